What follows belongs to an exercise in optimizing a design on an open flow for small area and a short achievable clock period; a production flow would make more cautious choices. The RTL was checked by simulation tests, not by an equivalence proof against the original design. The runs stand in the order in which they began. Some may have run side by side, so a run need not build on the results above it, and the first need not be the original design. Not every run is shown, and edits may drop behaviour that the tests do not exercise. Power is estimated from default activity; no workload was simulated.

==> flow/design.v <==
module just_add (a, b, sum);
	parameter numwidth = 16;
	input [numwidth:0] a;
	input [7:0] b;
	output [numwidth:0] sum; 
	wire [numwidth:0] a;
	wire [7:0] b;
	wire [numwidth:0] sum;
	assign sum = 				
						(((a[numwidth] == b[7])) ? 
							{a[numwidth], a[numwidth-1:0] + b[6:0]} : 
							(((a[numwidth-1:0] > b[6:0]) && (a[numwidth] != b[7])) ? 
								{a[numwidth], a[numwidth-1:0] + ~b[6:0] + 1'b1} : 
								(((b[6:0] > a[numwidth-1:0]) && (a[numwidth] != b[7])) ? 
									{b[7], ~a[numwidth-1:0] + b[6:0] + 1'b1} : 
									0)));
endmodule
module compute_in_memory(clk, reset, ld_en, ld_weight, eff_tag, aff_tag, read_en, swap, fifo_empty, busy, req_deq, fired_tag, i_tag, i_out, state_out);
    parameter numwidth = 16;
    parameter tagbits = 4;
    parameter numneurons = 2**tagbits;
    parameter WAIT_TAG = 2'b00;
    parameter FETCH_WEIGHT = 2'b01;
    parameter COMPUTE_I_NEXT = 2'b11;
    parameter SWAP = 2'b10;
    input clk, reset, swap, fifo_empty, read_en, ld_en;
    input [tagbits-1:0] fired_tag, i_tag, eff_tag, aff_tag;
	 input [7:0] ld_weight;
    output req_deq, busy;
    output [1:0] state_out;
    output [numwidth:0] i_out;
    reg [tagbits-1:0] fired_tag_reg, i_tag_reg;
    wire req_deq, busy;
    wire [numwidth:0] i_out;
    wire [1:0] state_out;
    reg [numwidth:0] i_out_reg;
    reg [numwidth:0] i_next [0:numneurons-1];
    reg [numwidth:0] i [0:numneurons-1];
    reg [numwidth:0] j, j2;
    reg [1:0] i_next_state; 
    reg [7:0] eff_syn_reg [0:numneurons-1];
    wire [numwidth:0] i_next_result [0:numneurons-1];
    generate
    genvar k;
    for (k=0; k<numneurons; k=k+1) begin : adders
        just_add k_just_add(
        .a(i_next[k])
        ,.b(eff_syn_reg[k])
        ,.sum(i_next_result[k])
        );
    end
    endgenerate
    assign i_out = i_out_reg;  
    assign req_deq = (i_next_state == FETCH_WEIGHT);
    assign busy = (i_next_state != WAIT_TAG);
    assign state_out = i_next_state;
    reg [7:0] mem [0:numneurons-1][0:numneurons-1];
    always @(posedge clk)
    begin
        if (reset) begin
            i_next_state <= 2'b00;
            for (j=0; j<numneurons; j=j+1)
                    i_next[j][numwidth:0] <= 17'b0_0000_0000_0000_0000;
            for (j=0; j<numneurons; j=j+1)
                    i[j][numwidth:0] <= 17'b0_0000_0000_0000_0000; 
            for (j=0; j<numneurons; j=j+1) begin
					for (j2=0; j2<numneurons; j2=j2+1) begin
						mem[j][j2] <= 17'b0_0000_0000_0000_0000;  
					end
				end
			end else if (ld_en) begin
				mem[eff_tag][aff_tag] <= ld_weight;
			end else begin
            case (i_next_state)
                WAIT_TAG: begin
                    if (!fifo_empty) begin
                        i_next_state <= FETCH_WEIGHT;
                        fired_tag_reg <= fired_tag;
                    end else if (swap) begin
                        i_next_state <= SWAP;
                    end else begin
                        i_next_state <= WAIT_TAG;
                    end
                end
                FETCH_WEIGHT: begin
                    i_next_state <= COMPUTE_I_NEXT;
                    for (j=0; j<numneurons; j=j+1) begin
                        eff_syn_reg[j] <= mem[fired_tag_reg][j];
                    end	
                end
                COMPUTE_I_NEXT: begin
                    if (fifo_empty)
                        i_next_state <= WAIT_TAG;  
                    else begin
                        i_next_state <= FETCH_WEIGHT;  
                        fired_tag_reg <= fired_tag;
                    end
                    for (j=0; j<numneurons; j=j+1) begin
                        i_next[j] <= i_next_result[j];  
                    end
                end
                SWAP: begin
                    i_next_state <= WAIT_TAG;
                    for (j=0; j<numneurons; j=j+1)
            	       i[j][numwidth:0] <= i_next[j][numwidth:0];
                    for (j=0; j<numneurons; j=j+1) begin
                            i_next[j][numwidth-2:0] <= i_next[j][numwidth-1:1];
                            i_next[j][numwidth-1] <= 1'b0;  
	                end
                end
            endcase
	    end
    end 
    always @(posedge clk) begin
		if (reset) begin
			i_tag_reg <= 0;
			i_out_reg <= i[0];
		end else begin
			if (read_en)
				i_tag_reg <= i_tag;  
			i_out_reg <= i[i_tag_reg];
		end   
	 end
endmodule
==> flow/run.sh <==
#!/bin/bash
# synth_recipe.tcl (not shown) runs the flow's synth.tcl, then flattens the netlist and writes it again
# the make line also repeats each setting of config.mk as NAME=value (left out here)
make -C /OpenROAD-flow-scripts/flow DESIGN_CONFIG=/design/flow/config.mk WORK_HOME=/design/flow/orfs CLKGATE_MAP_FILE= SYNTH_SCRIPT=/design/flow/synth_recipe.tcl finish
==> flow/config.mk <==
export PLATFORM = sky130hd
export DESIGN_NAME = compute_in_memory
export DESIGN_NICKNAME = compute_in_memory
export VERILOG_FILES = /design/flow/design.v
export SDC_FILE = /design/flow/constraint.sdc
export NUM_CORES = 4
export LEC_CHECK = 0
export CAP_MARGIN = 20
export CORE_MARGIN = 2
export CORE_UTILIZATION = 40
export SLEW_MARGIN = 20
==> flow/constraint.sdc <==
create_clock -name core_clock -period 7.0 [get_ports {clk}]
set_input_delay 1.4000 -clock core_clock [delete_from_list [all_inputs] [get_ports {clk}]]
set_output_delay 1.4000 -clock core_clock [all_outputs]
set_load 0.01 [all_outputs]
==> results of run 1 <==
-- cell type report --
cell class / instances / area (µm²) / share of cell area, %
clock buffer: 366 / 8110 / 5.107
multi-input combinational: 8319 / 61760 / 38.89
inverter: 367 / 1388 / 0.8738
clock inverter: 183 / 1953 / 1.230
timing repair buffer: 311 / 2795 / 1.760
sequential: 2747 / 76810 / 48.37
tap: 4751 / 5944 / 3.743
antenna: 12 / 30.03 / 0.01891
-- power breakdown --
part | switching, W | leakage (nW) | internal [W]
clock network | 0.00688 | 4.89 | 0.00953
registers | 0.000470 | 25.2 | 0.0183
logic | 0.00258 | 24.3 | 0.00141
-- layer usage --
metal / global-route usage [%] / vias to the layer above / routed length [µm]
li1: - / 44782 / -
met1: 34.32 / 51202 / 191100
met2: 38.39 / 5133 / 207700
met3: 3.545 / 858 / 39090
met4: 10.28 / 4 / 21440
met5: 0 / - / 27
-- final timing paths --
path,from,to,slack (ns),depth (start not counted)
worst min-delay path,i[7][5],i[7][5],0.46,2
worst min register to register,i[7][5],i[7][5],0.46,2
worst max register to register,i_next_state[0],i_next[14][11],2.98,11
worst max-delay path,eff_tag[2],mem[106][4],2.41,5
-- worst max-delay path, cell delays in order --
cell             delay (ns)
clkdlybuf4s50_1        0.86
nor2b_1                0.57
nand2_1                0.87
buf_4                  0.51
o21ai_0                0.87
-- cell families (layout without fill, tap and decap cells) --
group / Yosys count / count (layout)
muxes: 662 / 662
AOI/OAI and AO/OA: 2421 / 2421
buffers and inverters: 1370 / 1227
adders and majority gates: 389 / 389
and+or+nand+nor: 4701 / 4701
DFF: 2747 / 2747
other: 0 / 12
xor gates and xnor gates: 146 / 146
-- through the flow --
| stage | setup WS (ns) | hold slack [ns] |
|---|---|---|
| 2_1_floorplan | 1.096 | 0.4360 |
| 3_3_place_gp | 1.452 | 0.4432 |
| 3_5_place_dp | 1.550 | 0.4489 |
| 4_1_cts | 2.536 | 0.4565 |
| 5_1_grt | 2.340 | 0.4739 |
| 6_report | 2.412 | 0.4552 |
-- synth_stat cells (184+ instances only) --
cell      instances
nand2_1         979
ha_1            341
nor3_1          226
and2_1         2078
inv_1           365
clkbuf_1        900
mux4_2          625
a21oi_1         643
o21ai_0         612
dfxtp_1         567
edfxtp_1       2180
nor2_1          664
nand3_1         184
==> impl_results.md, run 1 <==
* Final min period at 4.588 ns
* Synth top area cells: edfxtp_1, mux4_2, and2_1, dfxtp_1, ha_1
* RSZ-0062 raised after global routing: no
* Via Count at 101979
* Hold crit path type: flop to flop
* Peak supply drop at 179.9 µV
* Cell Area, Placed at 148600 µm²
* Max Clock Skew at 0.06691 ns
* Port Buf Inserts at 50
* Worst EP arrival at 5.11 ns
* Final setup vio count at 0
* CTS Buf Count at 303
* Post CTS Setup Buffer Count at 0
* Gp weighted congestion at 0.9611
* Slew HR at 17.67%
* Synth Area in Simple Gates at 17.43%
* Area growth syn-to-layout at 10.66%
* Layout cells sized above 1 at 11.95%
* Post-synthesis mux area share at 10.07%
* Endpoint type of the worst setup path: flop
* Layout Cells excl Fill at 17056
* Vias in the first global route at 97827
* Die X at 602.9 µm
* Tightest Pin Transition at 1.235 ns
* GRT Total Usage at 24.60%
* Area share of fa/ha/maj cells after synthesis at 3.643%
* Commonest non-fill, non-tap cells in the layout: edfxtp_1, and2_1, nand2_1, nor2_1, a21oi_1
* Antenna violation net count after detailed routing at 0
* CP Max Fanout at 9
* Leakage dissipation at 54.42 nW
* Core Util, Final at 44.54%
* Post-synthesis compound-gate area fraction at 10.82%
* Total power at 0.03918 W
* DPL Wire Length at 301700 µm
* Fill cells at 32072
* Largest Register: mem
* Crit start category: input port
* Post-Synthesis Cells at 12436
* Die height at 602.9 µm
* First-pass GRT wire length at 670200 µm
* Worst-path clk slew at 0.06 ns
* Post-synth EDFFs at 2180
* Sequential area share after synthesis at 53.53%
* #FFs+latches synth at 2747
* Clk root buf: clkbuf_16
* Die Area at 363500 µm²
* Starting DRT DRC Count at 13636
* NumNets Final at 12468
* Synth cell types at 98
* Post-Syn Area per Cell at 11.54 µm²
* Initial Util at 40.25%
* Core box area at 356500 µm²
* Synthesized area at 143500 µm²
* Largest family of logic cells by synthesized area: simple AND/OR/NAND/NOR gates
* Via/cell ratio at 5.979
* Synth Flop Type: edfxtp_1
* Placement Rows at 219
* Post-route cell area at 158800 µm²
* Post-CTS Hold Fix Bufs at 0
* CTS resizes at 0
* CTS H-tree depth at 5
* Max cap viols at 0
* Antenna violations before repair at 20
* Yosys Warn Count at 7
* Final Slew Violations at 0
* Critical setup path kind: input port to flop
* Final Hold Vio Count at 0
* CTS tree: done
* Per-cell routed wire length at 26.94 µm
* First-pass DRT Iterations at 7
* Leading area contributor after synthesis: edfxtp_1
* Fmax at 218.0 MHz
* Max reg flops at 2048
* Grt ovf at 0
* Largest net degree at the start of global routing at 172
* Synth Net Count at 12855
* Crit share post-route at 65.54%
* Placed instance count at 16486
* Clock buffer depth at 4
* Clock Latency Late Sink at 0.93 ns
* DRC Markers at 0
* PwrDens at 246.7 nW/µm²
* Outcome: no timing/DRC/antenna violations
* I/O pin cnt at 51
* Top cell type's share of synthesized area at 45.62%
* Req. time, crit path at 7.53 ns
* Setup TNS at 0 ns
* Most common cell after layout, fill and taps aside: edfxtp_1
* WL final at 459400 µm
* CTS sink count at 2747
* Async set or reset register ratio after synthesis at 0%
* Post-Synth XOR/XNOR Area at 0.8911%
* Biggest regs: mem: 2048 flops, i: 272 flops, i_next: 272 flops
==> run 2, diff against run 1 <==
==> flow/design.v (replaced) <==
module just_add (a, b, sum);
    input  [16:0] a;
    input  [7:0]  b;
    output [16:0] sum;
    wire       sa = a[16];
    wire       sw = b[7];
    wire [6:0] m  = b[6:0];
    wire [6:0] al = a[6:0];
    wire [8:0] hi = a[15:7];
    wire [7:0] lo_sum  = {1'b0, al} + {1'b0, m};
    wire [7:0] lo_dif  = {1'b0, al} - {1'b0, m};
    wire [6:0] lo_ndif = m - al;
    wire [8:0] hi_inc  = hi + 9'd1;
    wire [8:0] hi_dec  = hi - 9'd1;
    wire       hi_zero = (hi == 9'd0);
    wire       lo_eq   = (al == m);
    wire same = (sa == sw);
    wire brw  = lo_dif[7];
    reg [16:0] r;
    always @(*) begin
        if (same)
            r = {sa, (lo_sum[7] ? hi_inc : hi), lo_sum[6:0]};
        else if (!hi_zero)
            r = {sa, (brw ? hi_dec : hi), lo_dif[6:0]};
        else if (brw)
            r = {sw, 9'd0, lo_ndif};
        else if (lo_eq)
            r = 17'd0;
        else
            r = {sa, 9'd0, lo_dif[6:0]};
    end
    assign sum = r;
endmodule
module compute_in_memory(clk, reset, ld_en, ld_weight, eff_tag, aff_tag, read_en, swap, fifo_empty, busy, req_deq, fired_tag, i_tag, i_out, state_out);
    input clk, reset, swap, fifo_empty, read_en, ld_en;
    input [3:0] fired_tag, i_tag, eff_tag, aff_tag;
    input [7:0] ld_weight;
    output req_deq, busy;
    output [1:0] state_out;
    output [16:0] i_out;
    localparam WAIT_TAG = 2'b00, FETCH_WEIGHT = 2'b01, COMPUTE_I_NEXT = 2'b11, SWAP = 2'b10;
    reg [1:0]  st;
    reg [15:0] tag_oh;       
    reg [15:0] rd_oh;        
    reg [16:0] i_out_reg;
    reg [16:0] i_next [0:15];
    reg [16:0] i      [0:15];
    reg [7:0]  w      [0:255];
    assign state_out = st;
    assign req_deq   = (st == FETCH_WEIGHT);
    assign busy      = (st != WAIT_TAG);
    assign i_out     = i_out_reg;
    wire go      = !reset && !ld_en;
    wire do_fetch = go && (st == FETCH_WEIGHT);
    wire do_swap  = go && (st == SWAP);
    wire ld_tag  = go && !fifo_empty && (st == WAIT_TAG || st == COMPUTE_I_NEXT);
    always @(posedge clk) begin
        if (reset)
            st <= WAIT_TAG;
        else if (!ld_en) begin
            case (st)
                WAIT_TAG:       st <= !fifo_empty ? FETCH_WEIGHT : (swap ? SWAP : WAIT_TAG);
                FETCH_WEIGHT:   st <= COMPUTE_I_NEXT;
                COMPUTE_I_NEXT: st <= !fifo_empty ? FETCH_WEIGHT : WAIT_TAG;
                SWAP:           st <= WAIT_TAG;
            endcase
        end
    end
    integer t;
    always @(posedge clk) begin
        if (ld_tag)
            for (t = 0; t < 16; t = t + 1)
                tag_oh[t] <= (fired_tag == t);
    end
    wire [7:0] wdata = ld_weight & {8{!reset}};
    genvar r, c;
    generate
        for (r = 0; r < 16; r = r + 1) begin : wrow
            wire row_we = ld_en && (eff_tag == r);
            for (c = 0; c < 16; c = c + 1) begin : wcol
                wire we = reset || (row_we && (aff_tag == c));
                always @(posedge clk)
                    if (we) w[16*r+c] <= wdata;
            end
        end
    endgenerate
    generate
        for (c = 0; c < 16; c = c + 1) begin : col
            reg [7:0] rowv;
            integer k;
            always @(*) begin
                rowv = 8'd0;
                for (k = 0; k < 16; k = k + 1)
                    rowv = rowv | (w[16*k+c] & {8{tag_oh[k]}});
            end
            wire [16:0] acc;
            just_add u_add (.a(i_next[c]), .b(rowv), .sum(acc));
            always @(posedge clk) begin
                if (reset) begin
                    i_next[c] <= 17'd0;
                    i[c]      <= 17'd0;
                end else if (do_fetch) begin
                    i_next[c] <= acc;
                end else if (do_swap) begin
                    i_next[c] <= {i_next[c][16], 1'b0, i_next[c][15:1]};
                    i[c]      <= i_next[c];
                end
            end
        end
    endgenerate
    reg [16:0] iv;
    integer q;
    always @(*) begin
        iv = 17'd0;
        for (q = 0; q < 16; q = q + 1)
            iv = iv | (i[q] & {17{rd_oh[q]}});
    end
    always @(posedge clk) begin
        if (reset) begin
            rd_oh     <= 16'd1;
            i_out_reg <= i[0];
        end else begin
            if (read_en)
                for (q = 0; q < 16; q = q + 1)
                    rd_oh[q] <= (i_tag == q);
            i_out_reg <= iv;
        end
    end
endmodule
==> run 2 against run 1 <==
Still clean; sequential cell count fell by 104; via count fell by 15%; final cell count fell by 17%; sequential share of layout area rose by 6.8 points; critical path depth rose by 9; routed wire length decreased by 15%; count of clock-buffer cells in the layout grew 4; synthesized cell count decreased by 19%; design area fell by 16%; clock power shrank about 10%; largest cell class unchanged.
==> impl_results.md, run 2 <==
* CTS tree: done
* Per-cell routed wire length at 27.59 µm (+2.4%)
* CP Cell Sequence: buf_12, buf_4, a22oi_1, nand2_1, or4_1, ha_1, and2_1, o211ai_1, and3_1, o21ai_0, o21ai_0, nand2_1, o21ai_0, a221o_1
* Clk pwr share at 40.3% (-1.6 points)
* Total power at 0.03639 W (-7.1%)
* Layout cells sized above 1 at 7.668% (-4.3 points)
* Sequential area share after synthesis at 61.84% (+8.3 points)
* Most common library cells after synthesis: edfxtp_1, nand2_1, a22oi_1
* Post-Syn Area per Cell at 11.74 µm² (+1.8%)
* Tightest Pin Transition at 1.219 ns (-0.01620 ns)
* Placement Rows at 200 (-8.7%)
* GRT Total Usage at 25.23% (+0.63 points)
* Via Count at 86669 (-15%)
* Starting DRT DRC Count at 12331 (-9.6%)
* Clk root buf: clkbuf_16
* Count leader, synth: edfxtp_1
* CP Max Fanout at 35 (+26)
* Area growth syn-to-layout at 11.99%
* Yosys Warn Count at 8 (+1)
* Die Area at 301800 µm² (-17%)
* RSZ-0062 raised after global routing: no
* Sw Pwr at 0.008867 W (-11%)
* Placed instance count at 13659 (-17%)
* Worst path max stage delay at 0.82 ns (-0.05 ns)
* Synthesized area at 119000 µm² (-17%)
* Sw frac at 24.37% (-0.98 points)
* Antenna violations before repair at 19 (-5.0%)
* Clock Latency Late Sink at 0.89 ns (-0.04 ns)
* Async set or reset register ratio after synthesis at 0% (unchanged)
* #FFs+latches synth at 2643 (-3.8%)
* Pint at 0.02752 W (-5.9%)
* CTS Buf Count at 284 (-6.3%)
* Synth Flop Type: edfxtp_1
* Endpoint type of the worst setup path: flop
* Die X at 549.4 µm (-8.9%)
* CTS resizes at 0 (unchanged)
* WL final at 391000 µm (-15%)
* Synth Net Count at 10567 (-18%)
* Final setup vio count at 0 (unchanged)
* Grt ovf at 0 (unchanged)
* CTS sink count at 2643 (-3.8%)
* Final Slew Violations at 0 (unchanged)
* Crit share post-route at 75.25% (+9.7 points)
* Core box area at 296300 µm² (-17%)
* Crit start category: flop
* Worst-path clk slew at 0.06 ns (about the same)
* DPL Wire Length at 253100 µm (-16%)
* Die height at 549.4 µm (-8.9%)
* Reg power frac at 50.9% (+3.0 points)
* First-pass DRT Iterations at 7 (unchanged)
* Final Hold Vio Count at 0 (unchanged)
* Gp weighted congestion at 0.9223 (-4.0%)
* Worst path bufs/invs at 2 (unchanged)
* Clock buffer depth at 4 (unchanged)
* Max cap viols at 0 (unchanged)
* Most common cell after layout, fill and taps aside: edfxtp_1
* Core Util, Final at 44.97% (+0.42 points)
* Post-CTS Hold Fix Bufs at 0 (unchanged)
* Max Clock Skew at 0.06933 ns (+0.002418 ns)
* Via/cell ratio at 6.116 (+2.3%)
* Slew HR at 18.64% (+0.97 points)
* DRC Markers at 0 (unchanged)
* Leading area contributor after synthesis: edfxtp_1
* First-pass GRT wire length at 570100 µm (-15%)
* Largest net degree at the start of global routing at 192 (+12%)
* Biggest regs: w: 2048 flops, i: 272 flops, i_next: 272 flops
* Hold crit path type: flop to flop
* Leakage dissipation at 46.57 nW (-14%)
* CTS H-tree depth at 5 (unchanged)
* Port Buf Inserts at 50 (unchanged)
* Final min period at 5.268 ns (+0.6795 ns)
* Critical Path Most Common Cell: o21ai_0
* Top cell family by delay on the critical path: compound AO/OA/AOI/OAI gates
* I/O pin cnt at 51 (unchanged)
* Peak supply drop at 186.3 µV (+3.6%)
* Top cell type's share of synthesized area at 52.10% (+6.5 points)
* Combinational Power Share at 8.8% (-1.4 points)
* Post-synth EDFFs at 2064 (-5.3%)
* Layout Cells excl Fill at 14172 (-17%)
* Fill cells at 26968 (-16%)
* Slowest cell on crit path: edfxtp_1
* Post-Synthesis Cells at 10132 (-19%)
* Largest Register: w
* Commonest non-fill, non-tap cells in the layout: edfxtp_1, nand2_1, a22oi_1, a21oi_1, dfxtp_1
* Synth top area cells: edfxtp_1, dfxtp_1, a22oi_1, nand2_1, ha_1
* Vias in the first global route at 82486 (-16%)
* Synth cell types at 107 (+9.2%)
* Hold WS at 0.4544 ns (-0.0008580 ns)
* Req. time, crit path at 7.72 ns (+0.19 ns)
* Outcome: no timing/DRC/antenna violations
* NumNets Final at 10441 (-16%)
* Initial Util at 40.15% (-0.098 points)
* Fmax at 189.8 MHz (-13%)
* PwrDens at 273.1 nW/µm² (+11%)
* Post CTS Setup Buffer Count at 0 (unchanged)
* Worst EP arrival at 5.99 ns (+0.88 ns)
* Max reg flops at 2048 (unchanged)
* Critical setup path kind: flop to flop
* Antenna violation net count after detailed routing at 0 (unchanged)
run 2: logic make-up (layout without fill, tap and decap cells):
group / after synthesis / after routing / synth area share [%]
AO/OA/AOI/OAI: 3004 / 3004 / 17.64
buffers and inverters: 1141 / 1233 / 3.733
AND/OR/NAND/NOR: 2710 / 2710 / 10.45
flip-flops: 2643 / 2643 / 61.84
XOR/XNOR: 189 / 189 / 1.423
other: 0 / 9 / 0
adder cells (fa/ha/maj): 405 / 405 / 4.562
multiplexers: 40 / 40 / 0.3565
run 2: final timing paths:
| kind | end | from | slack (ns) | depth (start not counted) |
|---|---|---|---|---|
| worst max-delay path | i_next[7][5] | tag_oh[11] | 1.73 | 14 |
| worst min-delay path | i[9][0] | i[9][0] | 0.45 | 2 |
| worst max register to register | i_next[7][5] | tag_oh[11] | 1.73 | 14 |
| worst min register to register | i[9][0] | i[9][0] | 0.45 | 2 |
run 2: metrics by stage:
| step | setup WS (ns) | setup TNS (ns) | area (µm²) |
|---|---|---|---|
| floorplan | -2.429 | -4973.89 | 119000 |
| global placement | 1.613 | 0 | 124200 |
| detailed placement | 1.521 | 0 | 124300 |
| CTS | 1.827 | 0 | 133200 |
| global route | 1.444 | 0 | 133200 |
| finish | 1.732 | 0 | 133200 |
run 2: layer usage:
metal / vias up / routed length [µm] / global-route usage [%] / share of wire (%)
met4: 16 / 14460 / 8.796 / 3.7
met5: - / 103 / 0 / 0.026
met2: 4539 / 176600 / 39.25 / 45
met1: 43291 / 162000 / 35.32 / 41
met3: 636 / 37840 / 4.626 / 9.7
li1: 38187 / - / - / -
run 2: power by group through the flow:
stage | clock network (W) | registers (W) | logic, W
5_1_grt | 0.0155 | 0.0186 | 0.00348
4_1_cts | 0.0148 | 0.0185 | 0.00316
3_5_place_dp | 0 | 0.0188 | 0.00315
2_1_floorplan | 0 | 0.0187 | 0.00207
3_3_place_gp | 0 | 0.0188 | 0.00310
6_report | 0.0147 | 0.0185 | 0.00320
run 2: final cells by class:
| cell class | instances | area, µm² | area share (%) |
|---|---|---|---|
| multi-input cells | 6348 | 41200 | 30.92 |
| flip-flops and latches | 2643 | 73570 | 55.22 |
| well taps | 3939 | 4928 | 3.699 |
| clock buffers | 370 | 7690 | 5.772 |
| diodes | 9 | 22.52 | 0.01690 |
| repair buffers | 310 | 3008 | 2.258 |
| clock inverters | 134 | 1230 | 0.9232 |
| inverters | 419 | 1580 | 1.186 |
run 2: worst register-to-register path: stages (launching register included):
cell      delay, ns
edfxtp_1       0.82
buf_12         0.43
buf_4          0.27
a22oi_1        0.21
nand2_1        0.08
or4_1          0.72
ha_1           0.58
and2_1         0.23
o211ai_1       0.14
and3_1         0.20
o21ai_0        0.66
o21ai_0        0.18
nand2_1        0.11
o21ai_0        0.13
a221o_1        0.35
==> run 3, diff against run 2 <==
==> flow/design.v (replaced) <==
module just_add (a, b, sum);
    input  [16:0] a;
    input  [7:0]  b;
    output [16:0] sum;
    wire       sa  = a[16];
    wire       sw  = b[7];
    wire       sub = sa ^ sw;
    wire [6:0] m   = b[6:0];
    wire [8:0] hi  = a[15:7];
    wire [6:0] x   = a[6:0] ^ {7{sub}};
    wire [6:0] g = x & m;
    wire [6:0] p = x ^ m;
    reg [6:0] G, P;
    reg       term;
    integer i, j, k;
    always @(*) begin
        for (i = 0; i < 7; i = i + 1) begin
            G[i] = 1'b0;
            P[i] = 1'b1;
            for (k = 0; k <= i; k = k + 1)
                P[i] = P[i] & p[k];
            for (j = 0; j <= i; j = j + 1) begin
                term = g[j];
                for (k = j + 1; k <= i; k = k + 1)
                    term = term & p[k];
                G[i] = G[i] | term;
            end
        end
    end
    wire [6:0] s0 = p ^ {G[5:0], 1'b0};
    wire [6:0] s1 = p ^ {G[5:0] | P[5:0], 1'b1};
    wire       co = G[6];
    wire [8:0] hi_inc = hi + 9'd1;
    wire [8:0] hi_dec = hi - 9'd1;
    wire       hz     = ~|hi;
    wire ltm = sub & hz & co;            
    wire eq  = sub & hz & P[6];          
    wire inc = ~sub & co;
    wire dec = sub & co & ~hz;
    wire [6:0] lo = ~sub ? s0 : (hz & co ? s1 : ~s0);
    wire [8:0] hn = inc ? hi_inc : (dec ? hi_dec : hi);
    wire       s  = ltm ? sw : (sa & ~eq);
    assign sum = {s, hn, lo};
endmodule
module compute_in_memory(clk, reset, ld_en, ld_weight, eff_tag, aff_tag, read_en, swap, fifo_empty, busy, req_deq, fired_tag, i_tag, i_out, state_out);
    input clk, reset, swap, fifo_empty, read_en, ld_en;
    input [3:0] fired_tag, i_tag, eff_tag, aff_tag;
    input [7:0] ld_weight;
    output req_deq, busy;
    output [1:0] state_out;
    output [16:0] i_out;
    localparam WAIT_TAG = 2'b00, FETCH_WEIGHT = 2'b01, COMPUTE_I_NEXT = 2'b11, SWAP = 2'b10;
    reg [1:0]  st;
    reg        acc_e;        
    reg        acc_o;        
    reg [15:0] sel_e;        
    reg [15:0] sel_o;        
    reg        busy_r, req_r;
    reg [15:0] rd_oh;        
    reg [16:0] i_out_reg;
    reg [16:0] i_next [0:15];
    reg [16:0] i      [0:15];
    reg [7:0]  w      [0:255];
    assign state_out = st;
    assign req_deq   = req_r;
    assign busy      = busy_r;
    assign i_out     = i_out_reg;
    wire go       = !reset && !ld_en;
    wire do_even  = go && (st == FETCH_WEIGHT);
    wire do_swap  = go && (st == SWAP);
    wire ld_tag   = go && !fifo_empty && (st == WAIT_TAG || st == COMPUTE_I_NEXT);
    reg [1:0] st_nx;
    always @(*) begin
        st_nx = st;
        if (reset)
            st_nx = WAIT_TAG;
        else if (!ld_en) begin
            case (st)
                WAIT_TAG:       st_nx = !fifo_empty ? FETCH_WEIGHT : (swap ? SWAP : WAIT_TAG);
                FETCH_WEIGHT:   st_nx = COMPUTE_I_NEXT;
                COMPUTE_I_NEXT: st_nx = !fifo_empty ? FETCH_WEIGHT : WAIT_TAG;
                SWAP:           st_nx = WAIT_TAG;
            endcase
        end
    end
    always @(posedge clk) begin
        st     <= st_nx;
        busy_r <= (st_nx != WAIT_TAG);
        req_r  <= (st_nx == FETCH_WEIGHT);
    end
    always @(posedge clk) begin
        acc_e  <= do_even;
        acc_o  <= !reset && acc_e;
    end
    integer t;
    always @(posedge clk) begin
        if (ld_tag) begin
            for (t = 0; t < 16; t = t + 1)
                sel_e[t] <= (fired_tag == t);
        end else if (do_even)
            sel_e <= 16'd0;
        sel_o <= do_even ? sel_e : 16'd0;
    end
    wire [7:0] wdata = ld_weight & {8{!reset}};
    genvar r, c;
    generate
        for (r = 0; r < 16; r = r + 1) begin : wrow
            wire row_we = ld_en && (eff_tag == r);
            for (c = 0; c < 16; c = c + 1) begin : wcol
                wire we = reset || (row_we && (aff_tag == c));
                always @(posedge clk)
                    if (we) w[16*r+c] <= wdata;
            end
        end
    endgenerate
        generate
        for (c = 0; c < 8; c = c + 1) begin : col
            reg [7:0] rowv;
            reg [7:0] row_h;
            integer k;
            always @(*) begin
                rowv = 8'd0;
                for (k = 0; k < 16; k = k + 1)
                    rowv = rowv | (w[16*k+2*c] & {8{sel_e[k]}}) | (w[16*k+2*c+1] & {8{sel_o[k]}});
            end
            always @(posedge clk)
                row_h <= rowv;
            wire [16:0] opnd = acc_o ? i_next[2*c+1] : i_next[2*c];
            wire [16:0] acc;
            just_add u_add (.a(opnd), .b(row_h), .sum(acc));
            always @(posedge clk) begin
                if (reset) begin
                    i_next[2*c]   <= 17'd0;
                    i_next[2*c+1] <= 17'd0;
                    i[2*c]        <= 17'd0;
                    i[2*c+1]      <= 17'd0;
                end else begin
                    if (acc_e)
                        i_next[2*c] <= acc;
                    else if (do_swap)
                        i_next[2*c] <= {i_next[2*c][16], 1'b0, i_next[2*c][15:1]};
                    if (acc_o)
                        i_next[2*c+1] <= acc;
                    else if (do_swap)
                        i_next[2*c+1] <= {i_next[2*c+1][16], 1'b0, i_next[2*c+1][15:1]};
                    if (do_swap) begin
                        i[2*c]   <= i_next[2*c];
                        i[2*c+1] <= i_next[2*c+1];
                    end
                end
            end
        end
    endgenerate
    reg [16:0] iv;
    integer q;
    always @(*) begin
        iv = 17'd0;
        for (q = 0; q < 16; q = q + 1)
            iv = iv | (i[q] & {17{rd_oh[q]}});
    end
    always @(posedge clk) begin
        if (reset) begin
            rd_oh     <= 16'd1;
            i_out_reg <= i[0];
        end else begin
            if (read_en)
                for (q = 0; q < 16; q = q + 1)
                    rd_oh[q] <= (i_tag == q);
            i_out_reg <= iv;
        end
    end
endmodule
--- a/flow/config.mk
+++ b/flow/config.mk
@@ -9,3 +9,5 @@
 export CORE_MARGIN = 2
 export CORE_UTILIZATION = 40
+export SETUP_SLACK_MARGIN = 4.2
 export SLEW_MARGIN = 20
+export TNS_END_PERCENT = 20
==> run 3 against run 2 <==
Sequential cell count up 84; synthesized cell count fell by 16%; worst hold slack lost 0.0046 ns; register-to-register slack better by 1.6 ns; routed wire length increased by 0.12%; area after synthesis down 7.5%; via count fell by 7.4%; clock skew is 0.020 ns higher; critical path type unchanged; critical endpoint is now i_next[4][8]; largest cell class unchanged; highest routed layer unchanged.
==> impl_results.md, run 3 <==
* Placed instance count at 11808 (-14%)
* Layout cells sized above 1 at 18.99% (+11 points)
* Gp weighted congestion at 0.9159 (-0.69%)
* Synth cell types at 104 (-2.8%)
* Synthesized area at 110100 µm² (-7.5%)
* Leakage dissipation at 44.81 nW (-3.8%)
* Grt ovf at 0 (unchanged)
* Core Util, Final at 48.45% (+3.5 points)
* Largest family of logic cells by synthesized area: compound AO/OA/AOI/OAI gates
* CP Cell Sequence: buf_6, buf_16, buf_12, mux2i_4, xnor2_2, buf_12, buf_6, xnor2_1, ha_1, buf_6, a21oi_4, a21oi_4, buf_12, buf_6, or2_4, nand2_1, mux2i_1, a221o_1, a221oi_2
* Antenna violations before repair at 21 (+2)
* Sequential area share after synthesis at 68.37% (+6.5 points)
* Count leader, synth: edfxtp_1
* Tightest Pin Transition at 1.402 ns (+0.1833 ns)
* #FFs+latches synth at 2727 (+3.2%)
* Fmax at 274.9 MHz (+45%)
* Post-Syn Area per Cell at 12.86 µm² (+9.5%)
* Per-cell routed wire length at 30.81 µm (+12%)
* Clock buffer depth at 4 (unchanged)
* DRC Markers at 0 (unchanged)
* Core box area at 273600 µm² (-7.6%)
* Max Clock Skew at 0.08945 ns (+0.02012 ns)
* Synth Net Count at 8687 (-18%)
* Most common cell after layout, fill and taps aside: edfxtp_1
* Critical setup path kind: flop to flop
* Req. time, crit path at 7.73 ns (about the same)
* Post-Synth XOR/XNOR Area at 1.712% (+0.29 points)
* Worst EP arrival at 4.36 ns (-1.63 ns)
* Post-synthesis compound-gate area fraction at 14.93% (-2.7 points)
* M3 GR Usage at 4.484% (-0.14 points)
* Slew HR at 6.530% (-12 points)
* Outcome: no timing/DRC/antenna violations
* Starting DRT DRC Count at 11360 (-7.9%)
* Clk root buf: clkbuf_16
* CTS H-tree depth at 5 (unchanged)
* Largest net degree at the start of global routing at 205 (+6.8%)
* CTS Buf Count at 291 (+2.5%)
* Area share of fa/ha/maj cells after synthesis at 1.191% (-3.4 points)
* Final setup vio count at 0 (unchanged)
* Hold WS at 0.4498 ns (-0.004556 ns)
* M2 GR Usage at 42.68% (+3.4 points)
* RSZ-0062 raised after global routing: yes
* Post-route cell area at 132600 µm² (-0.49%)
* CTS sink count at 2727 (+3.2%)
* Die Area at 279400 µm² (-7.4%)
* Endpoint type of the worst setup path: flop
* Leading area contributor after synthesis: edfxtp_1
* Met1 Use GR at 36.20% (+0.88 points)
* Post-Synthesis Cells at 8557 (-16%)
* Final Hold Vio Count at 0 (unchanged)
* First-pass DRT Iterations at 7 (unchanged)
* Via Count at 80290 (-7.4%)
* CTS tree: done
* Vias in the first global route at 75573 (-8.4%)
* Crit share post-route at 51.97% (-23 points)
* PwrDens at 295.0 nW/µm² (+8.0%)
* Clock Latency Late Sink at 0.91 ns (+0.02 ns)
* Cell Area, Placed at 114700 µm² (-7.7%)
* Synth Area in Simple Gates at 9.438% (-1.0 points)
* Critical Path Most Common Cell: buf_6
* Crit start category: flop
* Placement Rows at 192 (-4.0%)
* DPL Wire Length at 227900 µm (-10%)
* Peak supply drop at 222.8 µV (+20%)
* Post-synthesis mux area share at 1.735% (+1.4 points)
* Slowest cell on crit path: a221o_1
* I/O pin cnt at 51 (unchanged)
* Setup TNS at 0 ns (unchanged)
* Biggest regs: w: 2048 flops, i: 272 flops, i_next: 272 flops
* Die X at 528.6 µm (-3.8%)
* Yosys Warn Count at 5 (-3)
* CP Max Fanout at 6 (-83%)
* Post-synth EDFFs at 2064 (unchanged)
* Worst path bufs/invs at 8 (+6)
* WL final at 391500 µm (+0.12%)
* Area growth syn-to-layout at 20.46%
* Synth top area cells: edfxtp_1, dfxtp_1, a22oi_1, nand2_1, a21oi_1
* Top cell type's share of synthesized area at 56.31% (+4.2 points)
* Final min period at 3.638 ns (-1.630 ns)
* Worst path max stage delay at 0.38 ns (-0.44 ns)
* NumNets Final at 9009 (-14%)
* Fill cells at 23272 (-14%)
* Most common library cells after synthesis: edfxtp_1, nand2_1, a22oi_1
* Commonest non-fill, non-tap cells in the layout: edfxtp_1, nand2_1, a22oi_1, dfxtp_1, a21oi_1
* Initial Util at 40.22% (+0.069 points)
* Max reg flops at 2048 (unchanged)
* Layout Cells excl Fill at 12706 (-10%)
* Die height at 528.6 µm (-3.8%)
* Async set or reset register ratio after synthesis at 0% (unchanged)
* First-pass GRT wire length at 548200 µm (-3.8%)
* Via/cell ratio at 6.319 (+3.3%)
* Busiest grt layer: met2
* Antenna violation net count after detailed routing at 0 (unchanged)
* Largest Register: w
* Final Slew Violations at 0 (unchanged)
* Top cell family by delay on the critical path: buffers and inverters
* Worst-path clk slew at 0.07 ns (about the same)
* Port Buf Inserts at 50 (unchanged)
* Synth Flop Type: edfxtp_1
* GRT Total Usage at 26.82% (+1.6 points)
* Max cap viols at 0 (unchanged)
* Hold crit path type: flop to flop
==> run 3: cell count changes after synthesis, moves of 114 or more <==
| cell | previous run | this run |
|---|---|---|
| a22oi_1 | 996 | 842 |
| nor2_1 | 322 | 190 |
| ha_1 | 357 | 92 |
| a221oi_1 | 136 | 250 |
| a21oi_1 | 635 | 520 |
| nand2_1 | 1449 | 1322 |
| o21ai_0 | 330 | 214 |
| inv_1 | 416 | 85 |
| nand3_1 | 132 | 253 |
==> run 3: timing repair <==
action / 4_1_cts / 5_1_grt
cloned: 16 / 1
gates resized for setup: 629 / 407
hold buffers: 0 / 0
endpoints found under the setup margin: 3085 / 2708
pin swaps: 377 / 244
setup buffers: 240 / 110
==> run 3: worst register-to-register path, cell delays in order, from the launching register on <==
cell and delay [ns]:
dfxtp_4 0.36, buf_6 0.13, buf_16 0.13, buf_12 0.13
mux2i_4 0.19, xnor2_2 0.15, buf_12 0.15, buf_6 0.12
xnor2_1 0.12, ha_1 0.33, buf_6 0.14, a21oi_4 0.17
a21oi_4 0.08, buf_12 0.15, buf_6 0.12, or2_4 0.29
nand2_1 0.09, mux2i_1 0.06, a221o_1 0.38, a221oi_2 0.25
==> run 3: cell type report <==
| type | instances | area (µm²) | share of cell area, % |
|---|---|---|---|
| flip-flops and latches | 2727 | 75320 | 56.81 |
| multi-input cells | 5120 | 36540 | 27.56 |
| clock buffers | 365 | 7828 | 5.904 |
| repair buffers | 651 | 6546 | 4.938 |
| well taps | 3589 | 4491 | 3.387 |
| clock inverters | 152 | 1485 | 1.120 |
| inverters | 88 | 339.1 | 0.2557 |
| diodes | 14 | 35.03 | 0.02642 |
==> run 3: stage by stage <==
| stage | power (W) | setup WS (ns) |
|---|---|---|
| 2_1_floorplan | 0.02110 | 2.466 |
| 3_3_place_gp | 0.02221 | 1.218 |
| 3_5_place_dp | 0.02232 | 1.766 |
| 4_1_cts | 0.03838 | 3.443 |
| 5_1_grt | 0.04011 | 3.251 |
| 6_report | 0.03911 | 3.362 |
==> run 3: path summary, 6_finish.rpt <==
kind	from	to	slack, ns	depth (start not counted)
hold reg to reg	i[5][8]	i[5][8]	0.45	1
setup / recovery	acc_o	i_next[4][8]	3.36	19
setup reg to reg	acc_o	i_next[4][8]	3.36	19
hold / removal	i[5][8]	i[5][8]	0.45	1
==> run 3: where the power goes <==
part           internal [W]  switching [W]  leakage (nW)
clock               0.00881        0.00650          4.55
combinational       0.00195        0.00289          15.0
sequential           0.0186       0.000404          25.3
total                0.0293        0.00979          44.8
==> run 3: cells by family (layout without fill, tap and decap cells) <==
kind of cell,count (synthesis),count (layout)
DFF,2727,2727
other,0,14
buffers and inverters,713,1256
and+or+nand+nor,2294,2297
AOI/OAI and AO/OA,2344,2344
xor gates and xnor gates,207,207
adders and majority gates,100,100
muxes,172,172
==> run 3: metal layers <==
layer | routed length (µm) | vias to the layer above
met2 | 180800 | 5205
met1 | 149700 | 40483
met4 | 19780 | 10
li1 | - | 33622
met5 | 57 | -
met3 | 41160 | 970
==> run 4, diff against run 3 <==
--- a/flow/design.v
+++ b/flow/design.v
@@ -34,10 +34,9 @@
     wire [8:0] hi_dec = hi - 9'd1;
     wire       hz     = ~|hi;
-    wire ltm = sub & hz & co;            
-    wire eq  = sub & hz & P[6];          
-    wire inc = ~sub & co;
-    wire dec = sub & co & ~hz;
-    wire [6:0] lo = ~sub ? s0 : (hz & co ? s1 : ~s0);
-    wire [8:0] hn = inc ? hi_inc : (dec ? hi_dec : hi);
+    wire       ltm    = sub & hz & co;                        
+    wire       eq     = sub & hz & P[6];                      
+    wire [8:0] hi_co  = sub ? (hz ? hi : hi_dec) : hi_inc;    
+    wire [6:0] lo = ltm ? s1 : (s0 ^ {7{sub}});
+    wire [8:0] hn = co ? hi_co : hi;
     wire       s  = ltm ? sw : (sa & ~eq);
     assign sum = {s, hn, lo};
@@ -126,7 +125,6 @@
             always @(posedge clk)
                 row_h <= rowv;
-            wire [16:0] opnd = acc_o ? i_next[2*c+1] : i_next[2*c];
             wire [16:0] acc;
-            just_add u_add (.a(opnd), .b(row_h), .sum(acc));
+            just_add u_add (.a(i_next[2*c]), .b(row_h), .sum(acc));
             always @(posedge clk) begin
                 if (reset) begin
@@ -135,17 +133,12 @@
                     i[2*c]        <= 17'd0;
                     i[2*c+1]      <= 17'd0;
-                end else begin
-                    if (acc_e)
-                        i_next[2*c] <= acc;
-                    else if (do_swap)
-                        i_next[2*c] <= {i_next[2*c][16], 1'b0, i_next[2*c][15:1]};
-                    if (acc_o)
-                        i_next[2*c+1] <= acc;
-                    else if (do_swap)
-                        i_next[2*c+1] <= {i_next[2*c+1][16], 1'b0, i_next[2*c+1][15:1]};
-                    if (do_swap) begin
-                        i[2*c]   <= i_next[2*c];
-                        i[2*c+1] <= i_next[2*c+1];
-                    end
+                end else if (acc_e || acc_o) begin
+                    i_next[2*c]   <= i_next[2*c+1];
+                    i_next[2*c+1] <= acc;
+                end else if (do_swap) begin
+                    i_next[2*c]   <= {i_next[2*c][16], 1'b0, i_next[2*c][15:1]};
+                    i_next[2*c+1] <= {i_next[2*c+1][16], 1'b0, i_next[2*c+1][15:1]};
+                    i[2*c]        <= i_next[2*c];
+                    i[2*c+1]      <= i_next[2*c+1];
                 end
             end
==> run 4 against run 3 <==
Global-route usage down 1.1 points; clock power down 4%; synthesized cell count down 3.4%; register-to-register slack better by 0.67 ns; sequential cell count unchanged; final cell count down 5.0%; clock skew up 0.0052 ns; setup slack better by 0.67 ns; non-clock buffer count down 299.
==> impl_results.md, run 4 <==
* GRT Total Usage at 25.73% (-1.1 points)
* Post-route cell area at 125000 µm² (-5.7%)
* CP Cell Sequence: buf_8, buf_16, buf_8, a21o_1
* Initial Util at 40.13% (-0.095 points)
* Synthesized area at 108400 µm² (-1.5%)
* Synth Flop Type: edfxtp_1
* Fill cells at 23615 (+1.5%)
* Commonest non-fill, non-tap cells in the layout: edfxtp_1, nand2_1, a22oi_1, dfxtp_1, a21oi_1
* Synth Net Count at 8395 (-3.4%)
* Die height at 524.5 µm (-0.77%)
* Via Count at 75836 (-5.5%)
* HP Start: i_next[7][16]
* CTS tree: done
* Final setup vio count at 0 (unchanged)
* Most common cell after layout, fill and taps aside: edfxtp_1
* Hold crit path type: flop to flop
* CTS H-tree depth at 5 (unchanged)
* Worst-path clk slew at 0.06 ns (about the same)
* I/O pin cnt at 51 (unchanged)
* Port Buf Inserts at 50 (unchanged)
* Core box area at 270000 µm² (-1.3%)
* Area share of fa/ha/maj cells after synthesis at 1.210% (+0.019 points)
* Endpoint type of the worst setup path: flop
* Post-synth EDFFs at 2064 (unchanged)
* Tightest Pin Transition at 1.197 ns (-0.2046 ns)
* Leakage dissipation at 41.95 nW (-6.4%)
* Max reg flops at 2048 (unchanged)
* #FFs+latches synth at 2727 (unchanged)
* Via/cell ratio at 6.284 (-0.56%)
* Req. time, crit path at 7.56 ns (-0.17 ns)
* Antenna violation net count after detailed routing at 0 (unchanged)
* Crit start category: input port
* Setup TNS at 0 ns (unchanged)
* Worst path max stage delay at 0.53 ns (+0.15 ns)
* CTS Buf Count at 297 (+2.1%)
* Post-Syn Area per Cell at 13.11 µm² (+1.9%)
* Post-Synthesis Cells at 8265 (-3.4%)
* PwrDens at 298.6 nW/µm² (+1.2%)
* Max Clock Skew at 0.09462 ns (+0.005175 ns)
* Synth top area cells: edfxtp_1, dfxtp_1, a22oi_1, nand2_1, a21oi_1
* Final Hold Vio Count at 0 (unchanged)
* Count leader, synth: edfxtp_1
* Largest Register: w
* Gp weighted congestion at 0.8792 (-4.0%)
* Yosys Warn Count at 8 (+3)
* Clock buffer depth at 4 (unchanged)
* Critical setup path kind: input port to flop
* Crit share post-route at 42.33% (-9.6 points)
* Most common library cells after synthesis: edfxtp_1, nand2_1, a22oi_1
* Per-cell routed wire length at 30.59 µm (-0.73%)
* Final min period at 2.963 ns (-0.6748 ns)
* First-pass DRT Iterations at 6 (-1)
* Area growth syn-to-layout at 15.34%
* Critical R2R Launch: sel_o[9]
* Antenna violations before repair at 13 (-38%)
* Max cap viols at 0 (unchanged)
* Synth cell types at 91 (-13%)
* Starting DRT DRC Count at 11602 (+2.1%)
* Largest net degree at the start of global routing at 205 (unchanged)
* Crit path from: reset
* PnR worst setup slack at 4.037 ns (+0.6748 ns)
* Fmax at 337.5 MHz (+23%)
* Grt ovf at 0 (unchanged)
* Critical Path Most Common Cell: buf_8
* Slew HR at 20.17% (+14 points)
* Post-synthesis mux area share at 0.4676% (-1.3 points)
* Layout cells sized above 1 at 14.31% (-4.7 points)
* Sequential area share after synthesis at 69.44% (+1.1 points)
* Async set or reset register ratio after synthesis at 0% (unchanged)
* Die Area at 275100 µm² (-1.5%)
* Dpl ws at 1.643 ns (-0.1232 ns)
* Post-CTS Hold Fix Bufs at 0 (unchanged)
* NumNets Final at 8410 (-6.6%)
* WL final at 369100 µm (-5.7%)
* Cell Area, Placed at 112600 µm² (-1.9%)
* Clock Latency Late Sink at 0.96 ns (+0.05 ns)
* First-pass GRT wire length at 518700 µm (-5.4%)
* Post-Synth XOR/XNOR Area at 1.648% (-0.064 points)
* Outcome: no timing/DRC/antenna violations
* Clk root buf: clkbuf_16
* Leading area contributor after synthesis: edfxtp_1
* Peak supply drop at 210.8 µV (-5.4%)
* CTS sink count at 2727 (unchanged)
* Largest family of logic cells by synthesized area: compound AO/OA/AOI/OAI gates
* Top cell type's share of synthesized area at 57.19% (+0.88 points)
* RSZ-0062 raised after global routing: yes
* CP Max Fanout at 99 (+93)
* Synth Area in Simple Gates at 8.985% (-0.45 points)
* Slowest cell on crit path: a21o_1
* Final Slew Violations at 0 (unchanged)
* DPL Wire Length at 213300 µm (-6.4%)
* Die X at 524.5 µm (-0.77%)
* Worst EP arrival at 3.52 ns (-0.84 ns)
* Post-synthesis compound-gate area fraction at 15.68% (+0.76 points)
* Placement Rows at 191 (-0.52%)
* Biggest regs: w: 2048 flops, i: 272 flops, i_next: 272 flops
* DRC Markers at 0 (unchanged)
* Hold WS at 0.4520 ns (+0.002152 ns)
* Vias in the first global route at 70315 (-7.0%)
[run 4: cell types whose count changed in the layout (fill, tap and decap cells not counted), moves of 41 or more]
| cell | previous run | this run |
|---|---|---|
| mux2i_1 | 108 | 32 |
| xnor2_1 | 59 | 122 |
| buf_6 | 118 | 24 |
| xnor2_2 | 55 | 14 |
| o21ai_0 | 151 | 48 |
| buf_4 | 404 | 224 |
| a21o_2 | 0 | 198 |
| nand2_1 | 1247 | 1130 |
| nor2_1 | 161 | 244 |
| a311oi_1 | 1 | 162 |
| a221oi_2 | 54 | 6 |
[run 4: repair_timing]
action,in CTS,in global routing
setup endpoints to repair,2783,2314
setup buffers,92,50
cloned,12,1
resized for setup,392,196
pin swaps,62,65
[run 4: final cells by class]
type,instances,area [µm²],area share (%)
antenna,6,15.01,0.01201
clock buffer,398,7994,6.396
clock inverter,114,933.4,0.7468
inverter,86,322.8,0.2583
multi-input combinational,4816,32220,25.78
sequential,2727,75380,60.31
tap,3570,4467,3.574
timing repair buffer,352,3656,2.925
[run 4: final timing paths]
check	to	slack, ns	depth (start not counted)
max reg2reg	col[6].row_h[1]	4.04	5
min	i[7][16]	0.45	2
min reg2reg	i[7][16]	0.45	2
max	w[197][0]	4.04	4
[run 4: kinds of logic (layout without fill, tap and decap cells)]
family                     Yosys count  in the layout
AOI/OAI and AO/OA                 2327           2327
xor gates and xnor gates           203            203
adders and majority gates          100            100
buffers and inverters              726            950
DFF                               2727           2727
muxes                               49             49
other                                0              6
and+or+nand+nor                   2133           2137
[run 4: metrics by stage]
| step | cells | utilization (%) | total power, W |
|---|---|---|---|
| 2_1_floorplan | 8265 | - | 0.02118 |
| 3_3_place_gp | 11394 | 41.69 | 0.02221 |
| 3_5_place_dp | 11395 | 41.70 | 0.02231 |
| 4_1_cts | 12011 | 45.78 | 0.03712 |
| 5_1_grt | 12066 | 46.28 | 0.03838 |
| 6_report | 12069 | 46.28 | 0.03732 |
[run 4: power breakdown]
group          switching, W  internal [W]
clock network       0.00629       0.00845
registers          0.000475        0.0186
logic               0.00225       0.00127
[run 4: worst max-delay path, delay by kind of cell]
family / cells / cell delay [ns]
AOI/OAI and AO/OA: 1 / 0.53
buffers and inverters: 3 / 1.24
[run 4: routing by layer]
metal	track usage, %	vias to the layer above	wire (µm)
li1	-	32008	-
met1	35.46	38416	145000
met2	39.91	4618	167300
met3	5.300	788	40870
met4	9.955	6	16010
met5	0	-	40
==> run 5, diff against run 4 <==
--- a/flow/design.v
+++ b/flow/design.v
@@ -1,9 +1,9 @@
-module just_add (a, b, sum);
+module just_add (a, b, sub, sum);
     input  [16:0] a;
     input  [7:0]  b;
+    input         sub;
     output [16:0] sum;
     wire       sa  = a[16];
     wire       sw  = b[7];
-    wire       sub = sa ^ sw;
     wire [6:0] m   = b[6:0];
     wire [8:0] hi  = a[15:7];
@@ -101,20 +101,33 @@
         sel_o <= do_even ? sel_e : 16'd0;
     end
-    wire [7:0] wdata = ld_weight & {8{!reset}};
+    reg        p_rst;
+    reg [15:0] p_row, p_col;
+    reg [7:0]  p_d;
+    integer u;
+    always @(posedge clk) begin
+        p_rst <= reset;
+        for (u = 0; u < 16; u = u + 1) begin
+            p_row[u] <= !reset && ld_en && (eff_tag == u);
+            p_col[u] <= (aff_tag == u);
+        end
+        p_d   <= ld_weight & {8{!reset}};
+    end
     genvar r, c;
     generate
         for (r = 0; r < 16; r = r + 1) begin : wrow
-            wire row_we = ld_en && (eff_tag == r);
             for (c = 0; c < 16; c = c + 1) begin : wcol
-                wire we = reset || (row_we && (aff_tag == c));
+                wire we = p_rst || (p_row[r] && p_col[c]);
                 always @(posedge clk)
-                    if (we) w[16*r+c] <= wdata;
+                    if (we) w[16*r+c] <= p_d;
             end
         end
     endgenerate
-        generate
+    wire p_row_hit = |(sel_e & p_row);
+    wire rot = acc_e || acc_o;      
+    generate
         for (c = 0; c < 8; c = c + 1) begin : col
             reg [7:0] rowv;
             reg [7:0] row_h;
+            reg       sub_h;
             integer k;
             always @(*) begin
@@ -122,9 +135,14 @@
                 for (k = 0; k < 16; k = k + 1)
                     rowv = rowv | (w[16*k+2*c] & {8{sel_e[k]}}) | (w[16*k+2*c+1] & {8{sel_o[k]}});
+                if (p_row_hit && p_col[2*c])
+                    rowv = p_d;
             end
-            always @(posedge clk)
+            wire sa_nx = rot ? i_next[2*c+1][16] : i_next[2*c][16];
+            always @(posedge clk) begin
                 row_h <= rowv;
+                sub_h <= sa_nx ^ rowv[7];
+            end
             wire [16:0] acc;
-            just_add u_add (.a(i_next[2*c]), .b(row_h), .sum(acc));
+            just_add u_add (.a(i_next[2*c]), .b(row_h), .sub(sub_h), .sum(acc));
             always @(posedge clk) begin
                 if (reset) begin
--- a/flow/config.mk
+++ b/flow/config.mk
@@ -8,6 +8,8 @@
 export CAP_MARGIN = 20
 export CORE_MARGIN = 2
-export CORE_UTILIZATION = 40
-export SETUP_SLACK_MARGIN = 4.2
+export CORE_UTILIZATION = 65
+export CTS_CLUSTER_DIAMETER = 80
+export CTS_CLUSTER_SIZE = 25
+export SETUP_SLACK_MARGIN = 4.35
 export SLEW_MARGIN = 20
-export TNS_END_PERCENT = 20
+export TNS_END_PERCENT = 100
==> run 5 against run 4 <==
Still clean on timing, DRC and antenna; synthesized cell count rose by 1.6%; routed wire length rose by 0.28%; first-iteration DRC count grew 9.6%; critical path depth fell by 3; design area fell by 3.6%; clock power is 36% lower; core utilization up 26 points; sequential cell count rose by 49; largest cell class unchanged; largest power group unchanged; highest routed layer unchanged.
==> impl_results.md, run 5 <==
* Fmax at 359.4 MHz (+6.5%)
* Synth top area cells: edfxtp_1, dfxtp_1, a22oi_1, nand2_1, a221oi_1
* Post-synth EDFFs at 2064 (unchanged)
* CP Max Fanout at 2 (-98%)
* Biggest regs: w: 2048 flops, i: 272 flops, i_next: 272 flops
* Gp weighted congestion at 0.9071 (+3.2%)
* Post-CTS Hold Fix Bufs at 0 (unchanged)
* Clk root buf: clkbuf_16
* Commonest non-fill, non-tap cells in the layout: edfxtp_1, nand2_1, a22oi_1, dfxtp_1, a21oi_1
* Most common library cells after synthesis: edfxtp_1, nand2_1, dfxtp_1
* Req. time, crit path at 5.60 ns (-1.96 ns)
* Antenna violations before repair at 11 (-2)
* Largest Register: w
* Core box area at 167600 µm² (-38%)
* Synth Flop Type: edfxtp_1
* Leakage dissipation at 40.86 nW (-2.6%)
* Worst path max stage delay at 0.43 ns (-0.10 ns)
* Outcome: no timing/DRC/antenna violations
* Worst path bufs/invs at 1 (-2)
* PwrDens at 268.4 nW/µm² (-10%)
* CTS tree: done
* RR Endpoint: i_next[11][6]
* Post-Synthesis Cells at 8400 (+1.6%)
* Sequential area share after synthesis at 69.35% (-0.098 points)
* Async set or reset register ratio after synthesis at 0% (unchanged)
* Clock Latency Late Sink at 0.86 ns (-0.10 ns)
* Clock buffer depth at 3 (-1)
* CTS sink count at 2776 (+1.8%)
* First-pass GRT wire length at 520400 µm (+0.33%)
* #FFs+latches synth at 2776 (+1.8%)
* Count leader, synth: edfxtp_1
* Dpl ws at 2.281 ns (+0.6381 ns)
* Per-cell routed wire length at 35.22 µm (+15%)
* Synth Net Count at 8530 (+1.6%)
* Most common cell after layout, fill and taps aside: edfxtp_1
* Cell Area, Placed at 112300 µm² (-0.29%)
* HP Start: i[8][14]
* I/O pin cnt at 51 (unchanged)
* Via Count at 77190 (+1.8%)
* Tightest Pin Transition at 1.299 ns (+0.1017 ns)
* First-pass DRT Iterations at 10 (+4)
* Peak supply drop at 293.9 µV (+39%)
* Setup TNS at 0 ns (unchanged)
* Top cell type's share of synthesized area at 56.38% (-0.82 points)
* Placement Rows at 150 (-21%)
* Hold path cells at 2 (unchanged)
* Worst Hold Path EP: i[8][14]
* Post-Syn Area per Cell at 13.09 µm² (-0.18%)
* Antenna violation net count after detailed routing at 0 (unchanged)
* Die Area at 172400 µm² (-37%)
* Final setup vio count at 0 (unchanged)
* Final Slew Violations at 0 (unchanged)
* DPL Wire Length at 211600 µm (-0.79%)
* Crit start category: flop
* Synthesized area at 109900 µm² (+1.4%)
* Via/cell ratio at 7.344 (+17%)
* Worst-path clk slew at 0.10 ns (+0.04 ns)
* Die height at 415.3 µm (-21%)
* Layout cells sized above 1 at 10.51% (-3.8 points)
* Yosys Warn Count at 8 (unchanged)
* Grt ovf at 0 (unchanged)
* Slowest cell on crit path: dfxtp_4
* Crit share post-route at 39.75% (-2.6 points)
* RSZ-0062 raised after global routing: yes
* Initial Util at 65.59% (+25 points)
* Hold crit path type: flop to flop
* Stages on the worst setup path at 1 (-3)
* DRC Markers at 0 (unchanged)
* FF-to-FF path depth at 12 (+7)
* Die X at 415.3 µm (-21%)
* Worst EP arrival at 1.38 ns (-2.14 ns)
* Area growth syn-to-layout at 9.574%
* CP Cell Sequence: buf_6
* Critical R2R Launch: col[5].sub_h
* PnR worst setup slack at 4.218 ns (+0.1808 ns)
* CTS Buf Count at 140 (-53%)
* WL final at 370200 µm (+0.28%)
* Max reg flops at 2048 (unchanged)
* Post-route cell area at 120500 µm² (-3.6%)
* Endpoint type of the worst setup path: output port
* Port Buf Inserts at 50 (unchanged)
* CTS H-tree depth at 4 (-1)
* Leading area contributor after synthesis: edfxtp_1
* NumNets Final at 8325 (-1.0%)
* Final Hold Vio Count at 0 (unchanged)
* Max Clock Skew at 0.03494 ns (-0.05968 ns)
* GRT Total Usage at 42.13% (+16 points)
* Synth cell types at 80 (-12%)
* Top cell family by delay on the critical path: flip-flops
* Largest net degree at the start of global routing at 199 (-2.9%)
* Final min period at 2.782 ns (-0.1808 ns)
* R2R Setup Slk at 4.30 ns (+0.26 ns)
* Critical setup path kind: flop to output port
* Starting DRT DRC Count at 12714 (+9.6%)
* Slew HR at 13.27% (-6.9 points)
* Vias in the first global route at 70991 (+0.96%)
* Max cap viols at 0 (unchanged)
-- run 5: cell count changes in the layout (fill, tap and decap cells not counted), moves of 47 or more --
cell	before	now
a21o_1	63	269
a21o_2	198	2
a221oi_1	170	253
a22o_1	169	254
a22oi_1	826	659
clkbuf_16	300	144
nand2_1	1130	1077
nand3_1	216	72
nand4_1	182	236
nor2_1	244	338
or4_1	70	13
xnor2_1	122	75
-- run 5: cells by family (layout without fill, tap and decap cells) --
group	Yosys count	after routing	share of synthesized area, %
adder cells (fa/ha/maj)	100	100	1.193
AND/OR/NAND/NOR	2094	2099	8.629
flip-flops	2776	2776	69.35
multiplexers	68	68	0.6237
AO/OA/AOI/OAI	2386	2387	16.02
buffers and inverters	795	686	2.746
other	0	9	0
XOR/XNOR	181	181	1.442
-- run 5: how the worst max path moves through the flow --
stage | start | to | slack (ns)
after floorplan | col[1].sub_h | i_next[3][6] | 4.02
after global placement | ld_en | i[1][16] | 2.36
after detailed placement | ld_en | i[1][11] | 2.28
after CTS | st[1] | state_out[1] | 4.17
after global routing | st[1] | state_out[1] | 4.17
final | st[1] | state_out[1] | 4.22
-- run 5: area by class of cell --
class | instances | area [µm²]
flip-flops and latches | 2776 | 76410
fillers | 11222 | 47140
multi-input cells | 4835 | 32580
repair buffers | 341 | 3940
clock buffers | 197 | 3759
well taps | 2204 | 2758
clock inverters | 47 | 611.8
inverters | 101 | 379.1
diodes | 9 | 22.52
-- run 5: worst register-to-register path: stages, from the launching register on --
cell	delay (ns)
dfxtp_4	0.39
buf_12	0.14
xor2_4	0.18
ha_4	0.24
ha_4	0.16
o211ai_1	0.25
buf_4	0.20
nand2_2	0.09
a31o_4	0.30
buf_4	0.14
a211oi_2	0.22
a221oi_2	0.07
o32ai_2	0.23
-- run 5: repair_timing --
action / in CTS / in global routing
pin swaps: 40 / 85
gates cloned: 25 / 2
setup endpoints to repair: 615 / 435
resized for setup: 317 / 187
setup buffers: 64 / 67
-- run 5: power by group --
part           total [W]  switching (W)  internal [W]
Clock            0.00944        0.00538       0.00407
Sequential        0.0194       0.000564        0.0189
Combinational    0.00347        0.00221       0.00126
-- run 5: per-stage QoR --
stage	hold WS, ns	std cells	util, %	power [W]
floorplan	0.4360	8400	-	0.02156
global placement	0.4415	10098	67.00	0.02250
detailed placement	0.4466	10099	67.00	0.02260
CTS	0.4583	10432	70.95	0.03193
global route	0.4791	10502	71.86	0.03313
finish	0.4593	10510	71.87	0.03234
-- run 5: metal layers --
metal | GRT usage (%) | part of all wire (%) | up-vias | wire [µm]
met2 | 64.24 | 45 | 5973 | 166600
li1 | - | - | 31925 | -
met1 | 56.16 | 35 | 38158 | 128600
met4 | 23.39 | 6.8 | 8 | 25290
met3 | 10.07 | 13 | 1126 | 49570
met5 | 0 | 0.022 | - | 80
==> run 6, diff against run 5 <==
--- a/flow/design.v
+++ b/flow/design.v
@@ -1,7 +1,9 @@
-module just_add (a, b, sub, sum);
+module just_add (a, b, sub, take, other, d);
     input  [16:0] a;
     input  [7:0]  b;
     input         sub;
-    output [16:0] sum;
+    input         take;
+    input  [16:0] other;
+    output [16:0] d;
     wire       sa  = a[16];
     wire       sw  = b[7];
@@ -37,8 +39,22 @@
     wire       eq     = sub & hz & P[6];                      
     wire [8:0] hi_co  = sub ? (hz ? hi : hi_dec) : hi_inc;    
-    wire [6:0] lo = ltm ? s1 : (s0 ^ {7{sub}});
-    wire [8:0] hn = co ? hi_co : hi;
-    wire       s  = ltm ? sw : (sa & ~eq);
-    assign sum = {s, hn, lo};
+    wire [6:0] q  = a[6:0] ^ m;
+    wire [6:0] cl = ltm ? ~({G[5:0] | P[5:0], 1'b1}) : {G[5:0], 1'b0};
+    wire [6:0] lo_1 = take ? ~q : other[6:0];
+    wire [6:0] lo_0 = take ?  q : other[6:0];
+    wire [6:0] lo;
+    genvar n;
+    generate
+        for (n = 0; n < 7; n = n + 1) begin : lsel
+            assign lo[n] = cl[n] ? lo_1[n] : lo_0[n];
+        end
+    endgenerate
+    wire [8:0] hn_1 = take ? hi_co : other[15:7];
+    wire [8:0] hn_0 = take ? hi    : other[15:7];
+    wire [8:0] hn   = co ? hn_1 : hn_0;
+    wire       s_1 = take ? sw : other[16];
+    wire       s_0 = take ? (sa & ~eq) : other[16];
+    wire       s   = ltm ? s_1 : s_0;
+    assign d = {s, hn, lo};
 endmodule
 module compute_in_memory(clk, reset, ld_en, ld_weight, eff_tag, aff_tag, read_en, swap, fifo_empty, busy, req_deq, fired_tag, i_tag, i_out, state_out);
@@ -143,18 +159,20 @@
                 sub_h <= sa_nx ^ rowv[7];
             end
-            wire [16:0] acc;
-            just_add u_add (.a(i_next[2*c]), .b(row_h), .sub(sub_h), .sum(acc));
+            wire        take  = !reset && (acc_e || acc_o);
+            wire [16:0] r1_ot = (reset || acc_e || acc_o) ? 17'd0 :
+                                do_swap ? {i_next[2*c+1][16], 1'b0, i_next[2*c+1][15:1]} :
+                                          i_next[2*c+1];
+            wire [16:0] r1_d;
+            just_add u_add (.a(i_next[2*c]), .b(row_h), .sub(sub_h), .take(take), .other(r1_ot), .d(r1_d));
             always @(posedge clk) begin
+                i_next[2*c+1] <= r1_d;
                 if (reset) begin
                     i_next[2*c]   <= 17'd0;
-                    i_next[2*c+1] <= 17'd0;
                     i[2*c]        <= 17'd0;
                     i[2*c+1]      <= 17'd0;
                 end else if (acc_e || acc_o) begin
                     i_next[2*c]   <= i_next[2*c+1];
-                    i_next[2*c+1] <= acc;
                 end else if (do_swap) begin
                     i_next[2*c]   <= {i_next[2*c][16], 1'b0, i_next[2*c][15:1]};
-                    i_next[2*c+1] <= {i_next[2*c+1][16], 1'b0, i_next[2*c+1][15:1]};
                     i[2*c]        <= i_next[2*c];
                     i[2*c+1]      <= i_next[2*c+1];
--- a/flow/config.mk
+++ b/flow/config.mk
@@ -8,5 +8,5 @@
 export CAP_MARGIN = 20
 export CORE_MARGIN = 2
-export CORE_UTILIZATION = 65
+export CORE_UTILIZATION = 75
 export CTS_CLUSTER_DIAMETER = 80
 export CTS_CLUSTER_SIZE = 25
==> run 6 against run 5 <==
Count of clock-buffer cells in the layout grew 3; register-to-register slack worse by 0.03 ns; final cell count fell by 4.6%; sequential cell count is the same; non-clock buffer count is 106 lower; die area is 14% lower; synthesized cell count shrank 1.0%; combinational power down 16%; critical path type is now flop to flop; largest cell class unchanged; largest power group unchanged.
==> impl_results.md, run 6 <==
* First-pass DRT Iterations at 10 (unchanged)
* Final setup vio count at 0 (unchanged)
* Placement Rows at 140 (-6.7%)
* Post-Syn Area per Cell at 13.16 µm² (+0.57%)
* CP Cell Sequence: buf_6, buf_8, a221oi_1, nand4_1, nor3_1, a21oi_2
* Worst EP arrival at 3.38 ns (+2.00 ns)
* Clock Latency Late Sink at 0.81 ns (-0.05 ns)
* Post-route cell area at 117300 µm² (-2.7%)
* Leading area contributor after synthesis: edfxtp_1
* Via/cell ratio at 7.770 (+5.8%)
* NumNets Final at 8132 (-2.3%)
* Most common library cells after synthesis: edfxtp_1, nand2_1, dfxtp_1
* Outcome: no timing/DRC/antenna violations
* I/O pin cnt at 51 (unchanged)
* Top cell family by delay on the critical path: buffers and inverters
* First-pass GRT wire length at 503600 µm (-3.2%)
* #FFs+latches synth at 2776 (unchanged)
* Synth top area cells: edfxtp_1, dfxtp_1, a22oi_1, nand2_1, a221oi_1
* R2R Setup Slk at 4.27 ns (-0.03 ns)
* Post-synth EDFFs at 2064 (unchanged)
* Die X at 386.0 µm (-7.1%)
* Per-cell routed wire length at 36.09 µm (+2.5%)
* Max reg flops at 2048 (unchanged)
* Biggest regs: w: 2048 flops, i: 272 flops, i_next: 272 flops
* Starting DRT DRC Count at 14224 (+12%)
* Final Slew Violations at 0 (unchanged)
* PwrDens at 268.4 nW/µm² (about the same)
* Layout cells sized above 1 at 7.866% (-2.6 points)
* Most common cell after layout, fill and taps aside: edfxtp_1
* Area growth syn-to-layout at 7.159%
* Synth cell types at 88 (+10%)
* Critical R2R Launch: sel_e[0]
* Worst path max stage delay at 0.53 ns (+0.10 ns)
* Final Hold Vio Count at 0 (unchanged)
* Top cell type's share of synthesized area at 56.64% (+0.26 points)
* Sequential area share after synthesis at 69.67% (+0.32 points)
* Antenna violation net count after detailed routing at 0 (unchanged)
* CTS tree: done
* Antenna violations before repair at 14 (+3)
* DPL Wire Length at 208000 µm (-1.7%)
* Post-CTS Hold Fix Bufs at 0 (unchanged)
* Commonest non-fill, non-tap cells in the layout: edfxtp_1, nand2_1, a22oi_1, dfxtp_1, a21oi_1
* FF-to-FF path depth at 6 (-6)
* Gp weighted congestion at 0.9456 (+4.2%)
* Setup TNS at 0 ns (unchanged)
* Die height at 386.0 µm (-7.1%)
* Worst Hold Path EP: i[4][15]
* Count leader, synth: edfxtp_1
* CTS H-tree depth at 4 (unchanged)
* Leakage dissipation at 39.51 nW (-3.3%)
* Clock buffer depth at 3 (unchanged)
* Die Area at 149000 µm² (-14%)
* Peak supply drop at 307.0 µV (+4.5%)
* Slew HR at 15.82% (+2.6 points)
* CP Max Fanout at 34 (+32)
* RR Endpoint: col[6].row_h[1]
* Fmax at 365.7 MHz (+1.7%)
* CTS sink count at 2776 (unchanged)
* Crit start category: flop
* GRT Total Usage at 47.75% (+5.6 points)
* Worst-path clk slew at 0.10 ns (about the same)
* Synth Net Count at 8428 (-1.2%)
* Largest Register: w
* Cell Area, Placed at 111200 µm² (-0.98%)
* Port Buf Inserts at 50 (unchanged)
* Tightest Pin Transition at 1.261 ns (-0.03831 ns)
* Endpoint type of the worst setup path: flop
* RSZ-0062 raised after global routing: yes
* Grt ovf at 0 (unchanged)
* Fill cells at 7917 (-29%)
* Hold crit path type: flop to flop
* Vias in the first global route at 72634 (+2.3%)
* HP Start: i[4][15]
* Synthesized area at 109400 µm² (-0.46%)
* Initial Util at 75.35% (+9.8 points)
* Post-Synthesis Cells at 8314 (-1.0%)
* Async set or reset register ratio after synthesis at 0% (unchanged)
* CTS Buf Count at 136 (-2.9%)
* Largest net degree at the start of global routing at 231 (+16%)
* Crit share post-route at 39.07% (-0.68 points)
* Yosys Warn Count at 8 (unchanged)
* Max cap viols at 0 (unchanged)
* Via Count at 77942 (+0.97%)
* Hold path cells at 2 (unchanged)
* Total power at 0.03148 W (-2.7%)
* Worst path bufs/invs at 2 (+1)
* Synth Flop Type: edfxtp_1
* WL final at 362000 µm (-2.2%)
* Max Clock Skew at 0.03550 ns (+0.0005573 ns)
* Core box area at 145200 µm² (-13%)
* Critical setup path kind: flop to flop
* Final min period at 2.735 ns (-0.04736 ns)
* Slowest cell on crit path: buf_6
* DRC Markers at 0 (unchanged)
* Req. time, crit path at 7.64 ns (+2.04 ns)
* Clk root buf: clkbuf_16
-- run 6: cell count changes after synthesis, moves of 16 or more --
| cell | before | now |
|---|---|---|
| xnor2_1 | 77 | 101 |
| a211oi_1 | 54 | 24 |
| mux2i_1 | 64 | 84 |
| nand2_1 | 1090 | 1064 |
| clkbuf_1 | 552 | 536 |
| inv_1 | 100 | 77 |
-- run 6: worst max path at each step --
| stage | endpoint | startpoint | cells after the start |
|---|---|---|---|
| 4_1_cts | i_next[13][1] | col[6].sub_h | 8 |
| 3_5_place_dp | i[8][2] | ld_en | 9 |
| 6_report | col[6].row_h[1] | sel_e[0] | 6 |
| 5_1_grt | col[6].row_h[1] | sel_e[0] | 6 |
| 3_3_place_gp | i[10][13] | ld_en | 9 |
| 2_1_floorplan | i_next[13][1] | ld_en | 7 |
-- run 6: final cells by class --
type | count | area [µm²] | area share [%]
flip-flops and latches | 2776 | 76400 | 65.16
multi-input cells | 4791 | 31310 | 26.70
clock buffers | 200 | 3822 | 3.260
repair buffers | 235 | 2686 | 2.291
well taps | 1917 | 2399 | 2.046
clock inverters | 31 | 342.8 | 0.2924
inverters | 78 | 292.8 | 0.2497
diodes | 3 | 7.507 | 0.006402
-- run 6: kinds of logic (layout without fill, tap and decap cells) --
| family | count (synthesis) | count (layout) | share of synthesized area (%) |
|---|---|---|---|
| compound gates | 2369 | 2369 | 15.94 |
| other cells | 0 | 3 | 0 |
| buf+inv | 751 | 544 | 2.599 |
| mux | 89 | 89 | 0.8336 |
| simple gates | 2047 | 2051 | 8.416 |
| xor+xnor | 198 | 198 | 1.585 |
| fa+ha+maj | 84 | 84 | 0.9605 |
| flops | 2776 | 2776 | 69.67 |
-- run 6: worst reg2reg max path, cell delays in order, from the launching register on --
cell and delay [ns]:
edfxtp_1 0.42, buf_6 0.53, buf_8 0.51, a221oi_1 0.22, nand4_1 0.33, nor3_1 0.14, a21oi_2 0.44
-- run 6: routing by layer --
layer  vias up  wire (µm)  track usage, %
li1      31433          -               -
met1     37382     111800           59.72
met2      7416     159300           71.27
met3      1687      59570           15.79
met4        24      31170           32.36
met5         -        151          0.1949
-- run 6: per-stage QoR --
stage | util [%] | hold WS [ns] | setup slack, ns | instances
global route | 80.74 | 0.4775 | 4.283 | 10028
CTS | 80.24 | 0.4590 | 4.276 | 10005
global placement | 76.57 | 0.4418 | 2.618 | 9739
floorplan | - | 0.4329 | 4.332 | 8314
finish | 80.75 | 0.4589 | 4.265 | 10031
detailed placement | 76.57 | 0.4461 | 2.541 | 9739
-- run 6: where the power goes --
part / total (W) / switching (W) / internal (W)
logic: 0.00293 / 0.00195 / 0.000985
registers: 0.0195 / 0.000625 / 0.0189
clock network: 0.00906 / 0.00509 / 0.00397
total: 0.0315 / 0.00766 / 0.0238
-- run 6: timing repair --
item | in CTS | in global routing
setup buffers | 24 | 17
endpoints found under the setup margin | 1343 | 711
pin swaps | 10 | 15
gates resized for setup | 255 | 116
gates cloned | 11 | 4
==> run 7, diff against run 6 <==
--- a/flow/design.v
+++ b/flow/design.v
@@ -117,13 +117,11 @@
         sel_o <= do_even ? sel_e : 16'd0;
     end
-    reg        p_rst;
     reg [15:0] p_row, p_col;
     reg [7:0]  p_d;
     integer u;
     always @(posedge clk) begin
-        p_rst <= reset;
         for (u = 0; u < 16; u = u + 1) begin
-            p_row[u] <= !reset && ld_en && (eff_tag == u);
-            p_col[u] <= (aff_tag == u);
+            p_row[u] <= reset || (ld_en && (eff_tag == u));
+            p_col[u] <= reset || (aff_tag == u);
         end
         p_d   <= ld_weight & {8{!reset}};
@@ -133,7 +131,6 @@
         for (r = 0; r < 16; r = r + 1) begin : wrow
             for (c = 0; c < 16; c = c + 1) begin : wcol
-                wire we = p_rst || (p_row[r] && p_col[c]);
                 always @(posedge clk)
-                    if (we) w[16*r+c] <= p_d;
+                    if (p_row[r] && p_col[c]) w[16*r+c] <= p_d;
             end
         end
@@ -141,4 +138,7 @@
     wire p_row_hit = |(sel_e & p_row);
     wire rot = acc_e || acc_o;      
+    wire sw_nr    = do_swap && !rot;
+    wire hold_nr  = !reset && !rot && !do_swap;
+    wire ihold_nr = !reset && !(do_swap && !rot);
     generate
         for (c = 0; c < 8; c = c + 1) begin : col
@@ -167,15 +167,9 @@
             always @(posedge clk) begin
                 i_next[2*c+1] <= r1_d;
-                if (reset) begin
-                    i_next[2*c]   <= 17'd0;
-                    i[2*c]        <= 17'd0;
-                    i[2*c+1]      <= 17'd0;
-                end else if (acc_e || acc_o) begin
-                    i_next[2*c]   <= i_next[2*c+1];
-                end else if (do_swap) begin
-                    i_next[2*c]   <= {i_next[2*c][16], 1'b0, i_next[2*c][15:1]};
-                    i[2*c]        <= i_next[2*c];
-                    i[2*c+1]      <= i_next[2*c+1];
-                end
+                i_next[2*c]   <= ({17{take}} & i_next[2*c+1]) |
+                                 ({17{sw_nr}} & {i_next[2*c][16], 1'b0, i_next[2*c][15:1]}) |
+                                 ({17{hold_nr}} & i_next[2*c]);
+                i[2*c]        <= ({17{sw_nr}} & i_next[2*c])   | ({17{ihold_nr}} & i[2*c]);
+                i[2*c+1]      <= ({17{sw_nr}} & i_next[2*c+1]) | ({17{ihold_nr}} & i[2*c+1]);
             end
         end
==> run 7 against run 6 <==
The layout now fails its checks (max-capacitance violations); routed wire length down 2.0%; fmax shrank 5.7%; via count down 3.1%; critical path depth up 2; critical endpoint is now col[3].sub_h; power decreased by 1.8%; design area is 2.0% lower; setup slack worse by 0.16 ns; clock power decreased by 3.6%.
==> impl_results.md, run 7 <==
* Outcome: complete, but fails checks
* Layout check faults: max-capacitance violations
* Max cap viols at 1 (+1)
* Area growth syn-to-layout at 6.863%
* Top cell type's share of synthesized area at 57.62% (+0.98 points)
* Sequential area share after synthesis at 70.86% (+1.2 points)
* Post-synth EDFFs at 2064 (unchanged)
* Placement Rows at 138 (-1.4%)
* PnR worst setup slack at 4.100 ns (-0.1647 ns)
* Gp weighted congestion at 0.9687 (+2.4%)
* Layout cells sized above 1 at 6.932% (-0.93 points)
* Largest net degree at the start of global routing at 196 (-15%)
* Most common cell after layout, fill and taps aside: edfxtp_1
* Async set or reset register ratio after synthesis at 0% (unchanged)
* Worst-path clk slew at 0.10 ns (about the same)
* Final min period at 2.900 ns (+0.1647 ns)
* DRC Markers at 0 (unchanged)
* First-pass DRT Iterations at 9 (-1)
* Critical setup path kind: flop to flop
* GRT Total Usage at 48.09% (+0.35 points)
* Post-Synthesis Cells at 7949 (-4.4%)
* Synth top area cells: edfxtp_1, dfxtp_1, a22oi_1, nand2_1, a22o_1
* Setup TNS at 0 ns (unchanged)
* Grt ovf at 0 (unchanged)
* Slowest cell on crit path: mux2i_2
* Count leader, synth: edfxtp_1
* CTS Buf Count at 131 (-3.7%)
* Port Buf Inserts at 50 (unchanged)
* Die Area at 146500 µm² (-1.7%)
* Initial Util at 75.78% (+0.43 points)
* Max reg flops at 2048 (unchanged)
* Total power at 0.03091 W (-1.8%)
* Crit share post-route at 41.42% (+2.4 points)
* PwrDens at 268.9 nW/µm² (+0.18%)
* Final Slew Violations at 0 (unchanged)
* RSZ-0062 raised after global routing: yes
* FF-to-FF path depth at 8 (+2)
* NumNets Final at 7851 (-3.5%)
* Dpl ws at 2.199 ns (-0.3419 ns)
* Max Clock Skew at 0.03570 ns (+0.0002020 ns)
* Leading area contributor after synthesis: edfxtp_1
* RR Endpoint: col[3].sub_h
* Tightest Pin Transition at 1.488 ns (+0.2269 ns)
* Crit start category: flop
* Synth cell types at 87 (-1.1%)
* Commonest non-fill, non-tap cells in the layout: edfxtp_1, nand2_1, a22oi_1, dfxtp_1, o21ai_0
* Antenna violation net count after detailed routing at 0 (unchanged)
* Hold WS at 0.4467 ns (-0.01221 ns)
* WL final at 354600 µm (-2.0%)
* DPL Wire Length at 205700 µm (-1.1%)
* Post-Syn Area per Cell at 13.53 µm² (+2.8%)
* Hold crit path type: flop to flop
* CTS tree: done
* I/O pin cnt at 51 (unchanged)
* Worst EP arrival at 3.62 ns (+0.24 ns)
* Final Hold Vio Count at 0 (unchanged)
* CTS sink count at 2775 (-0.036%)
* Endpoint type of the worst setup path: flop
* Hold path cells at 2 (unchanged)
* Worst path max stage delay at 0.51 ns (-0.02 ns)
* Largest Register: w
* Clock buffer depth at 3 (unchanged)
* Worst Hold Path EP: i[14][14]
* Antenna violations before repair at 21 (+7)
* Core box area at 141900 µm² (-2.3%)
* First-pass GRT wire length at 499800 µm (-0.74%)
* Via/cell ratio at 7.755 (-0.19%)
* Via Count at 75518 (-3.1%)
* R2R Setup Slk at 4.10 ns (-0.16 ns)
* Fill cells at 7714 (-2.6%)
* Die X at 382.7 µm (-0.85%)
* Biggest regs: w: 2048 flops, i: 272 flops, i_next: 272 flops
* Vias in the first global route at 71175 (-2.0%)
* Req. time, crit path at 7.72 ns (+0.08 ns)
* Clock Latency Late Sink at 0.82 ns (about the same)
* Synth Net Count at 8063 (-4.3%)
* CP Max Fanout at 66 (+94%)
* Synthesized area at 107600 µm² (-1.7%)
* Clk root buf: clkbuf_16
* Fmax at 344.9 MHz (-5.7%)
* Peak supply drop at 330.8 µV (+7.7%)
* HP Start: i[14][14]
* Per-cell routed wire length at 36.41 µm (+0.91%)
* Core Util, Final at 80.98% (+0.24 points)
* Leakage dissipation at 37.41 nW (-5.3%)
* Die height at 382.7 µm (-0.85%)
* Most common library cells after synthesis: edfxtp_1, nand2_1, a22oi_1
* #FFs+latches synth at 2775 (-0.036%)
* CTS H-tree depth at 4 (unchanged)
* Yosys Warn Count at 8 (unchanged)
* Final setup vio count at 0 (unchanged)
* Synth Flop Type: edfxtp_1
* Critical R2R Launch: sel_e[12]
* Slew HR at 0.7051% (-15 points)
* CP Cell Sequence: buf_12, a22o_1, a221oi_1, nand4_1, buf_4, nand2_2, mux2i_2, xnor2_1
* Starting DRT DRC Count at 14457 (+1.6%)
run 7: cell count changes after synthesis, sizes merged, moves of 25 or more:
cell,before,now
and2,12,268
nand2,1064,988
nand3,67,115
a21oi,457,186
nor2,330,166
a311oi,160,24
o21ai,62,329
a31o,33,4
clkbuf,539,420
mux2i,84,112
a21o,271,20
o22ai,33,58
a22oi,660,780
run 7: cells by family after synthesis:
logic type | after synthesis | synth area share [%]
flip-flops | 2775 | 70.86
AND/OR/NAND/NOR | 2093 | 9.427
multiplexers | 116 | 1.084
AO/OA/AOI/OAI | 2036 | 13.65
buffers and inverters | 625 | 2.210
XOR/XNOR | 220 | 1.791
adder cells (fa/ha/maj) | 84 | 0.9771
run 7: area by class of cell:
cell class              instances  area [µm²]  share of cell area, %
diodes                         29       72.57                0.06314
repair buffers                213        2331                  2.028
multi-input cells            4551       29680                  25.82
inverters                      65       260.3                 0.2264
well taps                    1890        2365                  2.057
clock buffers                 194        3588                  3.122
clock inverters                21       262.8                 0.2286
flip-flops and latches       2775       76380                  66.45
run 7: through the flow:
step,cells,instance area [µm²]
final,9738,114900
after global routing,9709,114900
after CTS,9690,114200
after detailed placement,9452,109700
after global placement,9451,109600
after floorplan,7949,107800
run 7: critical path, delay by kind of cell, from the launching register on:
family | cells | cell delay [ns]
xor+xnor | 1 | 0.17
mux | 1 | 0.51
simple gates | 2 | 0.48
compound gates | 2 | 0.30
flops | 1 | 0.38
buf+inv | 2 | 0.89
run 7: timing repair:
item / CTS / global route
endpoints found under the hold margin: 0 / 0
hold buffers: 0 / 0
cloned: 5 / 0
setup endpoints to repair: 709 / 283
resized for setup: 237 / 99
buffers inserted: 18 / 17
pin swaps: 9 / 7
run 7: report_power, final:
group	total, W	internal (W)	switching (W)
sequential	0.0194	0.0189	0.000551
clock	0.00873	0.00368	0.00504
combinational	0.00278	0.000846	0.00193
total	0.0309	0.0234	0.00753
run 7: worst max path at each step:
stage | start | endpoint | slack (ns) | depth (start not counted)
3_3_place_gp | ld_en | i_next[2][6] | 2.16 | 7
4_1_cts | sel_e[3] | col[2].sub_h | 4.17 | 8
2_1_floorplan | ld_en | i[14][12] | 4.35 | 10
5_1_grt | sel_e[12] | col[3].sub_h | 4.19 | 8
3_5_place_dp | ld_en | i[3][4] | 2.20 | 7
6_report | sel_e[12] | col[3].sub_h | 4.10 | 8
run 7: per-layer routing:
| layer | routed length (µm) | part of all wire [%] | track usage, % |
|---|---|---|---|
| met1 | 109700 | 31 | 59.82 |
| met2 | 156800 | 44 | 71.69 |
| met3 | 56530 | 16 | 15.40 |
| met4 | 31490 | 8.9 | 34.71 |
| met5 | 113 | 0.032 | 0 |
==> run 8, diff against run 7 <==
--- a/flow/design.v
+++ b/flow/design.v
@@ -110,9 +110,6 @@
     integer t;
     always @(posedge clk) begin
-        if (ld_tag) begin
-            for (t = 0; t < 16; t = t + 1)
-                sel_e[t] <= (fired_tag == t);
-        end else if (do_even)
-            sel_e <= 16'd0;
+        for (t = 0; t < 16; t = t + 1)
+            sel_e[t] <= (ld_tag && fired_tag == t) || (!ld_tag && !do_even && sel_e[t]);
         sel_o <= do_even ? sel_e : 16'd0;
     end
@@ -151,6 +148,6 @@
                 for (k = 0; k < 16; k = k + 1)
                     rowv = rowv | (w[16*k+2*c] & {8{sel_e[k]}}) | (w[16*k+2*c+1] & {8{sel_o[k]}});
-                if (p_row_hit && p_col[2*c])
-                    rowv = p_d;
+                rowv = (rowv & {8{!(p_row_hit && p_col[2*c])}}) |
+                       (p_d  & {8{p_row_hit && p_col[2*c]}});
             end
             wire sa_nx = rot ? i_next[2*c+1][16] : i_next[2*c][16];
@@ -160,7 +157,6 @@
             end
             wire        take  = !reset && (acc_e || acc_o);
-            wire [16:0] r1_ot = (reset || acc_e || acc_o) ? 17'd0 :
-                                do_swap ? {i_next[2*c+1][16], 1'b0, i_next[2*c+1][15:1]} :
-                                          i_next[2*c+1];
+            wire [16:0] r1_ot = ({17{sw_nr}} & {i_next[2*c+1][16], 1'b0, i_next[2*c+1][15:1]}) |
+                                ({17{hold_nr}} & i_next[2*c+1]);
             wire [16:0] r1_d;
             just_add u_add (.a(i_next[2*c]), .b(row_h), .sub(sub_h), .take(take), .other(r1_ot), .d(r1_d));
@@ -175,4 +171,5 @@
         end
     endgenerate
+    wire [15:0] rsel = reset ? 16'd1 : rd_oh;
     reg [16:0] iv;
     integer q;
@@ -180,16 +177,13 @@
         iv = 17'd0;
         for (q = 0; q < 16; q = q + 1)
-            iv = iv | (i[q] & {17{rd_oh[q]}});
+            iv = iv | (i[q] & {17{rsel[q]}});
     end
     always @(posedge clk) begin
-        if (reset) begin
-            rd_oh     <= 16'd1;
-            i_out_reg <= i[0];
-        end else begin
-            if (read_en)
-                for (q = 0; q < 16; q = q + 1)
-                    rd_oh[q] <= (i_tag == q);
-            i_out_reg <= iv;
-        end
+        i_out_reg <= iv;
+        if (reset)
+            rd_oh <= 16'd1;
+        else if (read_en)
+            for (q = 0; q < 16; q = q + 1)
+                rd_oh[q] <= (i_tag == q);
     end
 endmodule
==> run 8 against run 7 <==
Now clean on timing, DRC and antenna; count of clock-buffer cells in the layout up 4; first-iteration DRC count fell by 0.61%; critical path depth fell by 1; sequential power increased by 3%; clock power increased by 2.7%; register-to-register slack gained 0.16 ns; power up 13%; sequential share of layout area is 0.91 points higher; core utilization grew 0.18 points; final cell count decreased by 7.5%; largest cell class unchanged.
==> impl_results.md, run 8 <==
* Outcome: no timing/DRC/antenna violations
* Leading area contributor after synthesis: edfxtp_1
* Via/cell ratio at 7.880 (+1.6%)
* Crit share post-route at 39.21% (-2.2 points)
* Most common cell after layout, fill and taps aside: edfxtp_1
* Placed instance count at 8681 (-8.2%)
* Crit start category: flop
* Post-synth EDFFs at 2048 (-0.78%)
* GRT Total Usage at 45.44% (-2.7 points)
* Fmax at 364.4 MHz (+5.7%)
* NumNets Final at 7129 (-9.2%)
* Starting DRT DRC Count at 14369 (-0.61%)
* Synth Net Count at 7296 (-9.5%)
* Reg power frac at 56.8% (-6.0 points)
* WL final at 332100 µm (-6.3%)
* Final Hold Vio Count at 0 (unchanged)
* Setup TNS at 0 ns (unchanged)
* CTS H-tree depth at 4 (unchanged)
* #FFs+latches synth at 2775 (unchanged)
* First-pass GRT wire length at 460800 µm (-7.8%)
* Synth cell types at 90 (+3.4%)
* Async set or reset register ratio after synthesis at 0% (unchanged)
* Die X at 379.1 µm (-0.95%)
* Placement Rows at 137 (-0.72%)
* Top cell type's share of synthesized area at 58.29% (+0.67 points)
* Total power at 0.03500 W (+13%)
* Leakage dissipation at 37.15 nW (-0.68%)
* Critical setup path kind: flop to flop
* RSZ-0062 raised after global routing: yes
* Port Buf Inserts at 50 (unchanged)
* Max Clock Skew at 0.03585 ns (+0.0001424 ns)
* Post-CTS Hold Fix Bufs at 0 (unchanged)
* Synth Flop Type: edfxtp_1
* Combinational Power Share at 17.6% (+8.6 points)
* Sw frac at 28.03% (+3.7 points)
* Per-cell routed wire length at 36.88 µm (+1.3%)
* Core box area at 139500 µm² (-1.7%)
* RR Endpoint: col[0].row_h[3]
* PwrDens at 309.0 nW/µm² (+15%)
* Vias in the first global route at 65260 (-8.3%)
* Area growth syn-to-layout at 7.350%
* FF-to-FF path depth at 7 (-1)
* Gp weighted congestion at 0.9391 (-3.1%)
* Largest Register: w
* Post-Synthesis Cells at 7182 (-9.6%)
* CP Max Fanout at 43 (-35%)
* Max cap viols at 0 (-1)
* DPL Wire Length at 191800 µm (-6.8%)
* Worst EP arrival at 3.39 ns (-0.23 ns)
* Hold crit path type: flop to flop
* Max reg flops at 2048 (unchanged)
* Worst-path clk slew at 0.09 ns (about the same)
* Die Area at 143700 µm² (-1.9%)
* Endpoint type of the worst setup path: flop
* Peak supply drop at 321.2 µV (-2.9%)
* I/O pin cnt at 51 (unchanged)
* Antenna violations before repair at 18 (-14%)
* Via Count at 70956 (-6.0%)
* Pint at 0.02519 W (+7.7%)
* Biggest regs: w: 2048 flops, i: 272 flops, i_next: 272 flops
* Die height at 379.1 µm (-0.95%)
* Yosys Warn Count at 8 (unchanged)
* Tightest Pin Transition at 1.195 ns (-0.2927 ns)
* Post-Syn Area per Cell at 14.69 µm² (+8.6%)
* Layout cells sized above 1 at 8.202% (+1.3 points)
* Sequential area share after synthesis at 72.09% (+1.2 points)
* Final Slew Violations at 0 (unchanged)
* PnR worst setup slack at 4.256 ns (+0.1552 ns)
* Slew HR at 20.22% (+20 points)
* Worst Hold Path EP: i[6][16]
* Clk pwr share at 25.6% (-2.6 points)
* Hold path cells at 2 (unchanged)
* Layout Cells excl Fill at 9005 (-7.5%)
* Req. time, crit path at 7.64 ns (-0.08 ns)
* Count leader, synth: edfxtp_1
* Commonest non-fill, non-tap cells in the layout: edfxtp_1, a22oi_1, dfxtp_1, a22o_1, and2_1
* Dpl ws at 2.143 ns (-0.05655 ns)
* Most common library cells after synthesis: edfxtp_1, a22oi_1, dfxtp_1
* CTS sink count at 2775 (unchanged)
* CTS tree: done
* DRC Markers at 0 (unchanged)
* First-pass DRT Iterations at 14 (+5)
* Largest net degree at the start of global routing at 188 (-4.1%)
* Crit path from: sel_e[15]
* Initial Util at 75.61% (-0.18 points)
* CTS Buf Count at 134 (+2.3%)
* Clk root buf: clkbuf_16
* Clock buffer depth at 3 (unchanged)
* Critical R2R Launch: sel_e[15]
* Clock Latency Late Sink at 0.83 ns (about the same)
* Antenna violation net count after detailed routing at 0 (unchanged)
* Final min period at 2.744 ns (-0.1552 ns)
* HP Start: i[6][16]
* Sw Pwr at 0.009810 W (+30%)
* R2R Setup Slk at 4.26 ns (+0.16 ns)
* Synth top area cells: edfxtp_1, dfxtp_1, a22oi_1, a22o_1, a221oi_1
* Final setup vio count at 0 (unchanged)
* Synthesized area at 105500 µm² (-1.9%)
* Grt ovf at 0 (unchanged)
## run 8: cell count changes in the layout (fill, tap and decap cells not counted), sizes merged, moves of 56 or more
cell    change
nand2     -798
o21ai     -116
inv       +142
nand3      -65
a22o      +250
o22ai      -56
a222oi    +131
mux2i      -69
## run 8: area by class of cell
class                      instances  area, µm²
sequential                      2775      76290
multi-input combinational       3682      27230
fill                            7514      26280
clock buffer                     198       3720
timing repair buffer             226       2507
tap                             1876       2347
inverter                         196      743.2
clock inverter                    31      354.1
antenna                           21      52.55
## run 8: worst max path at each step
| stage | slack, ns | depth (start not counted) | to |
|---|---|---|---|
| 6_report | 4.26 | 7 | col[0].row_h[3] |
| 5_1_grt | 4.23 | 9 | i_next[3][2] |
| 4_1_cts | 4.26 | 1 | i_out[5] |
| 3_5_place_dp | 2.14 | 8 | i_next[1][13] |
| 3_3_place_gp | 2.18 | 8 | i_next[0][11] |
| 2_1_floorplan | 4.32 | 8 | i[2][14] |
## run 8: critical path, stage by stage (launching register included)
cell	delay [ns]
dfxtp_4	0.39
buf_6	0.59
buf_6	0.44
a22o_1	0.19
a221oi_1	0.05
nand4_1	0.25
nor3_1	0.12
a21oi_1	0.49
## run 8: through the flow
step | hold slack (ns) | area (µm²) | utilization, %
2_1_floorplan | 0.4401 | 106000 | -
3_3_place_gp | 0.4540 | 107400 | 76.97
3_5_place_dp | 0.4561 | 107400 | 76.98
4_1_cts | 0.4779 | 112400 | 80.54
5_1_grt | 0.4881 | 113200 | 81.14
6_report | 0.4805 | 113300 | 81.16
## run 8: power by group through the flow
stage          sequential (W)  clock (W)  combinational, W
2_1_floorplan          0.0198          0           0.00372
3_3_place_gp           0.0202          0           0.00509
3_5_place_dp           0.0202          0           0.00521
4_1_cts                0.0198    0.00889           0.00561
5_1_grt                0.0199    0.00940           0.00652
6_report               0.0199    0.00897           0.00616
## run 8: repair_timing
| item | CTS | global route |
|---|---|---|
| pin swaps | 17 | 46 |
| buffers inserted | 28 | 30 |
| gates cloned | 9 | 7 |
| endpoints found under the setup margin | 673 | 425 |
| resized for setup | 227 | 108 |
## run 8: logic make-up (layout without fill, tap and decap cells)
kind of cell | Yosys count | count (layout) | synth area share, %
compound gates | 2150 | 2151 | 15.81
xor+xnor | 226 | 226 | 1.876
fa+ha+maj | 84 | 84 | 0.9963
buf+inv | 732 | 651 | 2.689
flops | 2775 | 2775 | 72.09
mux | 44 | 44 | 0.4187
other cells | 0 | 21 | 0
simple gates | 1171 | 1177 | 6.122
## run 8: layer usage
| layer | up-vias | share of wire [%] | global-route usage, % | routed length [µm] |
|---|---|---|---|---|
| li1 | 28264 | - | - | - |
| met3 | 1293 | 17 | 13.98 | 54910 |
| met4 | 16 | 6.7 | 25.58 | 22260 |
| met5 | - | 0.028 | 0 | 94 |
| met1 | 34393 | 33 | 61.99 | 110800 |
| met2 | 6990 | 43 | 65.71 | 144100 |
==> run 9, diff against run 8 <==
--- a/flow/config.mk
+++ b/flow/config.mk
@@ -6,5 +6,5 @@
 export NUM_CORES = 4
 export LEC_CHECK = 0
-export CAP_MARGIN = 20
+export CAP_MARGIN = 30
 export CORE_MARGIN = 2
 export CORE_UTILIZATION = 75
==> run 9 against run 8 <==
Still clean on timing, DRC and antenna; via count is 0.17% lower; routed wire length hardly changed; count of clock-buffer cells in the layout is 6 lower; clock skew is 0.0023 ns higher; sequential share of layout area hardly changed; setup slack worse by 0.049 ns; worst hold slack worse by 0.0037 ns; core utilization hardly changed; design area hardly changed; power hardly changed; die area stayed put; synthesized cell count stayed put; critical endpoint is now col[2].row_h[1].
==> impl_results.md, run 9 <==
* Initial Util at 75.61% (unchanged)
* Crit start category: flop
* Storage cell area at 76280 µm² (about the same)
* Post-Synth XOR/XNOR Area at 1.876% (unchanged)
* Antenna violation net count after detailed routing at 0 (unchanged)
* Commonest non-fill, non-tap cells in the layout: edfxtp_1, a22oi_1, dfxtp_1, a22o_1, and2_1
* Die Area at 143700 µm² (unchanged)
* Post-synth EDFFs at 2048 (unchanged)
* Clock Latency Late Sink at 0.82 ns (about the same)
* Max reg flops at 2048 (unchanged)
* PnR worst setup slack at 4.207 ns (-0.04890 ns)
* Clk root buf: clkbuf_16
* Synth Area in Simple Gates at 6.122% (unchanged)
* Post-Syn Area per Cell at 14.69 µm² (unchanged)
* Endpoint type of the worst setup path: flop
* Die X at 379.1 µm (unchanged)
* Worst-path clk slew at 0.09 ns (about the same)
* WL final at 331900 µm (about the same)
* Critical setup path kind: flop to flop
* Layout cells sized above 1 at 8.035% (-0.17 points)
* Largest family of logic cells by synthesized area: compound AO/OA/AOI/OAI gates
* Per-cell routed wire length at 36.94 µm (+0.14%)
* Port Buf Inserts at 50 (unchanged)
* Via/cell ratio at 7.883 (about the same)
* Crit share post-route at 39.90% (+0.70 points)
* Final min period at 2.793 ns (+0.04890 ns)
* Via Count at 70833 (-0.17%)
* Gp weighted congestion at 0.9391 (unchanged)
* Outcome: no timing/DRC/antenna violations
* Total power at 0.03498 W (about the same)
* CTS H-tree depth at 4 (unchanged)
* Synthesized area at 105500 µm² (unchanged)
* GRT Total Usage at 45.38% (-0.057 points)
* I/O pin cnt at 51 (unchanged)
* Count leader, synth: edfxtp_1
* Core box area at 139500 µm² (unchanged)
* Met1 Use GR at 61.77% (-0.22 points)
* CTS Buf Count at 133 (-0.75%)
* Worst EP arrival at 3.45 ns (+0.06 ns)
* Final setup vio count at 0 (unchanged)
* Multi-input logic area at 27270 µm² (+0.14%)
* DPL Wire Length at 192100 µm (+0.17%)
* Leading area contributor after synthesis: edfxtp_1
* DRC Markers at 0 (unchanged)
* Antenna violations before repair at 19 (+1)
* Synth cell types at 90 (unchanged)
* Largest net degree at the start of global routing at 188 (unchanged)
* Biggest regs: w: 2048 flops, i: 272 flops, i_next: 272 flops
* Final Slew Violations at 0 (unchanged)
* Max Clock Skew at 0.03810 ns (+0.002253 ns)
* M3 GR Usage at 14.17% (+0.19 points)
* Core Util, Final at 81.15% (about the same)
* Max cap viols at 0 (unchanged)
* Tightest Pin Transition at 1.148 ns (-0.04689 ns)
* Starting DRT DRC Count at 14626 (+1.8%)
* Setup TNS at 0 ns (unchanged)
* #FFs+latches synth at 2775 (unchanged)
* Busiest grt layer: met2
* Fmax at 358.0 MHz (-1.8%)
* Area share of fa/ha/maj cells after synthesis at 0.9963% (unchanged)
* Async set or reset register ratio after synthesis at 0% (unchanged)
* Most common library cells after synthesis: edfxtp_1, a22oi_1, dfxtp_1
* M2 GR Usage at 65.47% (-0.23 points)
* Leakage dissipation at 37.16 nW (about the same)
* Placement Rows at 137 (unchanged)
* Sequential area share after synthesis at 72.09% (unchanged)
* Synth top area cells: edfxtp_1, dfxtp_1, a22oi_1, a22o_1, a221oi_1
* Grt ovf at 0 (unchanged)
* First-pass DRT Iterations at 11 (-3)
* Vias in the first global route at 65225 (-0.054%)
* NumNets Final at 7124 (-0.070%)
* Die height at 379.1 µm (unchanged)
* Clock buffer depth at 3 (unchanged)
* Hold crit path type: flop to flop
* Most common cell after layout, fill and taps aside: edfxtp_1
* Synth Flop Type: edfxtp_1
* RSZ-0062 raised after global routing: yes
* Peak supply drop at 326.2 µV (+1.6%)
* Post-synthesis mux area share at 0.4187% (unchanged)
* Slew HR at 23.46% (+3.2 points)
* Req. time, crit path at 7.66 ns (+0.02 ns)
* PwrDens at 309.0 nW/µm² (about the same)
* CTS tree: done
* Area growth syn-to-layout at 7.325% (about the same)
* CP Max Fanout at 24 (-44%)
* Synth Net Count at 7296 (unchanged)
* Post-synthesis compound-gate area fraction at 15.81% (unchanged)
* Fill cells at 7540 (+0.35%)
* Yosys Warn Count at 8 (unchanged)
* CTS sink count at 2775 (unchanged)
* Final Hold Vio Count at 0 (unchanged)
* Top cell type's share of synthesized area at 58.29% (unchanged)
* Post-Synthesis Cells at 7182 (unchanged)
* Dpl ws at 2.149 ns (+0.006180 ns)
* First-pass GRT wire length at 461000 µm (about the same)
* Largest Register: w
[run 9: cell counts after synthesis]
Identical to the previous run, type by type.
[run 9: timing repair]
| item | in CTS | in global routing |
|---|---|---|
| setup endpoints to repair | 656 | 437 |
| cloned | 10 | 7 |
| pin swaps | 20 | 25 |
| hold buffers | 0 | 0 |
| resized for setup | 220 | 108 |
| setup buffers | 28 | 20 |
[run 9: worst paths after layout]
check,start,end,slack [ns],cells after the start
hold reg to reg,i[0][16],i[0][16],0.48,2
setup / recovery,sel_o[14],col[2].row_h[1],4.21,6
hold / removal,i[0][16],i[0][16],0.48,2
setup reg to reg,sel_o[14],col[2].row_h[1],4.21,6
[run 9: cell type report]
class,count,area share [%]
flip-flops and latches,2775,67.37
multi-input cells,3681,24.09
clock buffers,192,3.219
repair buffers,223,2.263
well taps,1876,2.073
inverters,196,0.6564
clock inverters,27,0.2951
diodes,15,0.03315
[run 9: through the flow]
step / instances / instance area, µm² / hold WS (ns)
6_report: 8985 / 113200 / 0.4768
5_1_grt: 8975 / 113200 / 0.4882
4_1_cts: 8941 / 112400 / 0.4777
3_5_place_dp: 8684 / 107500 / 0.4548
3_3_place_gp: 8680 / 107400 / 0.4540
2_1_floorplan: 7182 / 106000 / 0.4401
[run 9: worst max-delay path, cell delays in order, from the launching register on]
cell and delay [ns]:
dfxtp_4 0.49, buf_4 0.40, a22o_1 0.30, a221oi_2 0.47, nand4_1 0.30, nor3_1 0.51
a21oi_1 0.15
[run 9: per-layer routing]
layer  routed length (µm)  vias up
li1                     -    28241
met4                22630       18
met2               143800     6999
met3                54860     1280
met5                  162        -
met1               110500    34295
[run 9: cell families (layout without fill, tap and decap cells)]
group / after synthesis / in the layout
adders and majority gates: 84 / 84
and+or+nand+nor: 1171 / 1176
DFF: 2775 / 2775
muxes: 44 / 44
xor gates and xnor gates: 226 / 226
buffers and inverters: 732 / 638
other: 0 / 15
AOI/OAI and AO/OA: 2150 / 2151
[run 9: where the power goes]
group / internal, W / switching (W)
Clock: 0.00381 / 0.00508
Sequential: 0.0190 / 0.000862
Combinational: 0.00229 / 0.00392
==> run 10, diff against run 9 <==
--- a/flow/config.mk
+++ b/flow/config.mk
@@ -8,5 +8,5 @@
 export CAP_MARGIN = 30
 export CORE_MARGIN = 2
-export CORE_UTILIZATION = 75
+export CORE_UTILIZATION = 65
 export CTS_CLUSTER_DIAMETER = 80
 export CTS_CLUSTER_SIZE = 25
==> run 10 against run 9 <==
First-iteration DRC count is 6.3% lower; still clean on timing, DRC and antenna; combinational power is 2% higher; sequential cell count stayed put; critical path type unchanged; worst hold slack better by 0.0049 ns; fmax is 0.99% higher; design area is 1.0% higher.
==> impl_results.md, run 10 <==
* Gp weighted congestion at 0.8913 (-5.1%)
* Endpoint type of the worst setup path: flop
* Core Util, Final at 71.06% (-10 points)
* Worst Hold Path EP: i[6][16]
* Post-Synthesis Cells at 7182 (unchanged)
* #FFs+latches synth at 2775 (unchanged)
* WL final at 342800 µm (+3.3%)
* R2R Setup Slk at 4.23 ns (+0.03 ns)
* Starting DRT DRC Count at 13710 (-6.3%)
* Peak supply drop at 285.3 µV (-13%)
* Max Clock Skew at 0.04112 ns (+0.003022 ns)
* Area growth syn-to-layout at 8.397%
* Placement Rows at 147 (+7.3%)
* Core box area at 160900 µm² (+15%)
* CTS sink count at 2775 (unchanged)
* PwrDens at 309.9 nW/µm² (+0.31%)
* Grt ovf at 0 (unchanged)
* Commonest non-fill, non-tap cells in the layout: edfxtp_1, a22oi_1, dfxtp_1, a22o_1, and2_1
* Post-CTS Hold Fix Bufs at 0 (unchanged)
* First-pass DRT Iterations at 9 (-2)
* Via Count at 69780 (-1.5%)
* Synthesized area at 105500 µm² (unchanged)
* Yosys Warn Count at 8 (unchanged)
* Per-cell routed wire length at 36.78 µm (-0.44%)
* Clock buffer depth at 3 (unchanged)
* Clk root buf: clkbuf_16
* Setup TNS at 0 ns (unchanged)
* Post-Syn Area per Cell at 14.69 µm² (unchanged)
* Post-route cell area at 114400 µm² (+1.0%)
* Stages on the worst setup path at 9 (+3)
* Slowest cell on crit path: dfxtp_4
* NumNets Final at 7155 (+0.44%)
* Placed instance count at 8976 (+3.4%)
* Die height at 406.9 µm (+7.3%)
* Worst-path clk slew at 0.10 ns (about the same)
* Crit share post-route at 39.51% (-0.39 points)
* Post-synth EDFFs at 2048 (unchanged)
* Port Buf Inserts at 50 (unchanged)
* CTS tree: done
* Slew HR at 25.95% (+2.5 points)
* Die X at 406.9 µm (+7.3%)
* FF-to-FF path depth at 9 (+3)
* RR Endpoint: i_next[3][3]
* Max reg flops at 2048 (unchanged)
* Antenna violations before repair at 19 (unchanged)
* Hold crit path type: flop to flop
* Cell Area, Placed at 108000 µm² (+0.46%)
* Final setup vio count at 0 (unchanged)
* Req. time, crit path at 7.67 ns (about the same)
* Die Area at 165500 µm² (+15%)
* Layout cells sized above 1 at 9.027% (+0.99 points)
* CP Max Fanout at 6 (-75%)
* Critical setup path kind: flop to flop
* CTS H-tree depth at 4 (unchanged)
* Vias in the first global route at 64259 (-1.5%)
* Initial Util at 65.55% (-10 points)
* Leakage dissipation at 37.51 nW (+0.94%)
* Synth top area cells: edfxtp_1, dfxtp_1, a22oi_1, a22o_1, a221oi_1
* Fmax at 361.5 MHz (+0.99%)
* Final min period at 2.766 ns (-0.02734 ns)
* Top cell type's share of synthesized area at 58.29% (unchanged)
* DR WL met2 at 152800 µm (+6.3%)
* Synth cell types at 90 (unchanged)
* Crit start category: flop
* CP Cell Sequence: xor2_2, ha_1, a21o_1, a221o_1, o31ai_4, or4_4, mux2i_1, xnor2_1, o21ai_1
* Metal-1 WL at 124800 µm (+13%)
* Tightest Pin Transition at 1.109 ns (-0.03898 ns)
* Top cell family by delay on the critical path: compound AO/OA/AOI/OAI gates
* Antenna violation net count after detailed routing at 0 (unchanged)
* Worst EP arrival at 3.44 ns (about the same)
* Worst path max stage delay at 0.42 ns (-0.09 ns)
* Final Slew Violations at 0 (unchanged)
* DR WL met3 at 48840 µm (-11%)
* Worst path bufs/invs at 0 (-1)
* Count leader, synth: edfxtp_1
* RSZ-0062 raised after global routing: yes
* Outcome: no timing/DRC/antenna violations
* Max cap viols at 0 (unchanged)
* First-pass GRT wire length at 475100 µm (+3.1%)
* Via/cell ratio at 7.487 (-5.0%)
* DRC Markers at 0 (unchanged)
* DPL Wire Length at 197200 µm (+2.6%)
* Clock Latency Late Sink at 0.83 ns (about the same)
* I/O pin cnt at 51 (unchanged)
* GRT Total Usage at 40.52% (-4.9 points)
* Synth Net Count at 7296 (unchanged)
* Most common cell after layout, fill and taps aside: edfxtp_1
* Final Hold Vio Count at 0 (unchanged)
* Largest net degree at the start of global routing at 199 (+5.9%)
* HP Start: i_next[6][16]
* Critical R2R Launch: col[1].sub_h
* CTS Buf Count at 136 (+2.3%)
* Layout Cells excl Fill at 9320 (+3.7%)
* Largest Register: w
* Async set or reset register ratio after synthesis at 0% (unchanged)
* Leading area contributor after synthesis: edfxtp_1
* Hold path cells at 2 (unchanged)
* Biggest regs: w: 2048 flops, i: 272 flops, i_next: 272 flops
* Max layer used: met5
* Most common library cells after synthesis: edfxtp_1, a22oi_1, dfxtp_1
* Sequential area share after synthesis at 72.09% (unchanged)
* Synth Flop Type: edfxtp_1
-- run 10: cell counts after synthesis --
No cell type changed its count.
-- run 10: report_power, final --
group / total [W] / switching, W / internal, W
combinational: 0.00636 / 0.00402 / 0.00235
clock: 0.00927 / 0.00520 / 0.00407
sequential: 0.0198 / 0.000792 / 0.0190
-- run 10: worst max path at each step --
stage | endpoint | from
final | i_next[3][3] | col[1].sub_h
after floorplan | i[2][14] | reset
after global routing | i_next[3][3] | col[1].sub_h
after global placement | i_next[12][11] | ld_en
after detailed placement | i_next[13][5] | ld_en
after CTS | i_next[3][3] | col[1].sub_h
-- run 10: worst reg2reg max path: stages, from the launching register on --
cell	delay, ns
dfxtp_4	0.42
xor2_2	0.16
ha_1	0.31
a21o_1	0.22
a221o_1	0.38
o31ai_4	0.34
or4_4	0.32
mux2i_1	0.24
xnor2_1	0.17
o21ai_1	0.09
-- run 10: cells by family after synthesis --
family	after synthesis	share of synthesized area [%]
adders and majority gates	84	0.9963
and+or+nand+nor	1171	6.122
buffers and inverters	732	2.689
xor gates and xnor gates	226	1.876
muxes	44	0.4187
AOI/OAI and AO/OA	2150	15.81
DFF	2775	72.09
-- run 10: layer usage --
metal	up-vias	GRT usage, %
met1	34624	57.20
met2	5908	60.38
met5	-	0
met4	4	16.96
li1	28344	-
met3	900	10.40
-- run 10: cell type report --
cell class | instances | area, µm²
Antenna cell | 37 | 92.59
Clock buffer | 188 | 3861
Clock inverter | 32 | 384.1
Fill cell | 10539 | 46580
Inverter | 196 | 740.7
Multi-Input combinational cell | 3678 | 27320
Sequential cell | 2775 | 76300
Tap cell | 2160 | 2703
Timing Repair Buffer | 254 | 2954
-- run 10: repair_timing --
action / CTS / global route
cloned: 12 / 12
pin swaps: 18 / 32
endpoints found under the setup margin: 576 / 437
resized for setup: 233 / 108
buffers inserted: 35 / 28
-- run 10: stage by stage --
stage	setup slack, ns	hold slack [ns]	total power, W
2_1_floorplan	4.324	0.4401	0.02355
3_3_place_gp	2.560	0.4551	0.02543
4_1_cts	4.243	0.4804	0.03483
6_report	4.234	0.4817	0.03544
5_1_grt	4.217	0.4965	0.03636
3_5_place_dp	2.504	0.4549	0.02557

==> static timing again, ports no longer ideal <==
The results above use ideal ports. As a check the final layouts listed here were re-extracted and re-timed, cells and wires unchanged.
Step 1 sets driving cells, clkbuf_16 on the clock port and buf_2 on the other inputs (assumed; they add their load-dependent delay and slew).
Step 2 adds t to the input delays and takes it off the output delays; t is the mean of the earliest and latest rising clock arrival at the registers after step 1. Input paths then give back, and output paths get back, about the clock's delay inside the block.
a / b / c = ideal ports / drivers / drivers and shift; a / b = the first two.
run	t (ns)	setup WS [ns]	hold WS [ns]	worst register clock-pin slew, ns	pins driven straight from the clock port
run 1	1.004	2.412 / 2.494 / 1.491	0.455 / 0.455 / 0.455	0.07 / 0.07	1
run 2	0.949	1.732 / 1.732 / 1.392	0.454 / 0.454 / 0.454	0.07 / 0.07	1
run 3	0.958	3.362 / 3.362 / 2.836	0.450 / 0.450 / 0.450	0.07 / 0.07	1
run 4	1.017	4.037 / 3.867 / 2.850	0.452 / 0.452 / 0.452	0.07 / 0.07	1
run 5	0.938	4.218 / 4.121 / 3.497	0.459 / 0.459 / 0.459	0.11 / 0.11	1
run 6	0.882	4.265 / 4.261 / 3.532	0.459 / 0.459 / 0.459	0.10 / 0.10	1
run 7	0.888	4.100 / 4.100 / 3.505	0.447 / 0.447 / 0.447	0.10 / 0.10	1
run 8	0.903	4.256 / 4.197 / 3.528	0.480 / 0.480 / 0.480	0.10 / 0.10	1
run 9	0.892	4.207 / 4.199 / 3.554	0.477 / 0.477 / 0.477	0.10 / 0.10	1
run 10	0.897	4.234 / 4.199 / 3.543	0.482 / 0.482 / 0.482	0.10 / 0.10	1
For run 4, which loses most, drivers alone change the setup slack by -0.170 ns; drivers and shift together by -1.187 ns.
